Background: an optimization exercise with open tools, aiming at small area. Do not read the settings as production practice. In this exercise RTL edits were held to simulation tests only and were not proved equivalent to the original. The runs stand in the order in which they began. Some may have run side by side, so a run need not build on the results above it, and the first need not be the original design. The series may have gaps, and a smaller design here may also do less where the tests do not look. No driver is modelled on the clock port, so clocking that relies on it looks cheaper here than on a real chip. Power and IR drop assume default switching activity.

## flow/config.mk

```make
export PLATFORM = sky130hd
export DESIGN_NAME = weaksoc
export DESIGN_NICKNAME = weaksoc
export VERILOG_FILES = /design/flow/design.v
export SDC_FILE = /design/flow/constraint.sdc
export NUM_CORES = 4
export LEC_CHECK = 0
export CAP_MARGIN = 20
export CORE_MARGIN = 2
export CORE_UTILIZATION = 40
export SLEW_MARGIN = 20
export SYNTH_MEMORY_MAX_BITS = 16384
```

## flow/constraint.sdc

```tcl
create_clock -name core_clock -period 10.0 [get_ports {clk}]
set_input_delay 2.0000 -clock core_clock [delete_from_list [all_inputs] [get_ports {clk}]]
set_output_delay 2.0000 -clock core_clock [all_outputs]
set_load 0.01 [all_outputs]
```

## flow/design.v

```verilog
module eno_uart(input wire clk,
		input wire rst,
		input wire [31:0] divider,
		input wire divider_access,
		input wire [7:0] tx_data,
		input wire tx_access,
		output wire [7:0] rx_data,
		input wire rx_access,
		output wire tx_idle,
		output wire rx_avail,
		output wire tx,
		input wire rx);
	reg [31:0] sample_divider;
	reg [31:0] sample_counter;
	wire counter_overflow = sample_counter == sample_divider;
	wire [31:0] next_counter = counter_overflow ?
					32'b0 : sample_counter + 1;
	wire sample_posedge =
		sample_counter == {1'b0, sample_divider[31:1]};
	always @ (posedge clk) begin
		if (~rst) begin
			sample_divider <= 32'hffffffff;
			sample_counter <= 32'h0;
		end else if (divider_access) begin
			sample_divider <= divider;
			sample_counter <= 32'h0;
		end else begin
			sample_counter <= next_counter;
		end
	end
	reg [9:0] tx_buf;
	reg [2:0] tx_counter;
	wire [2:0] next_tx_counter = sample_posedge ?
					tx_counter + 1 : tx_counter;
	wire [9:0] next_tx_buf = (next_tx_counter == 0) & sample_posedge ?
					{ 1'b0, tx_buf[9:1] } : tx_buf;
	wire tx_buf_valid = |tx_buf;
	assign tx_idle = ~tx_buf_valid;
	assign tx = tx_buf_valid ? tx_buf[0] : 1'b1;
	always @ (posedge clk) begin
		if (~rst) begin
			tx_buf <= 10'b0;
		end else if (tx_access & ~tx_buf_valid) begin
			tx_buf <= {1'b1, tx_data, 1'b0};
			tx_counter <= 3'h0;
		end else begin
			tx_buf <= next_tx_buf;
			tx_counter <= next_tx_counter;
		end
	end
	reg [7:0] rx_fifo[8];
	reg [2:0] rx_read_pos;
	reg [2:0] rx_write_pos;
	assign rx_avail = rx_read_pos != rx_write_pos;
	reg [9:0] rx_buf;
	reg [3:0] rx_bit_counter;
	reg [2:0] rx_sample_counter;
	wire rx_do_sample = sample_posedge & (rx_sample_counter == 3'd3);
	wire [3:0] next_rx_bit_counter = rx_bit_counter + 1;
	wire rx_ongoing = rx_bit_counter < 4'd10;
	wire rx_last_bit = next_rx_bit_counter == 4'd10;
	always @ (posedge clk) begin
		if (~rst) begin
			rx_bit_counter		<= 4'd10;
			rx_sample_counter	<= 3'b0;
		end else if (~rx_ongoing & ~rx) begin
			rx_bit_counter		<= 4'd0;
			rx_sample_counter	<= 3'b0;
		end else if (rx_do_sample & rx_ongoing) begin
			rx_bit_counter		<= next_rx_bit_counter;
			rx_sample_counter	<= rx_sample_counter + 1;
			rx_buf <= {rx, rx_buf[9:1]};
		end else if (sample_posedge & rx_ongoing) begin
			rx_sample_counter	<= rx_sample_counter + 1;
		end
	end
	assign rx_data = rx_fifo[rx_read_pos];
	always @ (posedge clk) begin
		if (~rst) begin
			rx_write_pos	<= 3'h0;
		end else if (sample_posedge & rx_last_bit & rx_do_sample) begin
			rx_write_pos		<= rx_write_pos + 1;
			rx_fifo[rx_write_pos]	<= rx_buf[9:2];
		end
		if (~rst) begin
			rx_read_pos	<= 3'h0;
		end else if (rx_access & rx_avail) begin
			rx_read_pos	<= rx_read_pos + 1;
		end
	end
endmodule
module weaksoc(input wire clk,
	       input wire rst_n,
	       input wire [31:0] bus_from_cpu,
	       output wire [31:0] bus_to_cpu,
	       input wire [31:0] bus_addr,
	       input wire bus_req,
	       output wire bus_ack,
	       input wire bus_wr,
	       input wire [3:0] bus_wr_mask,
	       output reg led,
	       output wire pin_tx, input wire pin_rx);
	wire rst = rst_n;
	wire access_brom	= bus_req & (bus_addr < 32'h00001000);
	wire access_led		= bus_req & (bus_addr == 32'h80000000);
	wire access_uart	= bus_req &
					(bus_addr >= 32'h90000000) &
					(bus_addr < 32'h90000010);
	reg [31:0] brom [0:255];
	wire [31:0] brom_data = brom[bus_addr[9:2]];
	initial $readmemh("brom.hex", brom);
	always @ (posedge clk) begin
		if (access_led & bus_wr & bus_wr_mask[0]) begin
			led <= bus_from_cpu[0];
		end
	end
	wire [3:0] uart_offset = bus_addr[3:0];
	wire is_uart_tx		= access_uart & (uart_offset == 4'h0);
	wire is_uart_rx 	= access_uart & (uart_offset == 4'h4);
	wire is_uart_div 	= access_uart & (uart_offset == 4'h8);
	wire is_uart_status	= access_uart & (uart_offset == 4'hc);
	wire [31:0] uart_rx;
	wire [31:0] uart_status;
	wire [31:0] uart_data	= ({32{is_uart_rx}} & uart_rx) |
				  ({32{is_uart_status}} & uart_status);
	assign uart_rx[31:8] = 24'b0;
	assign uart_status [31:2] = 30'b0;
	eno_uart eno_uart(
		.clk		(clk),
		.rst		(rst),
		.divider	(bus_from_cpu),
		.divider_access	(is_uart_div),
		.tx_data	(bus_from_cpu[7:0]),
		.tx_access	(is_uart_tx),
		.rx_data	(uart_rx[7:0]),
		.rx_access	(is_uart_rx),
		.tx_idle	(uart_status[0]),
		.rx_avail	(uart_status[1]),
		.tx		(pin_tx),
		.rx		(pin_rx));
	assign bus_ack = 1'b1;
	assign bus_to_cpu = ({32{access_brom}} & brom_data) |
			    ({32{access_uart}} & uart_data);
endmodule
```

## flow/brom.hex

```
900002b7
00828293
14500313
0062a023
00000517
05c50513
02c000ef
90000437
00c42283
0022f293
fe028ce3
00442303
00c42283
0012f293
fe028ce3
00642023
fe1ff06f
900002b7
00050303
00030e63
00c28383
0013f393
fe038ce3
0062a023
00150513
fe5ff06f
00008067
746f6f42
2e676e69
0d0a2e2e
00000000
00000000
00000000
00000000
00000000
00000000
00000000
00000000
00000000
00000000
00000000
00000000
00000000
00000000
00000000
00000000
00000000
00000000
00000000
00000000
00000000
00000000
00000000
00000000
00000000
00000000
00000000
00000000
00000000
00000000
00000000
00000000
00000000
00000000
00000000
00000000
00000000
00000000
00000000
00000000
00000000
00000000
00000000
00000000
00000000
00000000
00000000
00000000
00000000
00000000
00000000
00000000
00000000
00000000
00000000
00000000
00000000
00000000
00000000
00000000
00000000
00000000
00000000
00000000
00000000
00000000
00000000
00000000
00000000
00000000
00000000
00000000
00000000
00000000
00000000
00000000
00000000
00000000
00000000
00000000
00000000
00000000
00000000
00000000
00000000
00000000
00000000
00000000
00000000
00000000
00000000
00000000
00000000
00000000
00000000
00000000
00000000
00000000
00000000
00000000
00000000
00000000
00000000
00000000
00000000
00000000
00000000
00000000
00000000
00000000
00000000
00000000
00000000
00000000
00000000
00000000
00000000
00000000
00000000
00000000
00000000
00000000
00000000
00000000
00000000
00000000
00000000
00000000
00000000
00000000
00000000
00000000
00000000
00000000
00000000
00000000
00000000
00000000
00000000
00000000
00000000
00000000
00000000
00000000
00000000
00000000
00000000
00000000
00000000
00000000
00000000
00000000
00000000
00000000
00000000
00000000
00000000
00000000
00000000
00000000
00000000
00000000
00000000
00000000
00000000
00000000
00000000
00000000
00000000
00000000
00000000
00000000
00000000
00000000
00000000
00000000
00000000
00000000
00000000
00000000
00000000
00000000
00000000
00000000
00000000
00000000
00000000
00000000
00000000
00000000
00000000
00000000
00000000
00000000
00000000
00000000
00000000
00000000
00000000
00000000
00000000
00000000
00000000
00000000
00000000
00000000
00000000
00000000
00000000
00000000
00000000
00000000
00000000
00000000
00000000
00000000
00000000
00000000
00000000
00000000
00000000
00000000
00000000
00000000
00000000
00000000
```

## flow/run.sh

```bash
#!/bin/bash
# synth_recipe.tcl (not shown) runs the flow's synth.tcl, then flattens the netlist and writes it again
# the make line also repeats each setting of config.mk as NAME=value (left out here)
make -C /OpenROAD-flow-scripts/flow DESIGN_CONFIG=/design/flow/config.mk WORK_HOME=/design/flow/orfs CLKGATE_MAP_FILE= SYNTH_SCRIPT=/design/flow/synth_recipe.tcl finish
```

==> metrics.md, run 1 <==
| Metric | Value |
|---|---|
| Die area | 23100 um^2 |
| RSZ-0062 raised after global routing | no |
| Largest net degree at the start of global routing | 64 |
| Syn_area_per_cell | 9.77 um^2 |
| Clock root buffer | clkbuf_16 |
| Worst Hold Class | reg -> reg |
| Total grt overflow | 0 |
| Clock Path Buffers | 2 |
| Clock latency (worst-skew pair) | between 0.4 and 0.5 ns |
| Slowest stage cell, crit path | clkdlybuf4s50_1 |
| Power Dens Cells | 138 nW/um^2 |
| Post-CTS Setup Inserts | 0 |
| P_leak | 0.00352 uW |
| DIE HEIGHT | approximately 150 um |
| Syn Inst Count | 895 |
| Fmax | 136 MHz |
| CP Capture Type | primary output |
| Worst Clk Skew | 0.0147 ns |
| Synth Warn # | 2 |
| Prevailing post-synth register cell | dfxtp_1 |
| Initial core utilization | ~40% |
| Post-route design area | 10500 um^2 |
| Peak VDD IR | 0.122 mV |
| Global routing usage on met2 | 27.8% |
| Mapped Nets | 984 |
| Final hold viol count | 0 |
| Worst Slack Setup Final | 2.62 ns |
| Min cycle time layout | 7.38 ns |
| Post-CTS Hold Fix Bufs | 0 |
| R2r worst-path depth | 6 |
| Slew Limit Fails | 0 |
| Outcome | no timing/DRC/antenna violations |
| H-Tree Depth | 4 |
| Antenna violations before repair | 1 |
| Number of routed nets with antenna violations | 0 |
| Top Family by Delay on Critical Path | simple AND/OR/NAND/NOR gates |
| Hold Path Depth | 2 |
| Busiest grt layer | met2 |
| Synth-to-layout area growth | 20.0% |
| GR Layer Usage met3 | 4.19% |
| WL final | 21500 um |
| WP depth | 9 |
| FP Rows | 54 |
| Post-synthesis sequential area ratio | 46.7% |
| Netlist Area Pre-Place | 8750 um^2 |
| Period utilization | 73.8% |
| Met1 usage | about 28% |
| Kind of critical path | in -> out |
| TritonCTS Sinks | 166 |
| First-pass GRT wire length | about 35000 um |
| Layout cells sized above 1 | 8.72% |
| I/O Buffers | 103 |
| Post-DP Area | between 9000 and 10000 um^2 |
| Slew @ Worst Pin | 0.999 ns |
| DRC | 0 |
| Vias in the first global route | 6434 |
| Die width | 152 um |
| Place WS | approximately 2.7 ns |
| Min Hold Slack | 0.487 ns |
| Core ar. | 21600 um^2 |
| CTS tree | yes |
| Worst path most repeated cell | clkdlybuf4s50_1 |
| WP data arrival | 5.38 ns |
| Critical Path RT | 8.00 ns |
| Post-synth EDFFs | 76 |
| DR vias | a little under 7000 |
| CP max stage delay | approximately 0.56 ns |
| Clock transition at the registers of the reported paths | about 0.060 ns |
| Setup TNS | 0 ns |
| Crit start category | primary input |
| DP HPWL | 15200 um |
| Crit path cell chain | clkdlybuf4s50_1 -> buf_4 -> nor2_1 -> nand4_1 -> nor3_2 -> nand2_1 -> o211a_1 -> nor3_1 -> clkdlybuf4s50_1 |
| All-Layer GR Usage | 18.8% |
| Via-per-instance ratio | 5.35 |
| Drt first pass iters | 4 |
| Max Cap Violations | 0 |
| Post-CTS sizing | 0 |
| Synth async-reset ratio | 0% |
| I/O Pins | between 100 and 150 |
| Synth Register Bits | 166 |
| GPL Wtd Cong | around 0.9 |
| Bufs and invs on worst path | 3 |
| Worst Path Max Fanout | 49 |
| DR iter-0 viols | 389 |
| Number of buffers created by CTS | 17 |
| Max-slew headroom | 33.4% |
| DR WL/cell | 17.1 um |
| Final #Nets | 1051 |
| Synth cell types | 66 |
| Final setup vio count | 0 |
## synth_stat cells (all sizes together) (20+ instances only)
library cell	number	area, um^2
a21oi	29	145
nand2	109	412
xnor2	26	228
edfxtp	76	2280
nand3	59	295
dfxtp	90	1800
nor2	89	334
o21ai	24	120
clkbuf	43	161
buf	22	141
nor4	23	169
xor2	79	692
nor3	20	126
## per-layer routing
metal	wire length, um	vias up
met5	0	-
met4	338	0
met3	1300	24
met2	9540	203
met1	10300	3185
li1	-	3312
## per-stage QoR
step	power, uW	std cells	util (%)
floorplan	776	895	-
global placement	821	1223	45.8
detailed placement	821	1223	45.8
CTS	1450	1255	48.5
global route	1490	1255	48.5
finish	1440	1256	48.5
## registers in the layout, summed over array words and instances, names as in the netlist, named ones only
register / count
eno_uart.rx_bit_counter: 4
eno_uart.rx_buf: 8
eno_uart.rx_fifo: 64
eno_uart.rx_read_pos: 3
eno_uart.rx_sample_counter: 3
eno_uart.rx_write_pos: 3
eno_uart.sample_counter: 32
eno_uart.sample_divider: 32
eno_uart.tx_buf: 10
eno_uart.tx_counter: 3
led: 1
## report_power, final
group / total (uW) / switching [uW] / internal, uW
clock network: 638 / 306 / 333
registers: 709 / 3.30 / 706
logic: 97.1 / 51.3 / 45.8
total: 1440 / 360 / 1080
## tightest hold or removal path, stage by stage (launching register included)
cell and delay, ns:
dfxtp_1 0.32, nand2b_1 0.07, a21boi_1 0.05
## layout make-up
class,count,area [um^2]
fill,2052,11100
multi-input combinational,646,4310
sequential,166,4090
timing repair buffer,113,1100
clock buffer,17,425
tap,280,350
clock inverter,15,155
inverter,18,67.6
antenna,1,2.50
## cell families after synthesis
logic type	share of synthesized area [%]
adder cells (fa/ha/maj)	2.29
AO/OA/AOI/OAI	9.49
flip-flops	46.7
other	0.0429
AND/OR/NAND/NOR	20.6
multiplexers	6.09
buffers and inverters	4.23
XOR/XNOR	10.5
## path summary, 6_finish.rpt
kind / start / end / slack (ns)
worst min register to register: eno_uart.tx_buf[5] / eno_uart.tx_buf[5] / 0.49
worst min-delay path: eno_uart.tx_buf[5] / eno_uart.tx_buf[5] / 0.49
worst max register to register: eno_uart.sample_counter[5] / eno_uart.rx_fifo[7][1] / 6.83
worst max-delay path: bus_addr[4] / bus_to_cpu[0] / 2.62
## cell usage in the layout, fill, tap and decap left out, types with 3 or more instances in the layout
cell,synthesis,routed
a211oi_1,12,12
nand3_1,59,59
a21o_1,4,4
nor2_1,89,89
edfxtp_1,76,76
a21oi_1,29,29
xnor2_1,26,26
nand2b_1,10,10
mux2i_1,15,15
and2_1,5,5
nand4_1,12,12
clkbuf_16,0,17
clkdlybuf4s50_1,0,102
a21boi_1,5,5
a22oi_1,8,8
xor2_1,79,79
dfxtp_1,90,89
mux4_2,16,16
clkinvlp_4,0,3
a311oi_1,4,4
buf_4,3,10
inv_6,0,3
inv_1,18,18
o21ai_0,22,22
nor3_1,16,13
nor4_1,19,19
o22ai_1,6,6
nor3_2,3,6
nand2_1,108,108
inv_8,0,5
o211ai_1,6,6
nor2b_1,14,14
nor4_2,4,4
ha_1,16,16
and4_1,4,4
a31oi_1,4,4
and3_1,8,8
==> run 2, diff against run 1 <==
==> flow/design.v (replaced) <==
module eno_uart(input wire clk,
		input wire rst,
		input wire [31:0] divider,
		input wire divider_access,
		input wire [7:0] tx_data,
		input wire tx_access,
		output wire [7:0] rx_data,
		input wire rx_access,
		output wire tx_idle,
		output wire rx_avail,
		output wire tx,
		input wire rx);
	reg [31:0] ndiv;		 
	reg [30:0] cnt;
	reg half;			 
	reg fresh;			 
	wire [31:0] ndiv_next = ~rst ? 32'h0 :
				divider_access ? ~divider : ndiv;
	wire cnt_hi_ones = &cnt[30:1];
	wire half0_end = ~half & cnt_hi_ones & cnt[0];
	wire half1_end = half & cnt_hi_ones & (cnt[0] ^ ndiv[0]);
	wire cnt_load = ~rst | divider_access | half0_end | half1_end;
	wire sample_posedge = half0_end;
	always @ (posedge clk) begin
		ndiv	<= ndiv_next;
		cnt	<= cnt_load ? ndiv_next[31:1] : cnt + 31'd1;
		fresh	<= cnt_load;
		if (~rst | divider_access)
			half <= 1'b0;
		else if (half0_end)
			half <= ~ndiv[0] | ~fresh;
		else if (half1_end)
			half <= 1'b0;
	end
	reg [9:0] tx_buf;
	reg [2:0] tx_counter;
	wire tx_buf_valid = |tx_buf;
	wire tx_load = tx_access & ~tx_buf_valid;
	wire tx_shift = sample_posedge & (&tx_counter);
	assign tx_idle = ~tx_buf_valid;
	assign tx = tx_buf[0] | ~tx_buf_valid;
	always @ (posedge clk) begin
		if (~rst | tx_load | tx_shift)
			tx_buf <= {10{rst}} & ({1'b0, tx_buf[9:1]} |
				({10{tx_load}} & {1'b1, tx_data, 1'b0}));
		if (tx_load)
			tx_counter <= 3'h0;
		else if (sample_posedge)
			tx_counter <= tx_counter + 3'd1;
	end
	reg [2:0] rx_read_pos;
	reg [2:0] rx_write_pos;
	assign rx_avail = rx_read_pos != rx_write_pos;
	reg [7:0] rx_buf;
	reg [3:0] rx_bit_counter;
	reg [2:0] rx_sample_counter;
	wire rx_ongoing = rx_bit_counter < 4'd10;
	wire rx_start = ~rx_ongoing & ~rx;
	wire rx_do_sample = sample_posedge & (rx_sample_counter == 3'd3) &
			    rx_ongoing;
	wire rx_last_bit = rx_bit_counter == 4'd9;
	always @ (posedge clk) begin
		if (~rst)
			rx_bit_counter <= 4'd10;
		else if (rx_start)
			rx_bit_counter <= 4'd0;
		else if (rx_do_sample)
			rx_bit_counter <= rx_bit_counter + 4'd1;
		if (rx_start)
			rx_sample_counter <= 3'd0;
		else if (sample_posedge)
			rx_sample_counter <= rx_sample_counter + 3'd1;
		if (rx_do_sample)
			rx_buf <= {rx, rx_buf[7:1]};
	end
	wire rx_write = rst & rx_do_sample & rx_last_bit;
	reg [7:0] rx_fifo0, rx_fifo1, rx_fifo2, rx_fifo3,
		  rx_fifo4, rx_fifo5, rx_fifo6, rx_fifo7;
	always @ (posedge clk) begin
		if (rx_write & (rx_write_pos == 3'd0)) rx_fifo0 <= rx_buf;
		if (rx_write & (rx_write_pos == 3'd1)) rx_fifo1 <= rx_buf;
		if (rx_write & (rx_write_pos == 3'd2)) rx_fifo2 <= rx_buf;
		if (rx_write & (rx_write_pos == 3'd3)) rx_fifo3 <= rx_buf;
		if (rx_write & (rx_write_pos == 3'd4)) rx_fifo4 <= rx_buf;
		if (rx_write & (rx_write_pos == 3'd5)) rx_fifo5 <= rx_buf;
		if (rx_write & (rx_write_pos == 3'd6)) rx_fifo6 <= rx_buf;
		if (rx_write & (rx_write_pos == 3'd7)) rx_fifo7 <= rx_buf;
	end
	reg [7:0] rx_fifo_out;
	always @ (*) begin
		case (rx_read_pos)
		3'd0: rx_fifo_out = rx_fifo0;
		3'd1: rx_fifo_out = rx_fifo1;
		3'd2: rx_fifo_out = rx_fifo2;
		3'd3: rx_fifo_out = rx_fifo3;
		3'd4: rx_fifo_out = rx_fifo4;
		3'd5: rx_fifo_out = rx_fifo5;
		3'd6: rx_fifo_out = rx_fifo6;
		default: rx_fifo_out = rx_fifo7;
		endcase
	end
	assign rx_data = rx_fifo_out;
	always @ (posedge clk) begin
		if (~rst)
			rx_write_pos <= 3'h0;
		else if (rx_write)
			rx_write_pos <= rx_write_pos + 3'd1;
		if (~rst)
			rx_read_pos <= 3'h0;
		else if (rx_access & rx_avail)
			rx_read_pos <= rx_read_pos + 3'd1;
	end
endmodule
module weaksoc(input wire clk,
	       input wire rst_n,
	       input wire [31:0] bus_from_cpu,
	       output wire [31:0] bus_to_cpu,
	       input wire [31:0] bus_addr,
	       input wire bus_req,
	       output wire bus_ack,
	       input wire bus_wr,
	       input wire [3:0] bus_wr_mask,
	       output reg led,
	       output wire pin_tx, input wire pin_rx);
	wire rst = rst_n;
	wire access_brom	= bus_req & (bus_addr < 32'h00001000);
	wire access_led		= bus_req & (bus_addr == 32'h80000000);
	wire access_uart	= bus_req &
					(bus_addr >= 32'h90000000) &
					(bus_addr < 32'h90000010);
	reg [31:0] brom [0:255];
	wire [31:0] brom_data = brom[bus_addr[9:2]];
	initial $readmemh("brom.hex", brom);
	always @ (posedge clk) begin
		if (access_led & bus_wr & bus_wr_mask[0]) begin
			led <= bus_from_cpu[0];
		end
	end
	wire [3:0] uart_offset = bus_addr[3:0];
	wire is_uart_tx		= access_uart & (uart_offset == 4'h0);
	wire is_uart_rx 	= access_uart & (uart_offset == 4'h4);
	wire is_uart_div 	= access_uart & (uart_offset == 4'h8);
	wire is_uart_status	= access_uart & (uart_offset == 4'hc);
	wire [31:0] uart_rx;
	wire [31:0] uart_status;
	wire [31:0] uart_data	= ({32{is_uart_rx}} & uart_rx) |
				  ({32{is_uart_status}} & uart_status);
	assign uart_rx[31:8] = 24'b0;
	assign uart_status [31:2] = 30'b0;
	eno_uart eno_uart(
		.clk		(clk),
		.rst		(rst),
		.divider	(bus_from_cpu),
		.divider_access	(is_uart_div),
		.tx_data	(bus_from_cpu[7:0]),
		.tx_access	(is_uart_tx),
		.rx_data	(uart_rx[7:0]),
		.rx_access	(is_uart_rx),
		.tx_idle	(uart_status[0]),
		.rx_avail	(uart_status[1]),
		.tx		(pin_tx),
		.rx		(pin_rx));
	assign bus_ack = 1'b1;
	assign bus_to_cpu = ({32{access_brom}} & brom_data) |
			    ({32{access_uart}} & uart_data);
endmodule
==> flow/flow/run.sh (new file) <==
#!/bin/bash
# Layout flow: the standard flow with two changes.
#  - synthesis maps logic with an area-oriented ABC script (flow/area.abc)
#    instead of ORFS's speed script; the registers are mapped before ABC
#    runs, so they are the standard synthesis's.
#  - ports are buffered with buf_1 rather than the buffer ORFS picks.
set -euo pipefail
W=$PWD
{
  echo 'proc abc {args} {'
  echo '  set i [lsearch $args -script]'
  echo "  set args [lreplace \$args \$i [expr {\$i+1}] -script $W/flow/area.abc]"
  echo '  yosys abc {*}$args'
  echo '}'
  cat synth_recipe.tcl
} > area_synth.tcl
sed "s|SYNTH_SCRIPT=[^ ]*|SYNTH_SCRIPT=$W/area_synth.tcl|" standard.sh > area_standard.sh
grep -q "SYNTH_SCRIPT=$W/area_synth.tcl" area_standard.sh
export BUFFER_PORTS_ARGS="-buffer_cell sky130_fd_sc_hd__buf_1"
export CTS_ARGS="-sink_clustering_enable -repair_clock_nets -buf_list sky130_fd_sc_hd__clkbuf_8 -dont_use_dummy_load"
bash area_standard.sh finish > flow_make.log 2>&1
==> flow/flow/area.abc (new file) <==
strash
&get -n
&fraig -x
&put
scorr
dc2
dretime
strash
&get -n
&dch -f
&nf -p -F 10 -A 10 -a -R 1000
&put
==> flow/standard.sh (new file) <==
#!/bin/bash
# synth_recipe.tcl (not shown) runs the flow's synth.tcl, then flattens the netlist and writes it again
# the make line also repeats each setting of config.mk as NAME=value (left out here)
make -C /OpenROAD-flow-scripts/flow DESIGN_CONFIG=/design/flow/config.mk WORK_HOME=/design/flow/orfs CLKGATE_MAP_FILE= SYNTH_SCRIPT=/design/flow/synth_recipe.tcl "${@:-finish}"
removed: flow/run.sh
==> run 2 against run 1 <==
  * Utilization down 2.9 points
  * Register-to-register slack worse by 0.20 ns
  * Hold slack improved by 0.013 ns
  * Non-clock buffer count down 4
  * First-iteration DRC count grew 1.0%
  * Via count down 11%
  * Largest cell class is now registers
  * Cell count down 14%
  * Critical endpoint is now bus_to_cpu[1]
  * Critical path depth increased by 1
  * Die area down 14%
  * Still clean on timing, DRC and antenna
  * Synthesized cell count decreased by 19%
  * Wire length is 18% lower
==> metrics.md, run 2 <==
| Metric | Value |
|---|---|
| Post-CTS Setup Inserts | 0 |
| Flop pwr share | between 60% and 70% |
| Sw Ratio | 22.6% |
| I/O Pins | roughly 110 |
| Post-synth EDFFs | 83 |
| Core ar. | 18500 um^2 |
| Antenna violations before repair | 0 |
| DIE HEIGHT | 141 um |
| All-Layer GR Usage | 17.8% |
| Fin cells | 1085 |
| Clock root buffer | clkbuf_8 |
| Min cycle time layout | 6.67 ns |
| Period utilization | 66.7% |
| Netlist Area Pre-Place | 7490 um^2 |
| RSZ-0062 raised after global routing | no |
| Ant. Diodes | 0 |
| Min Hold Slack | 0.499 ns |
| Via-per-instance ratio | around 5.5 |
| WP data arrival | 4.67 ns |
| Largest registers | eno_uart.ndiv: 32 flops, eno_uart.cnt: 31 flops, eno_uart.tx_buf: 10 flops |
| Post-CTS sizing | 0 |
| Max-slew headroom | 30.7% |
| FP Rows | 50 |
| Crit start category | primary input |
| Synth Register Bits | roughly 160 |
| TritonCTS Sinks | roughly 160 |
| Sw power | 261 uW |
| Fmax | approximately 150 MHz |
| Post-DP Area | between 8000 and 9000 um^2 |
| Commonest cells post-synth | 99 x a21oi_1, 83 x edfxtp_1, 81 x dfxtp_1, 65 x nor2_1, 58 x nand2_1 |
| DP HPWL | 12200 um |
| Slew @ Worst Pin | just over 1 ns |
| Share of the synthesized area in the top cell type | 33.3% |
| Max FFs per register | 32 |
| Final #Nets | 952 |
| First-pass GRT wire length | 28400 um |
| Gate power share | 7.2% |
| Area contributors post-synth | edfxtp_1 33%, dfxtp_1 22%, a21oi_1 6.6% |
| Top reg by flops | eno_uart.ndiv |
| Most common cell after layout, fill and taps aside | buf_1 |
| Prevailing post-synth register cell | edfxtp_1 |
| Number of buffers created by CTS | 17 |
| Post-route design area | roughly 8500 um^2 |
| Final setup vio count | 0 |
| Internal power | 892 uW |
| H-Tree Depth | 4 |
| Most frequent cells in the layout | 102 x buf_1, 99 x a21oi_1, 83 x edfxtp_1 |
| DR WL/cell | 16.3 um |
| Kind of critical path | in -> out |
| Post-synthesis sequential area ratio | 54.9% |
| Largest net degree at the start of global routing | 67 |
| DR vias | about 6000 |
| P_leak | 0.00286 uW |
| Place WS | 3.29 ns |
| Clock transition at the registers of the reported paths | ~0.05 ns |
| Synth-to-layout area growth | 12.8% |
| Count leader, synth | a21oi_1 |
| Clock power share | between 30% and 40% |
| Worst Path Max Fanout | 9 |
| GPL Wtd Cong | slightly above 0.9 |
| Syn_area_per_cell | 10.3 um^2 |
| I/O Buffers | roughly 100 |
| Number of routed nets with antenna violations | 0 |
| Syn Inst Count | approximately 730 |
| Clock Path Buffers | 2 |
| Mapped Nets | 825 |
| Final hold viol count | 0 |
| DRC | 0 |
| Synth async-reset ratio | 0% |
| Power Dens Cells | 136 nW/um^2 |
| Synth cell types | 56 |
| WL final | 17700 um |
| DR iter-0 viols | just under 400 |
| Vias in the first global route | around 5600 |
| Peak VDD IR | 0.0795 mV |
| Slew Limit Fails | 0 |
| CTS tree | yes |
| Post-synth top area cell | edfxtp_1 |
| Die width | approximately 140 um |
| Drt first pass iters | 6 |
| CP Capture Type | primary output |
| Inst Count DP | 1068 |
| Worst Slack Setup Final | 3.33 ns |
| Worst Hold Class | reg -> reg |
| Max Cap Violations | 0 |
| Post-CTS Hold Fix Bufs | 0 |
| Clock latency (worst-skew pair) | 0.45 ns |
| Synth Warn # | 2 |
| Layout cells sized above 1 | 3.17% |
| Critical Path RT | 8.00 ns |
| Worst Clk Skew | 0.0486 ns |
| Setup TNS | 0 ns |
| Initial core utilization | 40.5% |
| Die area | around 20000 um^2 |
| Total grt overflow | 0 |
| Outcome | no timing/DRC/antenna violations |
==> run 2: cell types whose count changed in the layout (fill, tap and decap cells not counted), moves of 18 or more <==
cell | before | now
nor2_1 | 89 | 65
clkdlybuf4s50_1 | 102 | 0
inv_1 | 18 | 0
xor2_1 | 79 | 15
buf_1 | 0 | 102
nand3_1 | 59 | 22
a21oi_1 | 29 | 99
nand2_1 | 108 | 58
o21ai_0 | 22 | 55
==> run 2: kinds of logic (layout without fill, tap and decap cells) <==
logic type / after synthesis / after routing / share of synthesized area, %
and+or+nand+nor: 249 / 249 / 16.7
AOI/OAI and AO/OA: 239 / 239 / 19.5
DFF: 164 / 164 / 54.9
adders and majority gates: 26 / 26 / 4.34
xor gates and xnor gates: 26 / 26 / 3.04
buffers and inverters: 17 / 142 / 0.902
muxes: 4 / 4 / 0.551
other: 1 / 1 / 0.0501
==> run 2: area by class of cell <==
type                       count  area, um^2
tap                          234         293
sequential                   164        4110
fill                        1795       10100
clock buffer                  17         234
timing repair buffer         109         433
multi-input combinational    545        3320
inverter                      16        60.1
==> run 2: per-stage QoR <==
step,util [%],total power (uW)
floorplan,-,782
global placement,44.4,819
detailed placement,44.4,819
CTS,45.6,1160
global route,45.6,1200
finish,45.6,1150
==> run 2: final timing paths <==
kind	from	to	slack [ns]	cells after the start
hold / removal	eno_uart.tx_counter[2]	eno_uart.tx_counter[2]	0.50	2
setup reg to reg	eno_uart.cnt[11]	eno_uart.rx_fifo0[0]	6.63	9
setup / recovery	bus_addr[12]	bus_to_cpu[1]	3.33	10
hold reg to reg	eno_uart.tx_counter[2]	eno_uart.tx_counter[2]	0.50	2
==> run 2: layer usage <==
layer  wire length, um  track usage [%]
met1              8230             23.6
met2              8250             29.4
met3               994             3.74
met4               244             5.68
met5                 0                0
==> run 2: power by group through the flow <==
stage	sequential, uW	combinational (uW)	clock, uW
2_1_floorplan	735	47.3	0
3_3_place_gp	737	82.0	0
3_5_place_dp	738	81.4	0
4_1_cts	723	81.8	358
5_1_grt	724	92.6	382
6_report	723	82.7	347
==> run 2: worst max-delay path, stage by stage <==
cell and delay (ns):
buf_1 0.08, nor4_1 0.28, nand2_1 0.08, nor4_1 0.15, and3_1 0.28, nand3_1 0.13, nor4_1 0.61, nand3_1 0.45
o221ai_1 0.41, buf_1 0.19
==> run 3, diff against run 2 <==
--- a/flow/design.v
+++ b/flow/design.v
@@ -51,40 +51,37 @@
 	reg [2:0] rx_read_pos;
 	reg [2:0] rx_write_pos;
 	assign rx_avail = rx_read_pos != rx_write_pos;
-	reg [7:0] rx_buf;
-	reg [3:0] rx_bit_counter;
+	reg [9:0] rx_buf;
 	reg [2:0] rx_sample_counter;
-	wire rx_ongoing = rx_bit_counter < 4'd10;
+	wire rx_ongoing = |rx_buf;
 	wire rx_start = ~rx_ongoing & ~rx;
 	wire rx_do_sample = sample_posedge & (rx_sample_counter == 3'd3) &
 			    rx_ongoing;
-	wire rx_last_bit = rx_bit_counter == 4'd9;
+	wire rx_last_bit = rx_buf[0];
 	always @ (posedge clk) begin
 		if (~rst)
-			rx_bit_counter <= 4'd10;
+			rx_buf <= 10'b0;
 		else if (rx_start)
-			rx_bit_counter <= 4'd0;
+			rx_buf <= 10'b10_0000_0000;
 		else if (rx_do_sample)
-			rx_bit_counter <= rx_bit_counter + 4'd1;
+			rx_buf <= rx_last_bit ? 10'b0 : {rx, rx_buf[9:1]};
 		if (rx_start)
 			rx_sample_counter <= 3'd0;
 		else if (sample_posedge)
 			rx_sample_counter <= rx_sample_counter + 3'd1;
-		if (rx_do_sample)
-			rx_buf <= {rx, rx_buf[7:1]};
 	end
 	wire rx_write = rst & rx_do_sample & rx_last_bit;
 	reg [7:0] rx_fifo0, rx_fifo1, rx_fifo2, rx_fifo3,
 		  rx_fifo4, rx_fifo5, rx_fifo6, rx_fifo7;
 	always @ (posedge clk) begin
-		if (rx_write & (rx_write_pos == 3'd0)) rx_fifo0 <= rx_buf;
-		if (rx_write & (rx_write_pos == 3'd1)) rx_fifo1 <= rx_buf;
-		if (rx_write & (rx_write_pos == 3'd2)) rx_fifo2 <= rx_buf;
-		if (rx_write & (rx_write_pos == 3'd3)) rx_fifo3 <= rx_buf;
-		if (rx_write & (rx_write_pos == 3'd4)) rx_fifo4 <= rx_buf;
-		if (rx_write & (rx_write_pos == 3'd5)) rx_fifo5 <= rx_buf;
-		if (rx_write & (rx_write_pos == 3'd6)) rx_fifo6 <= rx_buf;
-		if (rx_write & (rx_write_pos == 3'd7)) rx_fifo7 <= rx_buf;
+		if (rx_write & (rx_write_pos == 3'd0)) rx_fifo0 <= rx_buf[9:2];
+		if (rx_write & (rx_write_pos == 3'd1)) rx_fifo1 <= rx_buf[9:2];
+		if (rx_write & (rx_write_pos == 3'd2)) rx_fifo2 <= rx_buf[9:2];
+		if (rx_write & (rx_write_pos == 3'd3)) rx_fifo3 <= rx_buf[9:2];
+		if (rx_write & (rx_write_pos == 3'd4)) rx_fifo4 <= rx_buf[9:2];
+		if (rx_write & (rx_write_pos == 3'd5)) rx_fifo5 <= rx_buf[9:2];
+		if (rx_write & (rx_write_pos == 3'd6)) rx_fifo6 <= rx_buf[9:2];
+		if (rx_write & (rx_write_pos == 3'd7)) rx_fifo7 <= rx_buf[9:2];
 	end
 	reg [7:0] rx_fifo_out;
 	always @ (*) begin
--- a/flow/flow/run.sh
+++ b/flow/flow/run.sh
@@ -17,5 +17,5 @@
 sed "s|SYNTH_SCRIPT=[^ ]*|SYNTH_SCRIPT=$W/area_synth.tcl|" standard.sh > area_standard.sh
 grep -q "SYNTH_SCRIPT=$W/area_synth.tcl" area_standard.sh
 export BUFFER_PORTS_ARGS="-buffer_cell sky130_fd_sc_hd__buf_1"
-export CTS_ARGS="-sink_clustering_enable -repair_clock_nets -buf_list sky130_fd_sc_hd__clkbuf_8 -dont_use_dummy_load"
+export CTS_ARGS="-sink_clustering_enable -repair_clock_nets -buf_list sky130_fd_sc_hd__clkbuf_8 -dont_use_dummy_load -sink_clustering_size 30 -sink_clustering_max_diameter 200"
 bash area_standard.sh finish > flow_make.log 2>&1
==> flow/flow/area.abc (replaced) <==
strash
&get -n
&fraig -x
&put
scorr
dc2
dretime
strash
&get -n
&deepsyn -T 60
&dch -f
&nf -p -F 10 -A 10 -a -R 1000
&put
==> run 3 against run 2 <==
  * Hold slack got worse by 0.050 ns
  * Non-clock buffer count up 4
  * Critical path depth rose by 1
  * Global-route usage rose by 1.3 points
  * Wire length up 1.9%
  * First-iteration DRC count is 24% higher
  * Flip-flop and latch count decreased by 2
  * Synthesized area fell by 4.3%
  * Critical path type unchanged
  * Largest cell class unchanged
==> metrics.md, run 3 <==
| Metric | Value |
|---|---|
| Slew @ Worst Pin | 1.03 ns |
| Max FFs per register | 32 |
| Most common cell after layout, fill and taps aside | nand2_1 |
| Syn_area_per_cell | slightly above 10 um^2 |
| Crit path cell chain | buf_1 -> or4_1 -> nor4_1 -> nor2b_1 -> nor2b_1 -> o21ai_0 -> nor2_1 -> nand2_1 -> a221o_1 -> o21ai_0 -> buf_1 |
| Kind of critical path | in -> out |
| Total grt overflow | 0 |
| Post-synth EDFFs | 75 |
| I/O Pins | 108 |
| Slew Limit Fails | 0 |
| CTS tree | yes |
| P_leak | 0.00282 uW |
| DP HPWL | 13200 um |
| DR iter-0 viols | about 490 |
| Setup TNS | 0 ns |
| Post-synthesis sequential area ratio | 55.7% |
| Clock root buffer | clkbuf_8 |
| R2r endpoint | eno_uart.rx_fifo3[4] |
| Hold path startpoint | eno_uart.tx_counter[1] |
| Largest net degree at the start of global routing | 63 |
| FP Rows | 48 |
| Commonest cells post-synth | 118 x nand2_1, 87 x dfxtp_1, 81 x o21ai_0, 75 x edfxtp_1, 33 x nor2_1 |
| Power Dens Cells | 136 nW/um^2 |
| Max Cap Violations | 0 |
| CP max stage delay | roughly 0.55 ns |
| Ant. Diodes | 0 |
| RSZ-0062 raised after global routing | no |
| Initial core utilization | 41.2% |
| DR vias | 5905 |
| Peak VDD IR | 0.0791 mV |
| Min cycle time layout | 6.73 ns |
| Die area | between 15000 and 20000 um^2 |
| Fin cells | 1050 |
| Final #Nets | 924 |
| I/O Buffers | just over 100 |
| Syn Inst Count | 696 |
| Netlist Area Pre-Place | 7170 um^2 |
| Final hold viol count | 0 |
| Slowest stage cell, crit path | or4_1 |
| Period utilization | 67.3% |
| Final setup vio count | 0 |
| Vias in the first global route | about 5500 |
| GPL Wtd Cong | 0.866 |
| Most frequent cells in the layout | 118 x nand2_1, 103 x buf_1, 87 x dfxtp_1 |
| Number of routed nets with antenna violations | 0 |
| Die width | 138 um |
| Worst Hold Class | reg -> reg |
| Hold Path Depth | 2 |
| Drt first pass iters | 6 |
| Area contributors post-synth | edfxtp_1 31%, dfxtp_1 24%, nand2_1 6.2% |
| DIE HEIGHT | around 140 um |
| Antenna violations before repair | 0 |
| Synth async-reset ratio | 0% |
| Synth-to-layout area growth | 13.5% |
| Number of buffers created by CTS | 17 |
| WL final | 18100 um |
| Prevailing post-synth register cell | dfxtp_1 |
| Clock transition at the registers of the reported paths | roughly 0.060 ns |
| Synth cell types | between 40 and 50 |
| Layout cells sized above 1 | 3.27% |
| Post-CTS Hold Fix Bufs | 0 |
| Worst Clk Skew | 0.0329 ns |
| Max-slew headroom | 30.9% |
| Mapped Nets | 793 |
| H-Tree Depth | 4 |
| Via-per-instance ratio | ~5.6 |
| Largest registers | eno_uart.ndiv: 32 flops, eno_uart.cnt: 31 flops |
| Top Family by Delay on Critical Path | simple AND/OR/NAND/NOR gates |
| Post-CTS sizing | 0 |
| Clock Path Buffers | 2 |
| Worst Path Max Fanout | 8 |
| TritonCTS Sinks | 162 |
| Reg-to-reg slack, setup | 6.24 ns |
| Top reg by flops | eno_uart.ndiv |
| Share of the synthesized area in the top cell type | 31.4% |
| Fmax | 149 MHz |
| Post-synth top area cell | edfxtp_1 |
| Synth Warn # | 2 |
| Clock latency (worst-skew pair) | roughly 0.46 ns |
| First-pass GRT wire length | between 20000 and 30000 um |
| Post-CTS Setup Inserts | 0 |
| Critical Path RT | 8.00 ns |
| Synth Register Bits | 162 |
| Hold Path End | eno_uart.tx_counter[1] |
| Inst Count DP | just over 1000 |
| DRC | 0 |
| Bufs and invs on worst path | 2 |
| Core ar. | around 17000 um^2 |
| Outcome | no timing/DRC/antenna violations |
| Crit start category | primary input |
| DR WL/cell | between 15 and 20 um |
| All-Layer GR Usage | 19.2% |
| WP data arrival | 4.73 ns |
| Reg2Reg Launch Point | eno_uart.cnt[0] |
| Count leader, synth | nand2_1 |
| R2r worst-path depth | 11 |
| CP Capture Type | primary output |
run 3: layer usage:
layer  part of all wire [%]  global-route usage, %
met1                     45                   25.8
met2                     46                   30.6
met3                    7.3                   4.28
met4                    1.7                   6.58
met5                      0                      0
run 3: power breakdown:
| part | internal, uW | switching [uW] |
|---|---|---|
| Sequential | 693 | 3.76 |
| Clock | 150 | 196 |
| Combinational | 20.8 | 41.1 |
| Total | 864 | 241 |
run 3: per-stage QoR:
stage	instance area (um^2)	util, %	power (uW)	hold WS [ns]	setup WS [ns]
after floorplan	7170	-	742	0.420	3.96
after global placement	7910	45.4	772	0.428	3.31
after detailed placement	7910	45.4	773	0.441	3.30
after CTS	8140	46.7	1110	0.448	3.29
after global routing	8140	46.7	1150	0.463	3.05
final	8140	46.7	1100	0.450	3.27
run 3: worst max path at each step:
| stage | from | end | slack, ns | cells past startpoint |
|---|---|---|---|---|
| after floorplan | bus_addr[16] | bus_to_cpu[6] | 3.96 | 9 |
| after global placement | bus_addr[16] | bus_to_cpu[6] | 3.31 | 11 |
| after detailed placement | bus_addr[16] | bus_to_cpu[6] | 3.30 | 11 |
| after CTS | bus_addr[16] | bus_to_cpu[6] | 3.29 | 11 |
| after global routing | bus_addr[16] | bus_to_cpu[6] | 3.05 | 11 |
| final | bus_addr[16] | bus_to_cpu[6] | 3.27 | 11 |
run 3: worst min-delay path: stages (launching register included):
cell and delay [ns]:
dfxtp_1 0.31, nand2_1 0.05, nand2_1 0.04
run 3: area by class of cell:
type                    count  area, um^2
clock buffers              17         234
multi-input cells         518        3110
well taps                 225         282
inverters                  15        56.3
repair buffers            113         462
flip-flops and latches    162        3990
fillers                  1676        9280
run 3: logic make-up (layout without fill, tap and decap cells):
logic type,Yosys count,count (layout),synth area share (%)
simple gates,272,272,18.1
compound gates,192,192,17.5
flops,162,162,55.7
xor+xnor,27,27,3.30
fa+ha+maj,24,24,4.19
buf+inv,16,145,0.890
mux,2,2,0.297
other cells,1,1,0.0523
==> run 4, diff against run 3 <==
--- a/flow/flow/run.sh
+++ b/flow/flow/run.sh
@@ -17,5 +17,5 @@
 sed "s|SYNTH_SCRIPT=[^ ]*|SYNTH_SCRIPT=$W/area_synth.tcl|" standard.sh > area_standard.sh
 grep -q "SYNTH_SCRIPT=$W/area_synth.tcl" area_standard.sh
 export BUFFER_PORTS_ARGS="-buffer_cell sky130_fd_sc_hd__buf_1"
-export CTS_ARGS="-sink_clustering_enable -repair_clock_nets -buf_list sky130_fd_sc_hd__clkbuf_8 -dont_use_dummy_load -sink_clustering_size 30 -sink_clustering_max_diameter 200"
+export CTS_ARGS="-sink_clustering_enable -repair_clock_nets -buf_list sky130_fd_sc_hd__clkbuf_8 -dont_use_dummy_load"
 bash area_standard.sh finish > flow_make.log 2>&1
--- a/flow/config.mk
+++ b/flow/config.mk
@@ -7,6 +7,6 @@
 export LEC_CHECK = 0
 export CAP_MARGIN = 20
 export CORE_MARGIN = 2
-export CORE_UTILIZATION = 40
+export CORE_UTILIZATION = 55
 export SLEW_MARGIN = 20
 export SYNTH_MEMORY_MAX_BITS = 16384
==> run 4 against run 3 <==
  * Sequential power about the same
  * Final area down 1.0%
  * Synthesized area unchanged
  * Synthesized cell count unchanged
  * Wire length is 3.8% lower
  * First-iteration DRC count grew 26%
  * Via count is 0.69% lower
  * Critical path depth is 3 lower
  * Critical endpoint is now bus_to_cpu[3]
  * Largest power group unchanged
==> metrics.md, run 4 <==
| Metric | Value |
|---|---|
| Outcome | no timing/DRC/antenna violations |
| Syn_area_per_cell | 10.3 um^2 |
| Final hold viol count | 0 |
| First-pass GRT wire length | 28200 um |
| Multi-input gate area | 3120 um^2 |
| DR vias | ~5900 |
| DP HPWL | approximately 12000 um |
| I/O Pins | between 100 and 150 |
| Worst Clk Skew | 0.0322 ns |
| CTS tree | yes |
| Clock latency (worst-skew pair) | 0.46 ns |
| Number of buffers created by CTS | 17 |
| Synth async-reset ratio | 0% |
| Clock Path Buffers | 2 |
| Slew Limit Fails | 0 |
| Period utilization | 67.2% |
| Min Hold Slack | 0.455 ns |
| Final setup vio count | 0 |
| H-Tree Depth | 4 |
| Worst Path Max Fanout | 13 |
| Largest net degree at the start of global routing | 46 |
| Post-synth EDFFs | 75 |
| Synth Area in Simple Gates | 18.1% |
| Synth Area in Adders | 4.19% |
| Crit start category | primary input |
| Share of the synthesized area in the top cell type | between 30% and 40% |
| Kind of critical path | in -> out |
| Post-synthesis compound-gate area fraction | 17.5% |
| FP Rows | around 40 |
| Post-CTS sizing | 0 |
| Register Area | 3990 um^2 |
| Core ar. | 12700 um^2 |
| Inst Count DP | 977 |
| Synth Warn # | 2 |
| DR iter-0 viols | 613 |
| Post-CTS Setup Inserts | 0 |
| Final #Nets | a little over 900 |
| Die area | 14000 um^2 |
| Fin cells | slightly below 1000 |
| Total grt overflow | 0 |
| Post-synthesis sequential area ratio | 55.7% |
| Max FFs per register | 32 |
| Prevailing post-synth register cell | dfxtp_1 |
| Synth-to-layout area growth | 12.4% |
| Mux share of post-synthesis cell area | 0.297% |
| Netlist Area Pre-Place | 7170 um^2 |
| Main combinational cell family by area after synthesis | simple AND/OR/NAND/NOR gates |
| Slew @ Worst Pin | 1.01 ns |
| Mapped Nets | 793 |
| P_leak | 0.00280 uW |
| Min cycle time layout | 6.72 ns |
| Worst Hold Class | reg -> reg |
| Core Util, Final | 63.6% |
| Max Cap Violations | 0 |
| TritonCTS Sinks | 162 |
| Power Dens Cells | 137 nW/um^2 |
| Vias in the first global route | 5753 |
| Synth cell types | 49 |
| Post-synth top area cell | edfxtp_1 |
| Xor/xnor share of the synthesized area | 3.30% |
| Area contributors post-synth | edfxtp_1 31%, dfxtp_1 24%, nand2_1 6.2% |
| Peak VDD IR | 0.117 mV |
| Fillers | between 1000 and 1500 |
| Count leader, synth | nand2_1 |
| All-Layer GR Usage | 25.6% |
| Die width | 118 um |
| Layout cells sized above 1 | under 10% |
| DIE HEIGHT | between 100 and 150 um |
| DR WL/cell | 17.5 um |
| CP Capture Type | primary output |
| Critical Path RT | 8.00 ns |
| Initial core utilization | 56.6% |
| Most frequent cells in the layout | 118 x nand2_1, 103 x buf_1, 87 x dfxtp_1 |
| Largest registers | eno_uart.ndiv: 32 flops, eno_uart.cnt: 31 flops |
| Clock transition at the registers of the reported paths | 0.05 ns |
| WP data arrival | ~4.7 ns |
| Post-route design area | approximately 8100 um^2 |
| Synth Register Bits | 162 |
| Most common cell after layout, fill and taps aside | nand2_1 |
| Ant. Diodes | 0 |
| Syn Inst Count | 696 |
| Commonest cells post-synth | 118 x nand2_1, 87 x dfxtp_1, 81 x o21ai_0, 75 x edfxtp_1, 33 x nor2_1 |
| RSZ-0062 raised after global routing | no |
| Max-slew headroom | approximately 32% |
| Top reg by flops | eno_uart.ndiv |
| Via-per-instance ratio | 5.90 |
| DRC | 0 |
| Setup TNS | 0 ns |
| WL final | 17400 um |
| Drt first pass iters | 5 |
| Number of routed nets with antenna violations | 0 |
| I/O Buffers | approximately 100 |
| Antenna violations before repair | 0 |
| Clock root buffer | clkbuf_8 |
| GPL Wtd Cong | 0.887 |
| Post-CTS Hold Fix Bufs | 0 |
| Post-DP Area | around 7800 um^2 |
| Fmax | 149 MHz |
[run 4: worst paths after layout]
kind | from | endpoint | slack, ns | cells past startpoint
min | eno_uart.tx_counter[2] | eno_uart.tx_counter[2] | 0.45 | 2
max | bus_addr[3] | bus_to_cpu[3] | 3.28 | 8
max reg2reg | eno_uart.cnt[0] | eno_uart.rx_fifo3[3] | 6.20 | 11
min reg2reg | eno_uart.tx_counter[2] | eno_uart.tx_counter[2] | 0.45 | 2
[run 4: final cells by class]
cell class	instances	area share, %
well taps	172	2.67
inverters	15	0.699
repair buffers	110	5.45
multi-input cells	518	38.7
clock buffers	17	2.90
flip-flops and latches	162	49.6
[run 4: per-stage QoR]
step | power, uW | worst slack (ns)
2_1_floorplan | 742 | 3.96
3_3_place_gp | 769 | 3.35
3_5_place_dp | 770 | 3.34
4_1_cts | 1110 | 3.34
5_1_grt | 1150 | 2.94
6_report | 1110 | 3.28
[run 4: critical path, stage by stage]
cell and delay (ns):
buf_1 0.48, clkinv_1 0.47, ha_1 0.49, a22oi_1 0.34
a21boi_0 0.43, o22ai_1 0.13, o21bai_1 0.21, buf_1 0.17
[run 4: layer usage]
metal	global-route usage (%)	up-vias	share of wire [%]
met1	32.5	2794	43
met3	5.02	34	4.4
li1	-	2872	-
met5	0	-	0
met4	9.49	0	1.9
met2	43.5	164	51
[run 4: logic make-up after synthesis]
group           after synthesis
flops                       162
simple gates                272
compound gates              192
buf+inv                      16
mux                           2
xor+xnor                     27
other cells                   1
fa+ha+maj                    24
[run 4: power by group]
group	switching [uW]	internal, uW
logic	39.6	20.2
clock network	199	150
registers	3.51	693
total	242	863
==> run 5, diff against run 4 <==
--- a/flow/config.mk
+++ b/flow/config.mk
@@ -7,6 +7,6 @@
 export LEC_CHECK = 0
 export CAP_MARGIN = 20
 export CORE_MARGIN = 2
-export CORE_UTILIZATION = 55
+export CORE_UTILIZATION = 45
 export SLEW_MARGIN = 20
 export SYNTH_MEMORY_MAX_BITS = 16384
==> run 5 against run 4 <==
  * Clock skew decreased by 0.010 ns
  * Final area increased by 0.65%
  * Register-to-register slack better by 0.07 ns
  * Die area is 21% higher
  * Utilization down 12 points
  * Clock-buffer cell count stayed put
  * Wire length rose by 3.2%
  * Power is 0.62% lower
==> metrics.md, run 5 <==
| Metric | Value |
|---|---|
| Outcome | no timing/DRC/antenna violations |
| I/O Buffers | 103 |
| Post-CTS sizing | 0 |
| Max Cap Violations | 0 |
| Die width | 130 um |
| Post-CTS Setup Inserts | 0 |
| Worst Setup EP | bus_to_cpu[6] |
| Power Dens Cells | between 100 and 150 nW/um^2 |
| Number of buffers created by CTS | 17 |
| Most common cell after layout, fill and taps aside | nand2_1 |
| Setup TNS | 0 ns |
| Area contributors post-synth | edfxtp_1 31%, dfxtp_1 24%, nand2_1 6.2% |
| Crit start category | primary input |
| Reg-to-reg slack, setup | 6.27 ns |
| Fmax | 147 MHz |
| Synth async-reset ratio | 0% |
| Synth-to-layout area growth | 13.1% |
| Final hold viol count | 0 |
| Vias in the first global route | about 5600 |
| Post-CTS Hold Fix Bufs | 0 |
| Clock latency (worst-skew pair) | 0.44 ns |
| Max FFs per register | 32 |
| Post-DP Area | around 8000 um^2 |
| Kind of critical path | in -> out |
| FP Rows | 46 |
| Number of routed nets with antenna violations | 0 |
| Worst Clk Skew | 0.0219 ns |
| Ant. Diodes | 0 |
| TritonCTS Sinks | around 160 |
| Period utilization | 67.9% |
| Antenna violations before repair | 0 |
| Synth Register Bits | ~160 |
| Layout cells sized above 1 | 3.05% |
| DRC | 0 |
| P_leak | 0.00280 uW |
| WP data arrival | 4.79 ns |
| Largest registers | eno_uart.ndiv: 32 flops, eno_uart.cnt: 31 flops |
| Die area | 17000 um^2 |
| Worst Hold Class | reg -> reg |
| Drt first pass iters | 5 |
| DIE HEIGHT | 130 um |
| Worst Path Max Fanout | 8 |
| Inst Count DP | 1020 |
| Commonest cells post-synth | 118 x nand2_1, 87 x dfxtp_1, 81 x o21ai_0, 75 x edfxtp_1, 33 x nor2_1 |
| I/O Pins | 108 |
| Most frequent cells in the layout | 118 x nand2_1, 103 x buf_1, 87 x dfxtp_1 |
| GPL Wtd Cong | 0.911 |
| Share of the synthesized area in the top cell type | 31.4% |
| DR iter-0 viols | 464 |
| Peak VDD IR | 0.0825 mV |
| RSZ-0062 raised after global routing | no |
| Reg2Reg Launch Point | eno_uart.cnt[0] |
| Via-per-instance ratio | 5.65 |
| DP HPWL | 12700 um |
| Clock root buffer | clkbuf_8 |
| Min cycle time layout | approximately 6.8 ns |
| Post-route design area | 8110 um^2 |
| CTS tree | yes |
| Max-slew headroom | ~30% |
| Initial core utilization | between 40% and 50% |
| Total grt overflow | 0 |
| R2r worst-path depth | 11 |
| Top reg by flops | eno_uart.ndiv |
| Final #Nets | 920 |
| Largest net degree at the start of global routing | 39 |
| DR WL/cell | 17.3 um |
| R2r endpoint | eno_uart.rx_fifo3[7] |
| Post-synthesis sequential area ratio | 55.7% |
| First-pass GRT wire length | 28400 um |
| Critical Path RT | roughly 8 ns |
| Netlist Area Pre-Place | 7170 um^2 |
| Mapped Nets | 793 |
| Count leader, synth | nand2_1 |
| Fin cells | 1037 |
| Prevailing post-synth register cell | dfxtp_1 |
| All-Layer GR Usage | 21.4% |
| Synth Warn # | 2 |
| Syn_area_per_cell | 10.3 um^2 |
| DR vias | roughly 5900 |
| CP Capture Type | primary output |
| Core ar. | roughly 16000 um^2 |
| H-Tree Depth | 4 |
| Slew Limit Fails | 0 |
| Clock transition at the registers of the reported paths | 0.05 ns |
| Syn Inst Count | 696 |
| Post-synth EDFFs | 75 |
| Synth cell types | 49 |
| Final setup vio count | 0 |
| Clock Path Buffers | 2 |
| WL final | 17900 um |
| Post-synth top area cell | edfxtp_1 |
| Slew @ Worst Pin | approximately 1.0 ns |
| Critical path startpoint | bus_addr[16] |
run 5: per-layer routing:
metal	GRT usage [%]	share of wire [%]
met1	27.7	44
met2	36.0	49
met4	6.70	1.2
met5	0	0
met3	4.67	6.1
run 5: final cells by class:
class | count | area (um^2)
clock buffers | 17 | 234
fillers | 1500 | 7600
inverters | 15 | 56.3
multi-input cells | 518 | 3120
flip-flops and latches | 162 | 3990
well taps | 216 | 270
repair buffers | 109 | 432
run 5: cell families after synthesis:
| group | after synthesis | share of synthesized area (%) |
|---|---|---|
| flops | 162 | 55.7 |
| other cells | 1 | 0.0523 |
| simple gates | 272 | 18.1 |
| xor+xnor | 27 | 3.30 |
| fa+ha+maj | 24 | 4.19 |
| compound gates | 192 | 17.5 |
| buf+inv | 16 | 0.890 |
| mux | 2 | 0.297 |
run 5: worst min path at each step:
stage | start | depth (start not counted) | endpoint
final | eno_uart.tx_counter[2] | 2 | eno_uart.tx_counter[2]
after global routing | eno_uart.ndiv[27] | 2 | eno_uart.ndiv[27]
after CTS | eno_uart.tx_counter[2] | 2 | eno_uart.tx_counter[2]
after detailed placement | eno_uart.ndiv[27] | 2 | eno_uart.ndiv[27]
after global placement | eno_uart.tx_counter[1] | 2 | eno_uart.tx_counter[1]
after floorplan | eno_uart.tx_counter[1] | 2 | eno_uart.tx_counter[1]
run 5: metrics by stage:
stage,utilization (%),hold slack [ns],setup WS (ns),total power [uW]
global placement,50.1,0.428,3.26,770
detailed placement,50.1,0.452,3.24,771
CTS,51.6,0.458,3.23,1110
global route,51.6,0.489,2.89,1140
floorplan,-,0.420,3.96,742
finish,51.6,0.454,3.21,1100
run 5: critical path, cell delays in order:
cell and delay, ns:
buf_1 0.06, or4_1 0.54, nor4_1 0.31, nor2b_1 0.23, nor2b_1 0.52, o21ai_0 0.34
nor2_1 0.16, nand2_1 0.10, a221o_1 0.27, o21ai_0 0.08, buf_1 0.17
run 5: power breakdown:
part	total (uW)	switching (uW)	internal, uW
sequential	697	3.71	693
combinational	61.1	40.7	20.3
clock	341	191	150
total	1100	235	863
==> run 6, diff against run 5 <==
--- a/flow/config.mk
+++ b/flow/config.mk
@@ -7,6 +7,6 @@
 export LEC_CHECK = 0
 export CAP_MARGIN = 20
 export CORE_MARGIN = 2
-export CORE_UTILIZATION = 45
+export CORE_UTILIZATION = 50
 export SLEW_MARGIN = 20
 export SYNTH_MEMORY_MAX_BITS = 16384
==> run 6 against run 5 <==
  * Power up 0.49%
  * Clock skew up 0.010 ns
  * Wire length down 2.8%
  * Critical path depth unchanged
  * Largest power group unchanged
  * Critical path type unchanged
  * Register-to-register slack worse by 0.19 ns
  * Clock-buffer cell count unchanged
  * Largest cell class unchanged
  * Sequential power about the same
  * Still clean on timing, DRC and antenna
==> metrics.md, run 6 <==
| Metric | Value |
|---|---|
| Outcome | no timing/DRC/antenna violations |
| First-pass GRT wire length | 27900 um |
| Total grt overflow | 0 |
| Synth-to-layout area growth | 12.5% |
| Worst Path Max Fanout | 8 |
| Most common cell after layout, fill and taps aside | nand2_1 |
| Internal power | 863 uW |
| Post-synthesis sequential area ratio | a little under three fifths |
| Flop pwr share | 63.1% |
| Clock root buffer | clkbuf_8 |
| FP Rows | 43 |
| I/O Pins | 108 |
| Clock transition at the registers of the reported paths | ~0.050 ns |
| Hold Path Depth | 2 |
| R2r endpoint | eno_uart.rx_fifo3[0] |
| Ant. Diodes | 0 |
| Post-CTS sizing | 0 |
| Synth async-reset ratio | 0% |
| Synth cell types | 49 |
| Vias in the first global route | 5588 |
| Critical Path RT | 8.00 ns |
| Hold path startpoint | eno_uart.tx_counter[1] |
| Hold Path End | eno_uart.tx_counter[1] |
| Slew @ Worst Pin | about 1.0 ns |
| Max FFs per register | 32 |
| DR iter-0 viols | 540 |
| Layout cells sized above 1 | 3.04% |
| Prevailing post-synth register cell | dfxtp_1 |
| Kind of critical path | in -> out |
| Global routing usage on met2 | 40.3% |
| Met1 usage | 30.9% |
| Slew Limit Fails | 0 |
| Clock latency (worst-skew pair) | 0.43 ns |
| Die width | about 120 um |
| Fillers | 1278 |
| CTS tree | yes |
| Setup TNS | 0 ns |
| Most frequent cells in the layout | 118 x nand2_1, 103 x buf_1, 87 x dfxtp_1 |
| Worst Clk Skew | 0.0320 ns |
| Top Family by Delay on Critical Path | simple AND/OR/NAND/NOR gates |
| Number of buffers created by CTS | 17 |
| WP data arrival | 4.76 ns |
| Final #Nets | around 920 |
| Drt first pass iters | 7 |
| Via-per-instance ratio | 5.77 |
| DP HPWL | about 12000 um |
| R2r worst-path depth | 11 |
| TritonCTS Sinks | 162 |
| Power Dens Cells | 137 nW/um^2 |
| Netlist Area Pre-Place | 7170 um^2 |
| Crit start category | primary input |
| Slowest stage cell, crit path | or4_1 |
| Final setup vio count | 0 |
| Reg2Reg Launch Point | eno_uart.cnt[0] |
| GR Layer Usage met3 | 3.89% |
| Largest registers | eno_uart.ndiv: 32 flops, eno_uart.cnt: 31 flops |
| Max Cap Violations | 0 |
| Min cycle time layout | between 6 and 7 ns |
| Min Hold Slack | 0.450 ns |
| Final hold viol count | 0 |
| Post-CTS Hold Fix Bufs | 0 |
| Initial core utilization | between 50% and 60% |
| Crit path cell chain | buf_1 -> or4_1 -> nor4_1 -> nor2b_1 -> nor2b_1 -> o21ai_0 -> nor2_1 -> nand2_1 -> a221o_1 -> o21ai_0 -> buf_1 |
| WL final | roughly 17000 um |
| DR WL/cell | 17.4 um |
| Reg-to-reg slack, setup | 6.08 ns |
| DR vias | 5782 |
| PnR Total Power | between 1000 and 1500 uW |
| Share of the synthesized area in the top cell type | 31.4% |
| Count leader, synth | nand2_1 |
| Core ar. | 13900 um^2 |
| I/O Buffers | 103 |
| Worst Hold Class | reg -> reg |
| Post-synth top area cell | edfxtp_1 |
| Period utilization | 67.6% |
| Syn Inst Count | between 600 and 700 |
| Post-CTS Setup Inserts | 0 |
| Clock power share | 31.4% |
| Syn_area_per_cell | 10.3 um^2 |
| CP max stage delay | 0.54 ns |
| DIE HEIGHT | 124 um |
| Synth Warn # | 2 |
| Bufs and invs on worst path | 2 |
| RSZ-0062 raised after global routing | no |
| Place WS | 3.26 ns |
| Synth Register Bits | 162 |
| DRC | 0 |
| Top reg by flops | eno_uart.ndiv |
| Die area | 15300 um^2 |
| Number of routed nets with antenna violations | 0 |
| Peak VDD IR | 0.0982 mV |
| H-Tree Depth | 4 |
| CP Capture Type | primary output |
| Fmax | 148 MHz |
| All-Layer GR Usage | 23.8% |
| Gate power share | between 5 and 6% |
| Sw power | 241 uW |
| Busiest grt layer | met2 |
| Clock Path Buffers | 2 |
| Worst Slack Setup Final | between 3 and 4 ns |
| Mapped Nets | 793 |
| Largest net degree at the start of global routing | 40 |
| Commonest cells post-synth | 118 x nand2_1, 87 x dfxtp_1, 81 x o21ai_0, 75 x edfxtp_1, 33 x nor2_1 |
| Max-slew headroom | between 30 and 40% |
| P_leak | ~0.0028 uW |
| Sw Ratio | about 22% |
| Antenna violations before repair | 0 |
| Post-synth EDFFs | 75 |
| Area contributors post-synth | edfxtp_1 31%, dfxtp_1 24%, nand2_1 6.2% |
| GPL Wtd Cong | roughly 0.90 |
==> run 6: changes by cell type in the layout (fill, tap and decap cells not counted), sizes merged <==
cell / change
buf: +1
==> run 6: worst min-delay path, delay by kind of cell, from the launching register on <==
kind	cells	cell delay, ns
flip-flops	1	0.31
AND/OR/NAND/NOR	2	0.09
==> run 6: power by group through the flow <==
stage	logic (uW)	clock network [uW]	registers [uW]
2_1_floorplan	31.6	0	710
3_3_place_gp	58.9	0	711
3_5_place_dp	59.8	0	711
4_1_cts	60.0	356	697
5_1_grt	67.0	381	697
6_report	60.6	347	697
==> run 6: final cells by class <==
type                       instances  area (um^2)  share of cell area (%)
sequential                       162         3990                    49.5
multi-input combinational        518         3120                    38.7
timing repair buffer             110          439                    5.44
clock buffer                      17          234                    2.90
tap                              180          225                    2.79
inverter                          15         56.3                   0.698
==> run 6: through the flow <==
stage / std cells / util [%] / instance area, um^2
after detailed placement: 985 / 56.2 / 7830
after global placement: 985 / 56.2 / 7830
after floorplan: 696 / - / 7170
final: 1002 / 57.9 / 8070
after CTS: 1002 / 57.9 / 8070
after global routing: 1002 / 57.9 / 8070
==> run 6: logic make-up (layout without fill, tap and decap cells) <==
kind of cell | Yosys count | in the layout | synth area share, %
XOR/XNOR | 27 | 27 | 3.30
flip-flops | 162 | 162 | 55.7
adder cells (fa/ha/maj) | 24 | 24 | 4.19
buffers and inverters | 16 | 142 | 0.890
AND/OR/NAND/NOR | 272 | 272 | 18.1
AO/OA/AOI/OAI | 192 | 192 | 17.5
multiplexers | 2 | 2 | 0.297
other | 1 | 1 | 0.0523
==> run 6: layer usage <==
layer  vias up  wire (um)
li1       2878          -
met1      2741       7720
met2       140       8740
met3        23        718
met4         0        260
met5         -          0
==> run 6: worst max path at each step <==
stage / to / depth (start not counted) / startpoint / slack (ns)
2_1_floorplan: bus_to_cpu[6] / 9 / bus_addr[16] / 3.96
3_3_place_gp: bus_to_cpu[6] / 11 / bus_addr[16] / 3.30
3_5_place_dp: bus_to_cpu[6] / 11 / bus_addr[16] / 3.26
4_1_cts: bus_to_cpu[6] / 11 / bus_addr[16] / 3.27
5_1_grt: bus_to_cpu[6] / 11 / bus_addr[16] / 2.95
6_report: bus_to_cpu[6] / 11 / bus_addr[16] / 3.24
==> run 7, diff against run 6 <==
--- a/flow/flow/run.sh
+++ b/flow/flow/run.sh
@@ -1,9 +1,14 @@
 #!/bin/bash
-# Layout flow: the standard flow with two changes.
+# Layout flow: the standard flow with these changes:
 #  - synthesis maps logic with an area-oriented ABC script (flow/area.abc)
 #    instead of ORFS's speed script; the registers are mapped before ABC
 #    runs, so they are the standard synthesis's.
+#  - synthesis leaves adders to ABC (no half/full adder cells, no
+#    Kogge-Stone carry logic), which suits a design with no timing pressure.
 #  - ports are buffered with buf_1 rather than the buffer ORFS picks.
+#  - the clock tree is built from clkbuf_8 without dummy loads.
+#  - after CTS, each clock buffer is downsized while the flip-flop clock
+#    pin slew stays within 100 ps (flow/cts_downsize.tcl).
 set -euo pipefail
 W=$PWD
 {
@@ -18,4 +23,5 @@
 grep -q "SYNTH_SCRIPT=$W/area_synth.tcl" area_standard.sh
 export BUFFER_PORTS_ARGS="-buffer_cell sky130_fd_sc_hd__buf_1"
 export CTS_ARGS="-sink_clustering_enable -repair_clock_nets -buf_list sky130_fd_sc_hd__clkbuf_8 -dont_use_dummy_load"
-bash area_standard.sh finish > flow_make.log 2>&1
+export POST_CTS_TCL="$W/flow/cts_downsize.tcl"
+bash area_standard.sh ADDER_MAP_FILE= SYNTH_OPERATIONS_ARGS=-nofsm finish > flow_make.log 2>&1
==> flow/flow/cts_downsize.tcl (new file) <==
set clk_slew_limit 0.110
proc worst_clk_slew {} {
  estimate_parasitics -placement
  set worst 0.0
  foreach pin [get_pins -hierarchical */CLK] {
    set s [get_property $pin slew_max]
    if { $s > $worst } { set worst $s }
  }
  return $worst
}
puts "clock pin slew before downsizing: [worst_clk_slew]"
foreach inst [get_cells -filter "ref_name =~ sky130_fd_sc_hd__clkbuf_*"] {
  set name [get_full_name $inst]
  set orig [get_property $inst ref_name]
  foreach cand {sky130_fd_sc_hd__clkbuf_1 sky130_fd_sc_hd__clkbuf_2 sky130_fd_sc_hd__clkbuf_4} {
    if { $cand eq $orig } { break }
    replace_cell $inst $cand
    set w [worst_clk_slew]
    if { $w <= $clk_slew_limit } {
      puts "clock buffer $name: $orig -> $cand (worst clock pin slew $w)"
      set orig $cand
      break
    }
    replace_cell $inst $orig
  }
}
puts "clock pin slew after downsizing: [worst_clk_slew]"
detailed_placement
check_placement -verbose
--- a/flow/config.mk
+++ b/flow/config.mk
@@ -7,6 +7,6 @@
 export LEC_CHECK = 0
 export CAP_MARGIN = 20
 export CORE_MARGIN = 2
-export CORE_UTILIZATION = 50
+export CORE_UTILIZATION = 45
 export SLEW_MARGIN = 20
 export SYNTH_MEMORY_MAX_BITS = 16384
==> run 7 against run 6 <==
  * Still clean on timing, DRC and antenna
  * Sequential share of layout area up 2.3 points
  * Synthesized area down 4.9%
  * Utilization down 5.2 points
  * Final area down 4.4%
  * Fmax down 10%
  * Global-route usage down 2.2 points
  * Critical endpoint is now bus_to_cpu[5]
==> metrics.md, run 7 <==
| Metric | Value |
|---|---|
| RSZ-0062 raised after global routing | no |
| DP HPWL | 12100 um |
| Fin cells | about 1000 |
| Hold Path Depth | 2 |
| Synth async-reset ratio | 0% |
| CTS tree | yes |
| Largest registers | eno_uart.ndiv: 32 flops, eno_uart.cnt: 31 flops |
| Fillers | 1407 |
| Top reg by flops | eno_uart.ndiv |
| Post-synth top area cell | edfxtp_1 |
| DIE HEIGHT | 127 um |
| Hold Path End | eno_uart.ndiv[14] |
| DR iter-0 viols | 541 |
| Reg2Reg Launch Point | eno_uart.cnt[0] |
| Slew @ Worst Pin | roughly 0.86 ns |
| First-pass GRT wire length | 27500 um |
| Worst Clk Skew | 0.0315 ns |
| DRC | 0 |
| Outcome | no timing/DRC/antenna violations |
| GPL Wtd Cong | roughly 0.87 |
| Synth-to-layout area growth | 13.2% |
| P_leak | roughly 0.0027 uW |
| I/O Buffers | 103 |
| Synth Register Bits | between 150 and 200 |
| Peak VDD IR | 0.106 mV |
| Worst Hold Class | reg -> reg |
| Max-slew headroom | 42.2% |
| Min cycle time layout | 7.54 ns |
| Final #Nets | approximately 890 |
| Crit start category | primary input |
| Period utilization | 75.4% |
| Commonest cells post-synth | 111 x nand2_1, 87 x dfxtp_1, 75 x edfxtp_1, 65 x o21ai_0, 46 x nor2_1 |
| Fmax | approximately 130 MHz |
| DR vias | 5823 |
| Share of the synthesized area in the top cell type | between 30% and 40% |
| Inst Count DP | 985 |
| Syn Inst Count | 686 |
| Most frequent cells in the layout | 111 x nand2_1, 103 x buf_1, 87 x dfxtp_1 |
| Max FFs per register | 32 |
| Max Cap Violations | 0 |
| Vias in the first global route | 5443 |
| Mapped Nets | 759 |
| All-Layer GR Usage | 21.6% |
| Slew Limit Fails | 0 |
| Drt first pass iters | 5 |
| Final setup vio count | 0 |
| Count leader, synth | nand2_1 |
| I/O Pins | 108 |
| Via-per-instance ratio | 5.81 |
| Core ar. | 14600 um^2 |
| CP Capture Type | primary output |
| R2r endpoint | eno_uart.cnt[24] |
| Number of routed nets with antenna violations | 0 |
| Layout cells sized above 1 | 3.79% |
| Initial core utilization | 46.5% |
| Area contributors post-synth | edfxtp_1 33%, dfxtp_1 26%, nand2_1 6.1% |
| Power Dens Cells | 136 nW/um^2 |
| Antenna violations before repair | 1 |
| Final hold viol count | 0 |
| Critical Path RT | 8.00 ns |
| FP Rows | 44 |
| Netlist Area Pre-Place | 6820 um^2 |
| Largest net degree at the start of global routing | 36 |
| Clock transition at the registers of the reported paths | 0.09 ns |
| Synth Warn # | 2 |
| Setup TNS | 0 ns |
| Kind of critical path | in -> out |
| Clock latency (worst-skew pair) | approximately 0.74 ns |
| Prevailing post-synth register cell | dfxtp_1 |
| Worst Path Max Fanout | 12 |
| Synth cell types | 46 |
| Syn_area_per_cell | between 9 and 10 um^2 |
| Reg-to-reg slack, setup | between 6 and 7 ns |
| R2r worst-path depth | 14 |
| WP data arrival | 5.54 ns |
| DR WL/cell | 17.2 um |
| WL final | 17200 um |
| Hold path startpoint | eno_uart.ndiv[14] |
| Most common cell after layout, fill and taps aside | nand2_1 |
| Die width | 127 um |
| TritonCTS Sinks | 162 |
| Die area | 16100 um^2 |
| Total grt overflow | 0 |
| Post-synthesis sequential area ratio | 58.6% |
| Post-synth EDFFs | 75 |
run 7: changes by cell type after synthesis, moves of 12 or more:
cell,previous run,this run
ha_1,24,0
o22ai_1,4,28
a21oi_1,23,44
and3_1,23,5
o21ai_0,81,65
nor2_1,33,46
a222oi_1,16,4
nor3_1,12,24
run 7: area by class of cell:
cell class	count	area [um^2]	share of cell area (%)
flip-flops and latches	162	3990	51.8
multi-input cells	515	2790	36.2
repair buffers	116	484	6.28
well taps	184	230	2.99
clock buffers	17	181	2.35
inverters	8	30.0	0.389
diodes	1	2.50	0.0324
run 7: cells by family (layout without fill, tap and decap cells):
kind of cell              after synthesis  in the layout  synth area share, %
other                                   1              2               0.0550
muxes                                   1              1                0.147
DFF                                   162            162                 58.6
and+or+nand+nor                       317            317                 22.9
xor gates and xnor gates               16             16                 2.06
buffers and inverters                   9            141                0.551
AOI/OAI and AO/OA                     180            180                 15.7
run 7: how the worst max path moves through the flow:
stage	startpoint	to	slack, ns
floorplan	bus_addr[21]	bus_to_cpu[5]	2.26
global placement	bus_addr[21]	bus_to_cpu[5]	2.53
detailed placement	bus_addr[21]	bus_to_cpu[5]	2.51
global route	bus_addr[21]	bus_to_cpu[5]	2.08
finish	bus_addr[21]	bus_to_cpu[5]	2.46
run 7: report_power, final:
part           switching, uW  internal, uW
sequential              6.02           694
clock                    189           113
combinational           30.0          16.4
run 7: worst max-delay path, cell delays in order:
cell and delay (ns):
buf_1 0.08, or4_1 0.51, nor4_1 0.31, nor4b_2 0.25
buf_4 0.23, nand2_1 0.17, nor4_1 0.75, nor2_1 0.09
a21oi_1 0.18, nand3_1 0.12, and2_0 0.20, or4_1 0.50
buf_1 0.14
run 7: metrics by stage:
step / hold WS (ns) / cell area (um^2) / setup WS (ns) / utilization (%) / power (uW)
2_1_floorplan: 0.433 / 6820 / 2.26 / - / 735
3_3_place_gp: 0.449 / 7530 / 2.53 / 51.4 / 760
3_5_place_dp: 0.453 / 7530 / 2.51 / 51.4 / 761
5_1_grt: 0.494 / 7710 / 2.08 / 52.7 / 1090
6_report: 0.473 / 7710 / 2.46 / 52.7 / 1050
run 7: layer usage:
layer,vias up,track usage (%),wire (um)
li1,2841,-,-
met1,2782,30.0,8280
met2,181,34.1,7730
met3,19,4.56,964
met4,0,7.18,240
met5,-,0,0
==> run 8, diff against run 7 <==
--- a/flow/flow/run.sh
+++ b/flow/flow/run.sh
@@ -7,8 +7,6 @@
 #    Kogge-Stone carry logic), which suits a design with no timing pressure.
 #  - ports are buffered with buf_1 rather than the buffer ORFS picks.
 #  - the clock tree is built from clkbuf_8 without dummy loads.
-#  - after CTS, each clock buffer is downsized while the flip-flop clock
-#    pin slew stays within 100 ps (flow/cts_downsize.tcl).
 set -euo pipefail
 W=$PWD
 {
@@ -23,5 +21,4 @@
 grep -q "SYNTH_SCRIPT=$W/area_synth.tcl" area_standard.sh
 export BUFFER_PORTS_ARGS="-buffer_cell sky130_fd_sc_hd__buf_1"
 export CTS_ARGS="-sink_clustering_enable -repair_clock_nets -buf_list sky130_fd_sc_hd__clkbuf_8 -dont_use_dummy_load"
-export POST_CTS_TCL="$W/flow/cts_downsize.tcl"
 bash area_standard.sh ADDER_MAP_FILE= SYNTH_OPERATIONS_ARGS=-nofsm finish > flow_make.log 2>&1
removed: flow/flow/cts_downsize.tcl
==> run 8 against run 7 <==
  * Fmax decreased by 0.26%
  * Still clean on timing, DRC and antenna
  * Clock-buffer cell count unchanged
  * Hold slack got worse by 0.0017 ns
  * Critical endpoint unchanged
==> metrics.md, run 8 <==
| Metric | Value |
|---|---|
| Outcome | no timing/DRC/antenna violations |
| Die area | around 16000 um^2 |
| Kind of critical path | in -> out |
| Hold path startpoint | eno_uart.ndiv[14] |
| Die width | about 130 um |
| RSZ-0062 raised after global routing | no |
| Most frequent cells in the layout | 111 x nand2_1, 103 x buf_1, 87 x dfxtp_1 |
| Share of the synthesized area in the top cell type | 33.0% |
| Top reg by flops | eno_uart.ndiv |
| Post-synth EDFFs | 75 |
| Slew Limit Fails | 0 |
| Ant. Diodes | 0 |
| Count leader, synth | nand2_1 |
| H-Tree Depth | 4 |
| Largest registers | eno_uart.ndiv: 32 flops, eno_uart.cnt: 31 flops |
| DP HPWL | 12100 um |
| TritonCTS Sinks | 162 |
| Min cycle time layout | around 7.6 ns |
| Hold Path Depth | 2 |
| P_leak | 0.00270 uW |
| Worst Hold Class | reg -> reg |
| Critical Path RT | 8.00 ns |
| Max-slew headroom | 40.6% |
| Synth Warn # | 2 |
| Core ar. | approximately 15000 um^2 |
| Post-CTS Hold Fix Bufs | 0 |
| Worst Clk Skew | 0.0244 ns |
| Period utilization | 75.5% |
| Max Cap Violations | 0 |
| Prevailing post-synth register cell | dfxtp_1 |
| Initial core utilization | 46.5% |
| Min Hold Slack | 0.472 ns |
| DR vias | ~5800 |
| Post-CTS sizing | 0 |
| Antenna violations before repair | 0 |
| Clock transition at the registers of the reported paths | 0.08 ns |
| Number of buffers created by CTS | 17 |
| WP data arrival | 5.55 ns |
| Drt first pass iters | 5 |
| CTS tree | yes |
| Via-per-instance ratio | approximately 5.8 |
| All-Layer GR Usage | ~22% |
| DR WL/cell | 17.2 um |
| Reg-to-reg slack, setup | 6.25 ns |
| First-pass GRT wire length | approximately 28000 um |
| Area contributors post-synth | edfxtp_1 33%, dfxtp_1 26%, nand2_1 6.1% |
| Post-CTS Setup Inserts | 0 |
| Synth async-reset ratio | 0% |
| DIE HEIGHT | 127 um |
| Vias in the first global route | between 5000 and 6000 |
| FP Rows | 44 |
| DRC | 0 |
| Final #Nets | 893 |
| Reg2Reg Launch Point | eno_uart.cnt[0] |
| Clock latency (worst-skew pair) | about 0.43 ns |
| Layout cells sized above 1 | 3.79% |
| Post-route design area | 7760 um^2 |
| GPL Wtd Cong | approximately 0.87 |
| Max FFs per register | 32 |
| Commonest cells post-synth | 111 x nand2_1, 87 x dfxtp_1, 75 x edfxtp_1, 65 x o21ai_0, 46 x nor2_1 |
| Fmax | 132 MHz |
| Synth cell types | 46 |
| R2r worst-path depth | 14 |
| Clock Path Buffers | 2 |
| Post-synthesis sequential area ratio | around three fifths |
| I/O Pins | 108 |
| Post-synth top area cell | edfxtp_1 |
| Most common cell after layout, fill and taps aside | nand2_1 |
| Setup TNS | 0 ns |
| Power Dens Cells | between 100 and 150 nW/um^2 |
| Netlist Area Pre-Place | 6820 um^2 |
| Crit start category | primary input |
| Hold Path End | eno_uart.ndiv[14] |
| Final setup vio count | 0 |
| DR iter-0 viols | ~530 |
| Slew @ Worst Pin | 0.882 ns |
| Total grt overflow | 0 |
| Post-DP Area | 7530 um^2 |
| Largest net degree at the start of global routing | 36 |
| Mapped Nets | roughly 760 |
| WL final | 17200 um |
| Number of routed nets with antenna violations | 0 |
| Final hold viol count | 0 |
| I/O Buffers | 103 |
| CP Capture Type | primary output |
| Clock root buffer | clkbuf_8 |
| Worst Path Max Fanout | 12 |
| Syn Inst Count | ~700 |
| Fillers | about 1400 |
| Peak VDD IR | 0.107 mV |
| Synth-to-layout area growth | 13.9% |
| R2r endpoint | eno_uart.cnt[24] |
| Synth Register Bits | 162 |
| Syn_area_per_cell | 9.93 um^2 |
==> run 8: cells by family after synthesis <==
family,Yosys count,share of synthesized area [%]
compound gates,180,15.7
xor+xnor,16,2.06
buf+inv,9,0.551
flops,162,58.6
mux,1,0.147
other cells,1,0.0550
simple gates,317,22.9
==> run 8: metal layers <==
layer,share of wire [%],global-route usage [%],vias up,wire (um)
met5,0,0,-,0
met1,48,30.1,2808,8310
met4,1.3,7.18,0,221
met2,45,34.0,168,7810
li1,-,-,2840,-
met3,5.2,4.56,20,893
==> run 8: worst max path at each step <==
stage	from	to	slack, ns	cells after the start
CTS	bus_addr[21]	bus_to_cpu[5]	2.50	13
floorplan	bus_addr[21]	bus_to_cpu[5]	2.26	10
global placement	bus_addr[21]	bus_to_cpu[5]	2.53	13
global route	bus_addr[21]	bus_to_cpu[5]	2.08	13
finish	bus_addr[21]	bus_to_cpu[5]	2.45	13
detailed placement	bus_addr[21]	bus_to_cpu[5]	2.51	13
==> run 8: power by group <==
part | internal, uW | switching, uW | total (uW)
clock | 150 | 193 | 343
sequential | 694 | 6.05 | 700
combinational | 16.4 | 29.9 | 46.4
==> run 8: critical path: stages <==
cell and delay, ns:
buf_1 0.08, or4_1 0.51, nor4_1 0.31, nor4b_2 0.25
buf_4 0.23, nand2_1 0.17, nor4_1 0.77, nor2_1 0.09
a21oi_1 0.18, nand3_1 0.12, and2_0 0.20, or4_1 0.49
buf_1 0.14
==> run 8: area by class of cell <==
cell class	count	area, um^2	share of cell area [%]
flip-flops and latches	162	3990	51.5
multi-input cells	515	2790	35.9
repair buffers	116	484	6.24
clock buffers	17	234	3.01
well taps	184	230	2.97
inverters	8	30.0	0.387
==> run 8: stage by stage <==
stage	worst slack [ns]	instances	total power, uW	util, %
finish	2.45	1002	1090	53.0
CTS	2.50	1002	1100	53.0
detailed placement	2.51	985	761	51.4
global placement	2.53	985	760	51.4
global route	2.08	1002	1130	53.0
floorplan	2.26	686	735	-
==> run 9, diff against run 8 <==
--- a/flow/flow/run.sh
+++ b/flow/flow/run.sh
@@ -7,6 +7,8 @@
 #    Kogge-Stone carry logic), which suits a design with no timing pressure.
 #  - ports are buffered with buf_1 rather than the buffer ORFS picks.
 #  - the clock tree is built from clkbuf_8 without dummy loads.
+#  - after CTS, each clock buffer is downsized while the flip-flop clock
+#    pin slew stays within 110 ps (flow/cts_downsize.tcl).
 set -euo pipefail
 W=$PWD
 {
@@ -21,4 +23,5 @@
 grep -q "SYNTH_SCRIPT=$W/area_synth.tcl" area_standard.sh
 export BUFFER_PORTS_ARGS="-buffer_cell sky130_fd_sc_hd__buf_1"
 export CTS_ARGS="-sink_clustering_enable -repair_clock_nets -buf_list sky130_fd_sc_hd__clkbuf_8 -dont_use_dummy_load"
-bash area_standard.sh ADDER_MAP_FILE= SYNTH_OPERATIONS_ARGS=-nofsm finish > flow_make.log 2>&1
+export POST_CTS_TCL="$W/flow/cts_downsize.tcl"
+bash area_standard.sh ADDER_MAP_FILE= SYNTH_OPERATIONS_ARGS=-nofsm RECOVER_POWER=100 finish > flow_make.log 2>&1
==> flow/flow/cts_downsize.tcl (new file) <==
set clk_slew_limit 0.110
proc worst_clk_slew {} {
  estimate_parasitics -placement
  set worst 0.0
  foreach pin [get_pins -hierarchical */CLK] {
    set s [get_property $pin slew_max]
    if { $s > $worst } { set worst $s }
  }
  return $worst
}
puts "clock pin slew before downsizing: [worst_clk_slew]"
foreach inst [get_cells -filter "ref_name =~ sky130_fd_sc_hd__clkbuf_*"] {
  set name [get_full_name $inst]
  set orig [get_property $inst ref_name]
  foreach cand {sky130_fd_sc_hd__clkbuf_1 sky130_fd_sc_hd__clkbuf_2 sky130_fd_sc_hd__clkbuf_4} {
    if { $cand eq $orig } { break }
    replace_cell $inst $cand
    set w [worst_clk_slew]
    if { $w <= $clk_slew_limit } {
      puts "clock buffer $name: $orig -> $cand (worst clock pin slew $w)"
      set orig $cand
      break
    }
    replace_cell $inst $orig
  }
}
puts "clock pin slew after downsizing: [worst_clk_slew]"
detailed_placement
check_placement -verbose
--- a/flow/config.mk
+++ b/flow/config.mk
@@ -5,8 +5,8 @@
 export SDC_FILE = /design/flow/constraint.sdc
 export NUM_CORES = 4
 export LEC_CHECK = 0
-export CAP_MARGIN = 20
+export CAP_MARGIN = 0
 export CORE_MARGIN = 2
 export CORE_UTILIZATION = 45
-export SLEW_MARGIN = 20
+export SLEW_MARGIN = 0
 export SYNTH_MEMORY_MAX_BITS = 16384
==> run 9 against run 8 <==
  * The layout now fails its checks (max-capacitance violations, max-slew violations)
  * First-iteration DRC count increased by 12%
  * Fmax rose by 7.8%
  * Highest routed layer unchanged
  * Critical path type unchanged
  * Global-route usage decreased by 0.75 points
  * Clock-buffer cell count did not move
==> metrics.md, run 9 <==
| Metric | Value |
|---|---|
| DR vias | just under 6000 |
| Layout cells sized above 1 | about 2.6% |
| DR iter-0 viols | 589 |
| Synth-to-layout area growth | 12.5% |
| Synth Warn # | 2 |
| Initial core utilization | 45.7% |
| Crit start category | primary input |
| DR WL/cell | 16.7 um |
| CP Capture Type | primary output |
| GPL Wtd Cong | 0.865 |
| Period utilization | 70.0% |
| Outcome | complete, but fails checks |
| Hold path startpoint | eno_uart.ndiv[10] |
| Slew Limit Fails | 48 |
| Max FFs per register | 32 |
| Final #Nets | 887 |
| Number of routed nets with antenna violations | 0 |
| Post-DP Area | 7600 um^2 |
| Vias in the first global route | approximately 5300 |
| Post-route design area | 7760 um^2 |
| Via-per-instance ratio | 5.82 |
| Syn Inst Count | between 600 and 700 |
| Mapped Nets | 756 |
| Post-synthesis sequential area ratio | 57.9% |
| Setup TNS | 0 ns |
| Fmax | 143 MHz |
| Reg2Reg Launch Point | eno_uart.cnt[0] |
| Area contributors post-synth | edfxtp_1 33%, dfxtp_1 25%, nand2_1 5.2% |
| DP HPWL | 11900 um |
| Synth cell types | 50 |
| Largest registers | eno_uart.ndiv: 32 flops, eno_uart.cnt: 31 flops |
| Final setup vio count | 0 |
| Kind of critical path | in -> out |
| CTS tree | yes |
| Die area | 16300 um^2 |
| I/O Pins | 108 |
| Clock transition at the registers of the reported paths | 0.08 ns |
| Worst Hold Class | reg -> reg |
| Total grt overflow | 0 |
| Max-slew headroom | -32.1% |
| Syn_area_per_cell | 10.1 um^2 |
| Core Util, Final | 51.4% |
| Worst Clk Skew | 0.0389 ns |
| Min cycle time layout | about 7 ns |
| All-Layer GR Usage | 20.9% |
| WL final | 16800 um |
| Critical path startpoint | bus_addr[21] |
| I/O Buffers | approximately 100 |
| Top reg by flops | eno_uart.ndiv |
| Power Dens Cells | 138 nW/um^2 |
| Prevailing post-synth register cell | dfxtp_1 |
| Core ar. | 15100 um^2 |
| Largest net degree at the start of global routing | 48 |
| Commonest cells post-synth | 95 x nand2_1, 87 x dfxtp_1, 75 x edfxtp_1, 62 x nor2_1, 54 x o21ai_0 |
| RSZ-0062 raised after global routing | no |
| Netlist Area Pre-Place | 6900 um^2 |
| Fillers | between 1000 and 1500 |
| WP data arrival | 5.00 ns |
| P_leak | 0.00271 uW |
| Max Cap Violations | 1 |
| Post-synth EDFFs | 75 |
| Most frequent cells in the layout | 102 x buf_1, 95 x nand2_1, 87 x dfxtp_1 |
| DIE HEIGHT | 128 um |
| Most common cell after layout, fill and taps aside | buf_1 |
| Slew @ Worst Pin | 1.98 ns |
| Peak VDD IR | 0.0813 mV |
| TritonCTS Sinks | 162 |
| Critical Path RT | 8.00 ns |
| Share of the synthesized area in the top cell type | 32.7% |
| Post-synth top area cell | edfxtp_1 |
| Clock latency (worst-skew pair) | 0.78 ns |
| DRC | 0 |
| Drt first pass iters | 6 |
| Synth async-reset ratio | 0% |
| Count leader, synth | nand2_1 |
| Failed Checks | max-capacitance violations, max-slew violations |
| Die width | 128 um |
| First-pass GRT wire length | 26800 um |
| Synth Register Bits | 162 |
| FP Rows | 45 |
| Antenna violations before repair | 1 |
| Final hold viol count | 0 |
| Worst Path Max Fanout | 8 |
[run 9: power by group]
part / leakage (uW) / switching [uW] / internal (uW)
Sequential: 0.00154 / 8.05 / 696
Clock: 0.000106 / 192 / 122
Combinational: 0.00106 / 33.3 / 20.4
[run 9: worst max-delay path, stage by stage]
cell and delay [ns]:
buf_1 0.07, or4_1 0.55, nor4_1 0.38, and2_0 0.49
nand2_1 0.34, nor2_1 0.19, nand3_1 0.15, nand2_1 0.14
o311ai_0 0.17, and2_0 0.23, nand3b_1 0.17, buf_1 0.14
[run 9: cells by family after synthesis]
group	after synthesis	share of synthesized area [%]
and+or+nand+nor	309	22.1
AOI/OAI and AO/OA	186	17.2
DFF	162	57.9
xor gates and xnor gates	17	2.16
buffers and inverters	7	0.435
muxes	1	0.145
other	1	0.0544
[run 9: path summary, 6_finish.rpt]
check	to	slack, ns	cells after the start
min reg2reg	eno_uart.ndiv[10]	0.47	2
max reg2reg	eno_uart.rx_fifo0[0]	5.13	13
min	eno_uart.ndiv[10]	0.47	2
max	bus_to_cpu[5]	3.00	12
[run 9: metrics by stage]
step	total power [uW]	hold WS [ns]	setup WS, ns	std cells
after global placement	772	0.449	3.09	983
final	1070	0.472	3.00	1001
after global routing	1120	0.507	2.52	1001
after floorplan	745	0.434	3.63	683
after detailed placement	772	0.458	3.06	983
[run 9: metal layers]
layer / vias up / track usage (%) / routed length [um]
met5: - / 0 / 0
met4: 0 / 6.98 / 264
met3: 33 / 4.47 / 1060
met2: 221 / 32.9 / 7520
met1: 2727 / 28.9 / 7910
li1: 2841 / - / -
[run 9: area by class of cell]
cell class                      instances  area, um^2  share of cell area (%)
Sequential cell                       162        3990                    51.5
Inverter                                6        22.5                   0.290
Timing Repair Buffer                  113         435                    5.61
Clock buffer                           17         194                    2.50
Multi-Input combinational cell        514        2880                    37.1
Antenna cell                            1        2.50                  0.0322
Tap cell                              188         235                    3.03
==> run 10, diff against run 9 <==
--- a/flow/flow/run.sh
+++ b/flow/flow/run.sh
@@ -24,4 +24,4 @@
 export BUFFER_PORTS_ARGS="-buffer_cell sky130_fd_sc_hd__buf_1"
 export CTS_ARGS="-sink_clustering_enable -repair_clock_nets -buf_list sky130_fd_sc_hd__clkbuf_8 -dont_use_dummy_load"
 export POST_CTS_TCL="$W/flow/cts_downsize.tcl"
-bash area_standard.sh ADDER_MAP_FILE= SYNTH_OPERATIONS_ARGS=-nofsm RECOVER_POWER=100 finish > flow_make.log 2>&1
+bash area_standard.sh ADDER_MAP_FILE= SYNTH_OPERATIONS_ARGS=-nofsm finish > flow_make.log 2>&1
==> flow/config.mk (replaced) <==
export PLATFORM = sky130hd
export DESIGN_NAME = weaksoc
export DESIGN_NICKNAME = weaksoc
export VERILOG_FILES = /design/flow/design.v
export SDC_FILE = /design/flow/constraint.sdc
export NUM_CORES = 4
export LEC_CHECK = 0
export CAP_MARGIN = 20
export CORE_MARGIN = 2
export CORE_UTILIZATION = 60
export SLEW_MARGIN = 20
export SYNTH_MEMORY_MAX_BITS = 16384
==> run 10 against run 9 <==
  * The run now finishes clean
  * Die area down 24%
  * Fmax decreased by 0.69%
  * Largest power group unchanged
  * Flip-flop and latch count is the same
  * Register-to-register slack better by 0.18 ns
==> metrics.md, run 10 <==
| Metric | Value |
|---|---|
| Outcome | no timing/DRC/antenna violations |
| Final #Nets | 886 |
| Drt first pass iters | 6 |
| Total grt overflow | 0 |
| Synth-to-layout area growth | 11.6% |
| Area contributors post-synth | edfxtp_1 33%, dfxtp_1 25%, nand2_1 5.2% |
| Top Family by Delay on Critical Path | simple AND/OR/NAND/NOR gates |
| Kind of critical path | in -> out |
| Slew @ Worst Pin | 0.853 ns |
| Netlist Area Pre-Place | 6900 um^2 |
| Initial core utilization | 60.9% |
| Prevailing post-synth register cell | dfxtp_1 |
| P_leak | approximately 0.0027 uW |
| Main combinational cell family by area after synthesis | simple AND/OR/NAND/NOR gates |
| Post-synth EDFFs | 75 |
| Bufs and invs on worst path | 2 |
| Place WS | around 3.1 ns |
| I/O Pins | 108 |
| CP Capture Type | primary output |
| Reg2Reg Launch Point | eno_uart.cnt[0] |
| R2r worst-path depth | 16 |
| Die area | roughly 12000 um^2 |
| Critical Path RT | 8.00 ns |
| Max-slew headroom | 43.2% |
| Synth cell types | 50 |
| Via-per-instance ratio | 6.14 |
| CTS tree | yes |
| Worst Clk Skew | 0.0298 ns |
| Post-synthesis sequential area ratio | 57.9% |
| First-pass GRT wire length | 26800 um |
| Slew Limit Fails | 0 |
| TritonCTS Sinks | 162 |
| WL final | 16300 um |
| Post-route design area | about 7700 um^2 |
| Final hold viol count | 0 |
| Post-synthesis compound-gate area fraction | 17.2% |
| PnR Total Power | 1040 uW |
| Power Dens Cells | 135 nW/um^2 |
| Reg-to-reg slack, setup | ~5.3 ns |
| Syn Inst Count | about 680 |
| Count leader, synth | nand2_1 |
| Largest net degree at the start of global routing | 47 |
| Post-DP Area | roughly 7500 um^2 |
| Most common cell after layout, fill and taps aside | buf_1 |
| Fmax | ~140 MHz |
| Number of routed nets with antenna violations | 0 |
| GPL Wtd Cong | approximately 0.93 |
| Synth Area in Simple Gates | 22.1% |
| Largest registers | eno_uart.ndiv: 32 flops, eno_uart.cnt: 31 flops |
| All-Layer GR Usage | 26.9% |
| RSZ-0062 raised after global routing | no |
| Hold Path Depth | 2 |
| Synth Register Bits | 162 |
| Share of the synthesized area in the top cell type | 32.7% |
| Xor/xnor share of the synthesized area | 2.16% |
| Peak VDD IR | 0.0923 mV |
| DIE HEIGHT | 111 um |
| Commonest cells post-synth | 95 x nand2_1, 87 x dfxtp_1, 75 x edfxtp_1, 62 x nor2_1, 54 x o21ai_0 |
| Hold path startpoint | eno_uart.ndiv[6] |
| Most frequent cells in the layout | 103 x buf_1, 95 x nand2_1, 87 x dfxtp_1 |
| Slowest stage cell, crit path | o32ai_1 |
| Core ar. | ~11000 um^2 |
| Antenna violations before repair | 0 |
| Synth Area in Adders | 0% |
| Synth async-reset ratio | 0% |
| WP data arrival | roughly 5.1 ns |
| Post-synth top area cell | edfxtp_1 |
| Mux share of post-synthesis cell area | 0.145% |
| Layout cells sized above 1 | 3.45% |
| DR WL/cell | about 17 um |
| Max FFs per register | 32 |
| Clock latency (worst-skew pair) | 0.68 ns |
| Clock transition at the registers of the reported paths | 0.10 ns |
| FP Rows | 39 |
| R2r endpoint | eno_uart.tx_buf[9] |
| Syn_area_per_cell | 10.1 um^2 |
| DP HPWL | ~12000 um |
| Worst Path Max Fanout | 8 |
| CP max stage delay | approximately 0.58 ns |
| DRC | 0 |
| Worst Hold Class | reg -> reg |
| Hold Path End | eno_uart.ndiv[6] |
| WP depth | 11 |
| I/O Buffers | 103 |
| Ant. Diodes | 0 |
| Max Cap Violations | 0 |
| Period utilization | 70.5% |
| Vias in the first global route | 5657 |
| Top reg by flops | eno_uart.ndiv |
| Final setup vio count | 0 |
| Crit start category | primary input |
| Mapped Nets | 756 |
| Die width | 111 um |
| Worst Slack Setup Final | 2.95 ns |
| Setup TNS | 0 ns |
| Synth Warn # | 2 |
| DR vias | 5860 |
| DR iter-0 viols | ~490 |
| Core Util, Final | 68.0% |
| Crit path cell chain | buf_1 -> or4_1 -> nor4_1 -> and2_0 -> nand2b_1 -> o32ai_1 -> nand2_1 -> o311ai_0 -> and2_0 -> nand3b_1 -> buf_1 |
| Min cycle time layout | 7.05 ns |
-- run 10: kinds of logic (layout without fill, tap and decap cells) --
kind of cell	after synthesis	after routing
xor+xnor	17	17
flops	162	162
mux	1	1
buf+inv	7	135
compound gates	186	186
simple gates	309	309
other cells	1	1
-- run 10: area by class of cell --
type,instances,area [um^2]
sequential,162,3990
fill,949,3630
multi-input combinational,514,2880
timing repair buffer,112,462
tap,143,179
clock buffer,17,156
inverter,6,22.5
-- run 10: stage by stage --
step / cells / hold WS [ns]
5_1_grt: 954 / 0.503
2_1_floorplan: 683 / 0.434
3_3_place_gp: 936 / 0.446
3_5_place_dp: 936 / 0.453
6_report: 954 / 0.473
-- run 10: layer usage --
| metal | track usage, % | share of wire [%] | vias up |
|---|---|---|---|
| li1 | - | - | 2846 |
| met1 | 33.4 | 42 | 2766 |
| met2 | 45.7 | 50 | 211 |
| met3 | 5.69 | 5.4 | 37 |
| met4 | 11.4 | 2.6 | 0 |
| met5 | 0 | 0 | - |
-- run 10: where the power goes --
group          leakage (uW)  total (uW)  internal (uW)  switching, uW
Clock             0.0000907         280           96.4            184
Combinational       0.00108        52.4           19.8           32.6
Sequential          0.00154         704            696           8.22
Total               0.00272        1040            812            225
-- run 10: tightest hold or removal path: stages (launching register included) --
cell and delay (ns):
dfxtp_1 0.32, nand2_1 0.04, o21ai_0 0.08
-- run 10: how the worst max path moves through the flow --
stage | startpoint | to
2_1_floorplan | bus_addr[21] | bus_to_cpu[5]
3_3_place_gp | bus_addr[21] | bus_to_cpu[5]
3_5_place_dp | bus_addr[21] | bus_to_cpu[5]
5_1_grt | bus_addr[21] | bus_to_cpu[5]
6_report | bus_addr[21] | bus_to_cpu[5]
==> run 11, diff against run 10 <==
--- a/flow/flow/run.sh
+++ b/flow/flow/run.sh
@@ -1,7 +1,8 @@
 #!/bin/bash
 # Layout flow: the standard flow with these changes:
-#  - synthesis maps logic with an area-oriented ABC script (flow/area.abc)
-#    instead of ORFS's speed script; the registers are mapped before ABC
+#  - synthesis maps logic with an area-oriented ABC script instead of
+#    ORFS's speed script, once per &deepsyn seed, keeping the smallest
+#    result (flow/abc_seeds.tcl); the registers are mapped before ABC
 #    runs, so they are the standard synthesis's.
 #  - synthesis leaves adders to ABC (no half/full adder cells, no
 #    Kogge-Stone carry logic), which suits a design with no timing pressure.
@@ -12,11 +13,7 @@
 set -euo pipefail
 W=$PWD
 {
-  echo 'proc abc {args} {'
-  echo '  set i [lsearch $args -script]'
-  echo "  set args [lreplace \$args \$i [expr {\$i+1}] -script $W/flow/area.abc]"
-  echo '  yosys abc {*}$args'
-  echo '}'
+  echo "source $W/flow/abc_seeds.tcl"
   cat synth_recipe.tcl
 } > area_synth.tcl
 sed "s|SYNTH_SCRIPT=[^ ]*|SYNTH_SCRIPT=$W/area_synth.tcl|" standard.sh > area_standard.sh
==> flow/flow/abc_seeds.tcl (new file) <==
# Sourced by the synthesis script before ORFS's synth.tcl: replaces ORFS's
# ABC call with an area-oriented script, run once per random seed of ABC's
# &deepsyn; the smallest mapped netlist is kept.  Registers are mapped
# before ABC runs, so every seed leaves the standard synthesis's registers.
set ::abc_seeds {1 2 3 4 5 6 7 8 9 10}
set ::abc_dir [file dirname [file normalize [info script]]]
proc abc {args} {
  set i [lsearch $args -script]
  set dir $::abc_dir
  set lib [lindex $::env(LIB_FILES) 0]
  yosys design -save pre_abc
  set best_area ""
  set best_seed ""
  foreach seed $::abc_seeds {
    yosys design -load pre_abc
    set script $dir/area_abc_seed$seed.abc
    set f [open $script w]
    puts $f "strash\n&get -n\n&fraig -x\n&put\nscorr\ndc2\ndretime\nstrash\n&get -n"
    puts $f "&deepsyn -J 50 -S $seed -T 600"
    puts $f "&dch -f\n&nf -p -F 10 -A 10 -a -R 1000\n&put"
    close $f
    set a [lreplace $args $i [expr {$i+1}] -script $script]
    yosys abc {*}$a
    yosys tee -q -o $dir/area_abc_seed$seed.stat stat -liberty $lib
    set f [open $dir/area_abc_seed$seed.stat r]
    set txt [read $f]
    close $f
    regexp {Chip area for module '[^']*': ([0-9.]+)} $txt -> area
    puts "ABC seed $seed: area $area"
    if { $best_area eq "" || $area < $best_area } {
      set best_area $area
      set best_seed $seed
      yosys design -save best_abc
    }
  }
  puts "ABC: keeping seed $best_seed (area $best_area)"
  yosys design -load best_abc
}
--- a/flow/config.mk
+++ b/flow/config.mk
@@ -7,6 +7,6 @@
 export LEC_CHECK = 0
 export CAP_MARGIN = 20
 export CORE_MARGIN = 2
-export CORE_UTILIZATION = 60
+export CORE_UTILIZATION = 45
 export SLEW_MARGIN = 20
 export SYNTH_MEMORY_MAX_BITS = 16384
removed: flow/flow/area.abc
==> run 11 against run 10 <==
  * Sequential power rose by 0.6%
  * Global-route usage down 6.7 points
  * Via count fell by 5.0%
  * Sequential share of layout area grew 0.55 points
  * First-iteration DRC count up 3.9%
  * Non-clock buffer count did not move
  * Clock power grew 8.2%
  * Power grew 3.2%
  * Synthesized area shrank 2.2%
  * Setup slack improved by 0.30 ns
  * Synthesized cell count fell by 1.6%
  * Critical endpoint is now bus_to_cpu[2]
==> metrics.md, run 11 <==
| Metric | Value |
|---|---|
| Fillers | 1342 |
| CTS tree | yes |
| DIE HEIGHT | roughly 130 um |
| FP Rows | 44 |
| RSZ-0062 raised after global routing | no |
| Largest registers | eno_uart.ndiv: 32 flops, eno_uart.cnt: 31 flops |
| Worst Hold Class | reg -> reg |
| GPL Wtd Cong | a little under 0.9 |
| Top reg by flops | eno_uart.ndiv |
| Worst Path Max Fanout | 12 |
| I/O Buffers | 103 |
| Syn_area_per_cell | 10.0 um^2 |
| DR WL/cell | 16.3 um |
| Critical Path RT | 8.00 ns |
| Synth async-reset ratio | 0% |
| Fin cells | between 900 and 1000 |
| Mapped Nets | 745 |
| Number of routed nets with antenna violations | 0 |
| Syn Inst Count | approximately 670 |
| P_leak | 0.00279 uW |
| Setup TNS | 0 ns |
| DR vias | 5565 |
| Kind of critical path | in -> out |
| Clock latency (worst-skew pair) | about 0.76 ns |
| Most common cell after layout, fill and taps aside | nand2_1 |
| Antenna violations before repair | 0 |
| Drt first pass iters | 7 |
| CP Capture Type | primary output |
| Slew @ Worst Pin | 1.03 ns |
| Worst path most repeated cell | buf_1 |
| TritonCTS Sinks | 162 |
| Crit start category | primary input |
| Area contributors post-synth | edfxtp_1 33%, dfxtp_1 26%, nand2_1 6.8% |
| Max FFs per register | 32 |
| Most frequent cells in the layout | 122 x nand2_1, 103 x buf_1, 87 x dfxtp_1 |
| Final setup vio count | 0 |
| Crit path cell chain | buf_1 -> nor2_1 -> and3_1 -> and3b_1 -> nor3b_1 -> nor2b_1 -> a21oi_1 -> o2111ai_1 -> buf_1 |
| Total grt overflow | 0 |
| WP data arrival | 4.75 ns |
| Final #Nets | 875 |
| Period utilization | 67.5% |
| Die width | 126 um |
| Final hold viol count | 0 |
| DR iter-0 viols | 506 |
| Netlist Area Pre-Place | between 6000 and 7000 um^2 |
| Synth Register Bits | around 160 |
| Post-synth top area cell | edfxtp_1 |
| Slew Limit Fails | 0 |
| Die area | 16000 um^2 |
| Commonest cells post-synth | 122 x nand2_1, 87 x dfxtp_1, 75 x edfxtp_1, 57 x o21ai_0, 54 x nor2_1 |
| DP HPWL | roughly 11000 um |
| Layout cells sized above 1 | 3.50% |
| Slowest stage cell, crit path | nor2_1 |
| Count leader, synth | nand2_1 |
| Via-per-instance ratio | 5.66 |
| Outcome | no timing/DRC/antenna violations |
| Max-slew headroom | 31.0% |
| Initial core utilization | 46.2% |
| DRC | 0 |
| Share of the synthesized area in the top cell type | 33.4% |
| Max Cap Violations | 0 |
| Prevailing post-synth register cell | dfxtp_1 |
| Synth Warn # | 2 |
| Core Util, Final | 52.2% |
| Worst Clk Skew | 0.0368 ns |
| CP max stage delay | 0.63 ns |
| Fmax | between 100 and 150 MHz |
| WL final | 16000 um |
| Peak VDD IR | between 0.08 and 0.09 mV |
| I/O Pins | 108 |
| Vias in the first global route | 5177 |
| Post-synthesis sequential area ratio | between 50% and 60% |
| Inst Count DP | 967 |
| Synth cell types | 45 |
| First-pass GRT wire length | 25800 um |
| Min cycle time layout | 6.75 ns |
| Ant. Diodes | 0 |
| Power Dens Cells | 141 nW/um^2 |
| Core ar. | between 10000 and 15000 um^2 |
| Largest net degree at the start of global routing | 37 |
| Clock transition at the registers of the reported paths | around 0.08 ns |
| Post-synth EDFFs | between 70 and 80 |
| Min Hold Slack | ~0.47 ns |
| Synth-to-layout area growth | 12.9% |
| All-Layer GR Usage | 20.2% |
[run 11: worst max-delay path: cells and delay by family]
family | cells | cell delay, ns
AOI/OAI and AO/OA | 2 | 0.32
and+or+nand+nor | 5 | 2.02
buffers and inverters | 2 | 0.41
[run 11: metal layers]
metal  GRT usage [%]  part of all wire, %  wire, um  vias to the layer above
met5               0                    0         0                        -
met4            6.79                  1.1       170                        0
met3            4.68                  5.8       931                       17
met2            31.2                   44      7120                      171
met1            28.3                   49      7790                     2608
li1                -                    -         -                     2769
[run 11: final cells by class]
type	count	area [um^2]	share of cell area [%]
clock buffers	17	181	2.38
inverters	5	18.8	0.247
multi-input cells	504	2740	36.0
flip-flops and latches	162	3990	52.5
well taps	184	230	3.02
repair buffers	112	452	5.93
[run 11: kinds of logic (layout without fill, tap and decap cells)]
kind of cell           Yosys count  count (layout)  share of synthesized area (%)
flip-flops                     162             162                           59.2
AO/OA/AOI/OAI                  177             177                           16.5
other                            1               1                         0.0556
AND/OR/NAND/NOR                310             310                           21.8
XOR/XNOR                        16              16                           2.08
buffers and inverters            6             134                          0.390
[run 11: final timing paths]
kind / to / cells past startpoint / from / slack [ns]
worst max-delay path: bus_to_cpu[2] / 9 / bus_addr[5] / 3.25
worst max register to register: eno_uart.rx_fifo5[2] / 22 / eno_uart.cnt[1] / 4.03
worst min-delay path: eno_uart.ndiv[19] / 2 / eno_uart.ndiv[19] / 0.47
worst min register to register: eno_uart.ndiv[19] / 2 / eno_uart.ndiv[19] / 0.47
[run 11: where the power goes]
group | leakage, uW | internal (uW) | switching [uW]
sequential | 0.00154 | 699 | 9.77
combinational | 0.00115 | 21.1 | 37.9
clock | 0.000101 | 113 | 190
total | 0.00279 | 833 | 238
[run 11: per-stage QoR]
| step | setup WS [ns] | cell area (um^2) | total power [uW] |
|---|---|---|---|
| after floorplan | 2.59 | 6750 | 753 |
| after global placement | 3.25 | 7430 | 781 |
| after detailed placement | 3.18 | 7430 | 782 |
| after global routing | 3.00 | 7610 | 1120 |
| final | 3.25 | 7610 | 1070 |
==> run 12, diff against run 11 <==
--- a/flow/flow/run.sh
+++ b/flow/flow/run.sh
@@ -1,8 +1,9 @@
 #!/bin/bash
 # Layout flow: the standard flow with these changes:
 #  - synthesis maps logic with an area-oriented ABC script instead of
-#    ORFS's speed script, once per &deepsyn seed, keeping the smallest
-#    result (flow/abc_seeds.tcl); the registers are mapped before ABC
+#    ORFS's speed script (&deepsyn, mapping, then mfs3 area recovery),
+#    once per &deepsyn seed, keeping the smallest result
+#    (flow/abc_seeds.tcl); the registers are mapped before ABC
 #    runs, so they are the standard synthesis's.
 #  - synthesis leaves adders to ABC (no half/full adder cells, no
 #    Kogge-Stone carry logic), which suits a design with no timing pressure.
--- a/flow/flow/abc_seeds.tcl
+++ b/flow/flow/abc_seeds.tcl
@@ -1,6 +1,7 @@
 # Sourced by the synthesis script before ORFS's synth.tcl: replaces ORFS's
 # ABC call with an area-oriented script, run once per random seed of ABC's
-# &deepsyn; the smallest mapped netlist is kept.  Registers are mapped
+# &deepsyn, followed by don't-care-based area recovery on the mapped
+# netlist (mfs3); the smallest mapped netlist is kept.  Registers are mapped
 # before ABC runs, so every seed leaves the standard synthesis's registers.
 set ::abc_seeds {1 2 3 4 5 6 7 8 9 10}
 set ::abc_dir [file dirname [file normalize [info script]]]
@@ -18,6 +19,7 @@
     puts $f "strash\n&get -n\n&fraig -x\n&put\nscorr\ndc2\ndretime\nstrash\n&get -n"
     puts $f "&deepsyn -J 50 -S $seed -T 600"
     puts $f "&dch -f\n&nf -p -F 10 -A 10 -a -R 1000\n&put"
+    puts $f "mfs3 -aez -H 6 -R 4"
     close $f
     set a [lreplace $args $i [expr {$i+1}] -script $script]
     yosys abc {*}$a
==> run 12 against run 11 <==
  * Via count down 0.23%
  * Largest power group unchanged
  * Combinational power down 7.3%
  * Critical path type unchanged
  * Global-route usage up 0.10 points
  * Still clean
  * Non-clock buffer count up 1
  * Sequential power about the same
  * Clock power up 3%
  * Synthesized area down 0.56%
==> metrics.md, run 12 <==
| Metric | Value |
|---|---|
| Outcome | no timing/DRC/antenna violations |
| Sw power | 238 uW |
| TritonCTS Sinks | 162 |
| Synth cell types | 42 |
| Slew Limit Fails | 0 |
| RSZ-0062 raised after global routing | no |
| Post-synthesis sequential area ratio | 59.5% |
| Top Family by Delay on Critical Path | simple AND/OR/NAND/NOR gates |
| Reg-to-reg slack, setup | 4.42 ns |
| Flop pwr share | 65.8% |
| Die area | 15900 um^2 |
| Fillers | ~1400 |
| WL final | 16000 um |
| Min Hold Slack | 0.473 ns |
| Period utilization | 67.9% |
| Syn_area_per_cell | 9.97 um^2 |
| DIE HEIGHT | 126 um |
| Largest registers | eno_uart.ndiv: 32 flops, eno_uart.cnt: 31 flops |
| Hold path startpoint | eno_uart.tx_counter[2] |
| Max-slew headroom | 25.9% |
| Worst Path Max Fanout | 16 |
| Slew @ Worst Pin | between 1 and 1.5 ns |
| DR iter-0 viols | just over 500 |
| FP Rows | 44 |
| Crit path cell chain | buf_1 -> or4_1 -> nor4_1 -> nor4b_2 -> buf_4 -> nand2_1 -> nor2_1 -> nand2_1 -> o211ai_1 -> nor2_1 -> nor2_1 -> buf_1 |
| Hold Path Depth | 1 |
| Commonest cells post-synth | 124 x nand2_1, 87 x dfxtp_1, 75 x edfxtp_1, 62 x nor2_1, 58 x o21ai_0 |
| Power Dens Cells | 141 nW/um^2 |
| Netlist Area Pre-Place | 6710 um^2 |
| Share of the synthesized area in the top cell type | 33.6% |
| Ant. Diodes | 0 |
| Die width | 126 um |
| Most common cell after layout, fill and taps aside | nand2_1 |
| Final #Nets | 877 |
| Clock latency (worst-skew pair) | 0.79 ns |
| Synth async-reset ratio | 0% |
| All-Layer GR Usage | 20.3% |
| Critical Path RT | 8.00 ns |
| WP data arrival | roughly 4.8 ns |
| Initial core utilization | 46.2% |
| Core ar. | 14500 um^2 |
| First-pass GRT wire length | approximately 26000 um |
| GPL Wtd Cong | 0.856 |
| Fmax | 147 MHz |
| Slowest stage cell, crit path | or4_1 |
| Top reg by flops | eno_uart.ndiv |
| Syn Inst Count | 673 |
| Post-synth EDFFs | 75 |
| Final hold viol count | 0 |
| CP max stage delay | 0.51 ns |
| R2r endpoint | eno_uart.rx_fifo5[0] |
| Gate power share | 5.1% |
| P_leak | 0.00275 uW |
| Vias in the first global route | 5272 |
| Final setup vio count | 0 |
| Sw Ratio | 22.2% |
| Reg2Reg Launch Point | eno_uart.cnt[1] |
| DP HPWL | 11400 um |
| Min cycle time layout | 6.79 ns |
| I/O Pins | 108 |
| DR vias | 5552 |
| I/O Buffers | a little over 100 |
| Mapped Nets | approximately 750 |
| Count leader, synth | nand2_1 |
| Setup TNS | 0 ns |
| Synth Warn # | 2 |
| R2r worst-path depth | 19 |
| Bufs and invs on worst path | 3 |
| Worst Slack Setup Final | between 3 and 4 ns |
| DR WL/cell | 16.2 um |
| Largest net degree at the start of global routing | 37 |
| Total grt overflow | 0 |
| Via-per-instance ratio | 5.63 |
| Number of routed nets with antenna violations | 0 |
| Max FFs per register | 32 |
| Clock transition at the registers of the reported paths | 0.10 ns |
| Synth Register Bits | 162 |
| Layout cells sized above 1 | 3.74% |
| Worst Clk Skew | ~0.040 ns |
| Prevailing post-synth register cell | dfxtp_1 |
| DRC | 0 |
| Antenna violations before repair | 0 |
| CTS tree | yes |
| Max Cap Violations | 0 |
| Area contributors post-synth | edfxtp_1 34%, dfxtp_1 26%, nand2_1 6.9% |
| Hold Path End | eno_uart.tx_counter[2] |
| Internal power | approximately 830 uW |
| Worst Hold Class | reg -> reg |
| Peak VDD IR | about 0.14 mV |
| CP Capture Type | primary output |
| Most frequent cells in the layout | 124 x nand2_1, 103 x buf_1, 87 x dfxtp_1 |
| Clock power share | 29.1% |
| Crit start category | primary input |
| Post-synth top area cell | edfxtp_1 |
| Drt first pass iters | 5 |
| Place WS | 3.25 ns |
| Worst path most repeated cell | nor2_1 |
| Synth-to-layout area growth | 13.2% |
| Kind of critical path | in -> out |
==> run 12: area by class of cell <==
class	instances	area, um^2	share of cell area [%]
flip-flops and latches	162	3990	52.6
well taps	184	230	3.03
repair buffers	113	462	6.08
clock buffers	17	188	2.47
multi-input cells	503	2700	35.5
inverters	7	26.3	0.346
==> run 12: power by group through the flow <==
stage          clock network [uW]  logic (uW)  registers [uW]
5_1_grt                       348        61.7             707
6_report                      312        54.7             706
3_3_place_gp                    0        54.3             721
3_5_place_dp                    0        54.6             721
2_1_floorplan                   0        29.6             719
==> run 12: worst max-delay path by stage <==
| stage | startpoint | depth (start not counted) | end | slack [ns] |
|---|---|---|---|---|
| 6_report | bus_addr[21] | 12 | bus_to_cpu[25] | 3.21 |
| 5_1_grt | bus_addr[21] | 12 | bus_to_cpu[25] | 2.95 |
| 3_5_place_dp | bus_addr[21] | 10 | bus_to_cpu[2] | 3.25 |
| 3_3_place_gp | bus_addr[21] | 12 | bus_to_cpu[25] | 3.23 |
| 2_1_floorplan | bus_addr[21] | 9 | bus_to_cpu[25] | 2.67 |
==> run 12: cells by family (layout without fill, tap and decap cells) <==
kind of cell	Yosys count	after routing	synth area share (%)
xor gates and xnor gates	17	17	2.22
DFF	162	162	59.5
and+or+nand+nor	312	312	21.6
buffers and inverters	8	137	0.504
AOI/OAI and AO/OA	173	173	16.1
other	1	1	0.0559
==> run 12: metal layers <==
| layer | wire length, um | part of all wire, % | GRT usage, % | vias to the layer above |
|---|---|---|---|---|
| met5 | 0 | 0 | 0 | - |
| met4 | 288 | 1.8 | 6.79 | 0 |
| met3 | 844 | 5.3 | 4.84 | 23 |
| met2 | 7240 | 45 | 32.2 | 161 |
| met1 | 7640 | 48 | 27.7 | 2608 |
| li1 | - | - | - | 2760 |
==> run 12: through the flow <==
step           utilization, %  power (uW)  cell area, um^2  instances
2_1_floorplan               -         748             6710        673
3_3_place_gp             50.9         775             7400        969
3_5_place_dp             50.9         776             7400        969
5_1_grt                  52.3        1120             7600        986
6_report                 52.3        1070             7600        986
==> run 13, diff against run 12 <==
--- a/flow/flow/run.sh
+++ b/flow/flow/run.sh
@@ -2,7 +2,7 @@
 # Layout flow: the standard flow with these changes:
 #  - synthesis maps logic with an area-oriented ABC script instead of
 #    ORFS's speed script (&deepsyn, mapping, then mfs3 area recovery),
-#    once per &deepsyn seed, keeping the smallest result
+#    over several &deepsyn seeds, keeping the smallest result
 #    (flow/abc_seeds.tcl); the registers are mapped before ABC
 #    runs, so they are the standard synthesis's.
 #  - synthesis leaves adders to ABC (no half/full adder cells, no
==> flow/flow/abc_seeds.tcl (replaced) <==
# Sourced by the synthesis script before ORFS's synth.tcl: replaces ORFS's
# ABC call with an area-oriented script built around ABC's &deepsyn, whose
# result depends on its random seed.  Round 1 runs one &deepsyn per seed;
# round 2 follows the best round-1 seed with a second &deepsyn per seed.
# Each run maps the result and then recovers area on the mapped netlist
# with don't-care-based optimization (mfs3).
# The smallest mapped netlist is kept.  Registers are mapped before ABC
# runs, so every run leaves the standard synthesis's registers.
set ::abc_seeds1 {1 2 3 4 5 6 7 8 9 10}
set ::abc_seeds2 {1 2 3 4 5 6 7 8}
set ::abc_dir [file dirname [file normalize [info script]]]

proc abc_try {args_in name deepsyn} {
  set i [lsearch $args_in -script]
  set script $::abc_dir/area_abc_$name.abc
  set f [open $script w]
  puts $f "strash\n&get -n\n&fraig -x\n&put\nscorr\ndc2\ndretime\nstrash\n&get -n"
  puts $f $deepsyn
  puts $f "&dch -f\n&nf -p -F 10 -A 10 -a -R 1000\n&put"
  puts $f "mfs3 -aez -H 6 -R 4"
  close $f
  yosys design -load pre_abc
  yosys abc {*}[lreplace $args_in $i [expr {$i+1}] -script $script]
  yosys tee -q -o $::abc_dir/area_abc_$name.stat stat -liberty [lindex $::env(LIB_FILES) 0]
  set f [open $::abc_dir/area_abc_$name.stat r]
  set txt [read $f]
  close $f
  regexp {Chip area for module '[^']*': ([0-9.]+)} $txt -> area
  puts "ABC run $name: area $area"
  if { $::abc_best_area eq "" || $area < $::abc_best_area } {
    set ::abc_best_area $area
    set ::abc_best_name $name
    yosys design -save best_abc
  }
  return $area
}

proc abc {args} {
  yosys design -save pre_abc
  set ::abc_best_area ""
  set ::abc_best_name ""
  set best1 ""
  set best1_area ""
  foreach s $::abc_seeds1 {
    set a [abc_try $args s$s "&deepsyn -J 50 -S $s -T 600"]
    if { $best1_area eq "" || $a < $best1_area } {
      set best1_area $a
      set best1 $s
    }
  }
  foreach s $::abc_seeds2 {
    abc_try $args s${best1}_s$s \
      "&deepsyn -J 50 -S $best1 -T 600\n&deepsyn -J 50 -S $s -T 600"
  }
  puts "ABC: keeping run $::abc_best_name (area $::abc_best_area)"
  yosys design -load best_abc
}
==> run 13 against run 12 <==
  * Still clean on timing, DRC and antenna
  * Via count unchanged
  * Power unchanged
  * Synthesized cell count unchanged
  * Cell count unchanged
  * Utilization unchanged
  * Clock skew unchanged
  * Final area unchanged
==> metrics.md, run 13 <==
| Metric | Value |
|---|---|
| Outcome | no timing/DRC/antenna violations |
| WL final | 16000 um |
| Fmax | 147 MHz |
| Fin cells | 986 |
| Gate power share | under 10% |
| Number of routed nets with antenna violations | 0 |
| Met1 usage | 27.7% |
| Crit start category | primary input |
| Ant. Diodes | 0 |
| Post-route design area | 7600 um^2 |
| DR iter-0 viols | 518 |
| Synth-to-layout area growth | 13.2% |
| Clock latency (worst-skew pair) | 0.79 ns |
| Critical Path RT | 8.00 ns |
| Via-per-instance ratio | about 5.6 |
| Inst Count DP | 969 |
| FP Rows | 44 |
| DR WL/cell | between 15 and 20 um |
| RSZ-0062 raised after global routing | no |
| Worst path most repeated cell | nor2_1 |
| Area contributors post-synth | edfxtp_1 34%, dfxtp_1 26%, nand2_1 6.9% |
| DRC | 0 |
| Most common cell after layout, fill and taps aside | nand2_1 |
| Initial core utilization | 46.2% |
| First-pass GRT wire length | 25700 um |
| Setup TNS | 0 ns |
| Clock power share | 29.1% |
| P_leak | 0.00275 uW |
| Slew @ Worst Pin | roughly 1.1 ns |
| Core ar. | 14500 um^2 |
| CP Capture Type | primary output |
| Netlist Area Pre-Place | ~6700 um^2 |
| Slew Limit Fails | 0 |
| Power Dens Cells | 141 nW/um^2 |
| Max Cap Violations | 0 |
| Final setup vio count | 0 |
| PnR Total Power | 1070 uW |
| Internal power | 835 uW |
| Final #Nets | just under 900 |
| R2r worst-path depth | 19 |
| Flop pwr share | 65.8% |
| Synth Register Bits | 162 |
| Count leader, synth | nand2_1 |
| Max FFs per register | 32 |
| Slowest stage cell, crit path | or4_1 |
| Final hold viol count | 0 |
| Global routing usage on met2 | 32.2% |
| Period utilization | 67.9% |
| Drt first pass iters | 5 |
| Sw Ratio | 22.2% |
| I/O Pins | 108 |
| Post-DP Area | 7400 um^2 |
| I/O Buffers | 103 |
| Top reg by flops | eno_uart.ndiv |
| Fillers | approximately 1400 |
| Layout cells sized above 1 | 3.74% |
| Hold Path Depth | 1 |
| Synth Warn # | 2 |
| Worst Hold Class | reg -> reg |
| DIE HEIGHT | 126 um |
| Syn Inst Count | about 670 |
| Crit path cell chain | buf_1 -> or4_1 -> nor4_1 -> nor4b_2 -> buf_4 -> nand2_1 -> nor2_1 -> nand2_1 -> o211ai_1 -> nor2_1 -> nor2_1 -> buf_1 |
| Worst Path Max Fanout | 16 |
| Sw power | 238 uW |
| GR Layer Usage met3 | 4.84% |
| DR vias | 5552 |
| Syn_area_per_cell | around 10 um^2 |
| Post-synth top area cell | edfxtp_1 |
| Clock transition at the registers of the reported paths | 0.10 ns |
| Min cycle time layout | between 6 and 7 ns |
| Share of the synthesized area in the top cell type | 33.6% |
| Largest net degree at the start of global routing | 37 |
| TritonCTS Sinks | 162 |
| Synth cell types | 42 |
| All-Layer GR Usage | 20.3% |
| Vias in the first global route | 5272 |
| CP max stage delay | 0.51 ns |
| Max-slew headroom | 25.9% |
| CTS tree | yes |
| Commonest cells post-synth | 124 x nand2_1, 87 x dfxtp_1, 75 x edfxtp_1, 62 x nor2_1, 58 x o21ai_0 |
| Die area | 15900 um^2 |
| Prevailing post-synth register cell | dfxtp_1 |
| Busiest grt layer | met2 |
| WP data arrival | 4.79 ns |
| GPL Wtd Cong | 0.856 |
| Largest registers | eno_uart.ndiv: 32 flops, eno_uart.cnt: 31 flops |
| Antenna violations before repair | 0 |
| Mapped Nets | 746 |
| Post-synth EDFFs | 75 |
| Post-synthesis sequential area ratio | 59.5% |
| Worst Clk Skew | between 0.03 and 0.04 ns |
| Synth async-reset ratio | 0% |
| Kind of critical path | in -> out |
| Total grt overflow | 0 |
| Peak VDD IR | 0.140 mV |
| Die width | 126 um |
| Most frequent cells in the layout | 124 x nand2_1, 103 x buf_1, 87 x dfxtp_1 |
| Core Util, Final | 52.3% |
| DP HPWL | approximately 11000 um |
[run 13: cell counts in the layout (fill, tap and decap cells not counted)]
No cell type changed its count.
[run 13: area by class of cell]
cell class                 instances  area [um^2]  area share, %
inverter                           7         26.3          0.346
timing repair buffer             113          462           6.08
sequential                       162         3990           52.6
clock buffer                      17          188           2.47
multi-input combinational        503         2700           35.5
tap                              184          230           3.03
[run 13: cells by family after synthesis]
group	count (synthesis)	synth area share [%]
other	1	0.0559
flip-flops	162	59.5
buffers and inverters	8	0.504
AND/OR/NAND/NOR	312	21.6
XOR/XNOR	17	2.22
AO/OA/AOI/OAI	173	16.1
[run 13: worst max-delay path, delay by kind of cell]
| kind | cells | cell delay (ns) |
|---|---|---|
| buf+inv | 3 | 0.48 |
| compound gates | 1 | 0.39 |
| simple gates | 8 | 1.93 |
[run 13: metal layers]
metal | vias up | routed length (um)
li1 | 2760 | -
met1 | 2608 | 7640
met2 | 161 | 7240
met3 | 23 | 844
met4 | 0 | 288
met5 | - | 0
[run 13: final timing paths]
| kind | slack (ns) | endpoint | start |
|---|---|---|---|
| worst min-delay path | 0.47 | eno_uart.tx_counter[2] | eno_uart.tx_counter[2] |
| worst max-delay path | 3.21 | bus_to_cpu[25] | bus_addr[21] |
| worst max register to register | 4.42 | eno_uart.rx_fifo5[0] | eno_uart.cnt[1] |
| worst min register to register | 0.47 | eno_uart.tx_counter[2] | eno_uart.tx_counter[2] |
[run 13: power groups by stage]
stage | logic, uW | clock network [uW] | registers, uW
2_1_floorplan | 29.6 | 0 | 719
3_3_place_gp | 54.3 | 0 | 721
3_5_place_dp | 54.6 | 0 | 721
5_1_grt | 61.7 | 348 | 707
6_report | 54.7 | 312 | 706
[run 13: through the flow]
stage	hold slack [ns]	setup slack (ns)
after detailed placement	0.453	3.25
after global routing	0.505	2.95
after global placement	0.449	3.23
final	0.473	3.21
after floorplan	0.433	2.67
==> run 14, diff against run 13 <==
--- a/flow/flow/run.sh
+++ b/flow/flow/run.sh
@@ -2,7 +2,7 @@
 # Layout flow: the standard flow with these changes:
 #  - synthesis maps logic with an area-oriented ABC script instead of
 #    ORFS's speed script (&deepsyn, mapping, then mfs3 area recovery),
-#    over several &deepsyn seeds, keeping the smallest result
+#    once per &deepsyn seed, keeping the smallest result
 #    (flow/abc_seeds.tcl); the registers are mapped before ABC
 #    runs, so they are the standard synthesis's.
 #  - synthesis leaves adders to ABC (no half/full adder cells, no
==> flow/flow/abc_seeds.tcl (replaced) <==
# Sourced by the synthesis script before ORFS's synth.tcl: replaces ORFS's
# ABC call with an area-oriented script, run once per random seed of ABC's
# &deepsyn, followed by don't-care-based area recovery on the mapped
# netlist (mfs3); the smallest mapped netlist is kept.  Registers are mapped
# before ABC runs, so every seed leaves the standard synthesis's registers.
set ::abc_seeds {1 2 3 4 5 6 7 8 9 10 11 12 13 14 15 16 17 18 19 20 21 22 23 24 25 26 27 28}
set ::abc_dir [file dirname [file normalize [info script]]]
proc abc {args} {
  set i [lsearch $args -script]
  set dir $::abc_dir
  set lib [lindex $::env(LIB_FILES) 0]
  yosys design -save pre_abc
  set best_area ""
  set best_seed ""
  foreach seed $::abc_seeds {
    yosys design -load pre_abc
    set script $dir/area_abc_seed$seed.abc
    set f [open $script w]
    puts $f "strash\n&get -n\n&fraig -x\n&put\nscorr\ndc2\ndretime\nstrash\n&get -n"
    puts $f "&deepsyn -J 50 -S $seed -T 600"
    puts $f "&dch -f\n&nf -p -F 10 -A 10 -a -R 1000\n&put"
    puts $f "mfs3 -aez -H 6 -R 4"
    close $f
    set a [lreplace $args $i [expr {$i+1}] -script $script]
    yosys abc {*}$a
    yosys tee -q -o $dir/area_abc_seed$seed.stat stat -liberty $lib
    set f [open $dir/area_abc_seed$seed.stat r]
    set txt [read $f]
    close $f
    regexp {Chip area for module '[^']*': ([0-9.]+)} $txt -> area
    puts "ABC seed $seed: area $area"
    if { $best_area eq "" || $area < $best_area } {
      set best_area $area
      set best_seed $seed
      yosys design -save best_abc
    }
  }
  puts "ABC: keeping seed $best_seed (area $best_area)"
  yosys design -load best_abc
}
==> run 14 against run 13 <==
  * Sequential power fell by 1%
  * Fmax fell by 5.5%
  * Highest routed layer unchanged
  * Clock-buffer cell count did not move
  * Final area fell by 0.68%
  * Die area fell by 0.61%
  * Power fell by 2.8%
  * Flip-flop and latch count did not move
  * Largest power group unchanged
==> metrics.md, run 14 <==
| Metric | Value |
|---|---|
| Outcome | no timing/DRC/antenna violations |
| Total grt overflow | 0 |
| Synth Warn # | 2 |
| I/O Buffers | 103 |
| R2r endpoint | eno_uart.cnt[30] |
| Peak VDD IR | slightly below 0.09 mV |
| CP Capture Type | primary output |
| Post-synthesis sequential area ratio | between 50 and 60% |
| Hold Path End | eno_uart.ndiv[17] |
| DP HPWL | roughly 12000 um |
| Max FFs per register | 32 |
| Worst Hold Class | reg -> reg |
| Antenna violations before repair | 1 |
| Hold path startpoint | eno_uart.ndiv[17] |
| Synth async-reset ratio | 0% |
| R2r worst-path depth | 14 |
| Layout cells sized above 1 | 3.84% |
| Min cycle time layout | 7.18 ns |
| Synth-to-layout area growth | 13.2% |
| Clock transition at the registers of the reported paths | about 0.08 ns |
| Crit start category | primary input |
| Critical Path RT | 8.00 ns |
| Worst Clk Skew | 0.0358 ns |
| DR vias | roughly 5500 |
| Crit path cell chain | buf_1 -> or4_1 -> or4_1 -> nor4_1 -> buf_4 -> nand2b_1 -> nor2_1 -> and2_0 -> a21oi_1 -> o31ai_1 -> nor2b_1 -> a211oi_1 -> nand2_1 -> buf_1 |
| Largest net degree at the start of global routing | 47 |
| DIE HEIGHT | ~130 um |
| First-pass GRT wire length | 26300 um |
| Period utilization | between 70% and 80% |
| FP Rows | 44 |
| Most frequent cells in the layout | 120 x nand2_1, 103 x buf_1, 87 x dfxtp_1 |
| Syn_area_per_cell | between 10 and 15 um^2 |
| RSZ-0062 raised after global routing | no |
| Die area | 15800 um^2 |
| Max Cap Violations | 0 |
| Fmax | 139 MHz |
| Final #Nets | 857 |
| Netlist Area Pre-Place | roughly 6700 um^2 |
| Syn Inst Count | 651 |
| Post-synth EDFFs | 75 |
| I/O Pins | ~110 |
| Count leader, synth | nand2_1 |
| Slowest stage cell, crit path | or4_1 |
| DR iter-0 viols | 520 |
| All-Layer GR Usage | 20.9% |
| Post-synth top area cell | edfxtp_1 |
| Fin cells | around 970 |
| CTS tree | yes |
| Drt first pass iters | 5 |
| Critical path startpoint | bus_addr[21] |
| Worst Path Max Fanout | 11 |
| Kind of critical path | in -> out |
| WP data arrival | 5.18 ns |
| Hold Path Depth | 2 |
| Power Dens Cells | 138 nW/um^2 |
| Share of the synthesized area in the top cell type | 33.8% |
| Final setup vio count | 0 |
| Commonest cells post-synth | 120 x nand2_1, 87 x dfxtp_1, 75 x edfxtp_1, 69 x o21ai_0, 42 x nor2_1 |
| Slew Limit Fails | 0 |
| TritonCTS Sinks | 162 |
| Max-slew headroom | 33.9% |
| Top reg by flops | eno_uart.ndiv |
| GPL Wtd Cong | 0.893 |
| Reg2Reg Launch Point | eno_uart.cnt[0] |
| Final hold viol count | 0 |
| Area contributors post-synth | edfxtp_1 34%, dfxtp_1 26%, nand2_1 6.8% |
| P_leak | around 0.0027 uW |
| DR WL/cell | 16.7 um |
| DRC | 0 |
| Core ar. | about 14000 um^2 |
| Synth Register Bits | 162 |
| Reg-to-reg slack, setup | 6.09 ns |
| Via-per-instance ratio | 5.72 |
| Most common cell after layout, fill and taps aside | nand2_1 |
| Setup TNS | 0 ns |
| CP max stage delay | 0.51 ns |
| Vias in the first global route | 5379 |
| Clock latency (worst-skew pair) | 0.75 ns |
| Mapped Nets | 724 |
| Number of routed nets with antenna violations | 0 |
| Post-route design area | 7550 um^2 |
| Largest registers | eno_uart.ndiv: 32 flops, eno_uart.cnt: 31 flops |
| Prevailing post-synth register cell | dfxtp_1 |
| WL final | between 15000 and 20000 um |
| Initial core utilization | roughly 46% |
| Synth cell types | 50 |
| Post-DP Area | 7370 um^2 |
| Inst Count DP | 949 |
| Die width | 126 um |
| Slew @ Worst Pin | 0.984 ns |
## run 14: changes by cell type in the layout (fill, tap and decap cells not counted), moves of 5 or more
cell     previous run  this run
nor2_1             62        42
a21oi_1            48        32
nand3_1            33        21
o21ai_0            58        69
nor3_1             12        18
a22oi_1             5        10
nor2b_1            19        14
or3_1               1         6
## run 14: routing by layer
layer  part of all wire (%)  vias to the layer above  routed length [um]  global-route usage (%)
met3                    5.7                       21                 922                    5.18
met1                     47                     2625                7550                    28.3
met2                     46                      168                7460                    33.4
li1                       -                     2717                   -                       -
met4                    1.5                        0                 247                    6.08
met5                      0                        -                   0                       0
## run 14: final cells by class
type	count	area (um^2)
sequential	162	3990
tap	184	230
clock buffer	17	175
multi-input combinational	479	2630
antenna	1	2.50
inverter	9	33.8
fill	1399	6930
timing repair buffer	115	477
## run 14: worst max-delay path by stage
stage	to
floorplan	bus_to_cpu[17]
global placement	bus_to_cpu[17]
detailed placement	bus_to_cpu[17]
global route	bus_to_cpu[17]
finish	bus_to_cpu[17]
## run 14: cells by family after synthesis
group,share of synthesized area [%]
and+or+nand+nor,19.0
AOI/OAI and AO/OA,17.8
DFF,59.9
xor gates and xnor gates,2.23
buffers and inverters,0.619
muxes,0.319
other,0.0563
## run 14: power breakdown
part	total [uW]	leakage [uW]	internal (uW)	switching, uW
clock network	302	0.0000985	109	192
logic	42.8	0.00102	14.3	28.5
registers	698	0.00154	693	5.09
total	1040	0.00265	816	226
## run 14: metrics by stage
step                      util [%]  power [uW]  hold slack (ns)  setup slack [ns]
after global placement        50.9         754            0.449              2.89
after global routing          52.1        1080            0.509              2.59
final                         52.1        1040            0.472              2.82
after floorplan                  -         731            0.428              2.67
after detailed placement      50.9         756            0.456              2.86
## run 14: critical path, delay by kind of cell
family / cells / cell delay [ns]
buf+inv: 3 / 0.45
compound gates: 3 / 0.48
simple gates: 8 / 2.24

## static timing again, ports no longer ideal
Ports are ideal in the flow. The routed layouts listed here were re-timed in OpenROAD.
Step 1 assumes that a clkbuf_16 drives the clock port and a buf_2 every other input.
Step 2 times the ports against the registers' clock, not the clock port: input delays grow and output delays shrink by t, the midpoint of the rising clock arrivals with the driver on.
Three values: ideal, step 1, step 2; two values: the first two.
run	shift t [ns]	slack for setup (ns)	worst hold slack (ns)	worst setup path after step 2	worst slew at a driven data input, ns
run 1	0.472	2.620 / 2.593 / 2.593	0.487 / 0.487 / 0.487	input to output	0.08
run 2	0.464	3.331 / 3.311 / 3.311	0.499 / 0.499 / 0.499	input to output	0.05
run 3	0.477	3.273 / 3.253 / 3.253	0.450 / 0.450 / 0.450	input to output	0.05
run 4	0.472	3.281 / 3.252 / 3.252	0.455 / 0.455 / 0.455	input to output	0.04
run 5	0.462	3.205 / 3.184 / 3.184	0.454 / 0.454 / 0.454	input to output	0.04
run 6	0.461	3.239 / 3.214 / 3.214	0.450 / 0.450 / 0.450	input to output	0.04
run 7	0.752	2.465 / 2.442 / 2.442	0.473 / 0.473 / 0.473	input to output	0.04
run 8	0.461	2.445 / 2.423 / 2.423	0.472 / 0.472 / 0.472	input to output	0.04
run 9	0.792	2.995 / 2.971 / 2.316	0.472 / 0.472 / 0.472	input to register	0.04
run 10	0.698	2.947 / 2.927 / 2.927	0.473 / 0.473 / 0.473	input to output	0.04
run 11	0.776	3.249 / 3.225 / 3.160	0.467 / 0.467 / 0.467	input to register	0.03
run 12	0.799	3.212 / 3.191 / 3.191	0.473 / 0.473 / 0.473	input to output	0.04
run 13	0.799	3.212 / 3.191 / 3.191	0.473 / 0.473 / 0.473	input to output	0.04
run 14	0.769	2.820 / 2.799 / 2.799	0.472 / 0.472 / 0.472	input to output	0.03
The setup slack of run 9, which loses most, moves by -0.024 ns with the drivers and by -0.679 ns with both steps.
